Source: an optimization exercise on an open RTL-to-GDS flow (aim: small area). Production flows keep margins and buffers that such runs may drop.
The RTL was checked by simulation tests, not by an equivalence proof against the original design.
Runs are listed by start time; runs that overlapped did not see each other's results, and the first one shown may already differ from the original design.
Not every run is shown, and edits may drop behaviour that the tests do not exercise.
No activity file was given, so power comes from the tool's default toggle rates.

===== design.v =====
module  clk_div_4Khz(clk_50Mhz,rst_n,clk_4Khz,tick);
	input clk_50Mhz,rst_n;
	output reg clk_4Khz;
	output tick;               
	parameter NUM = 10;
	reg[13:0] cnt;
	assign tick = (cnt == NUM - 1) && !clk_4Khz;
	always@(posedge clk_50Mhz or negedge rst_n) begin
		if(!rst_n)
			begin
				cnt <= 0;
				clk_4Khz <= 0;
			end
		else if(cnt == NUM - 1)
			begin
				cnt <= 0;
				clk_4Khz <= ~clk_4Khz;
			end
		else
			cnt <= cnt + 1'b1;
	end
endmodule
module key_scan  (
							clk,
							rst_n,
							key_in_y,          
							key_out_x,         
							led_out,           
							show_hou,          
							show_min,          
							show_sec,          
							stop_clk,
							h,m,s,             
							hou,               
							min,               
							sec,               
							led4
						);
input        clk;
input        rst_n;
input  [3:0] key_in_y;
input [5:0] show_hou,show_min,show_sec;
output reg [3:0] key_out_x;
output [15:0] led_out;
output reg[3:0] stop_clk,h,m,s,led4;
output reg[5:0] hou ,min ,sec;
reg [19:0] count;
always @(posedge clk or negedge rst_n)
begin
   if(!rst_n) begin
      count <= 20'd0;
      key_out_x <= 4'b1111;
   end
   else begin
	       if(count == 20'd0)
            begin
               key_out_x <= 4'b1110;
					count <= count + 20'b1;
            end
         else if(count == 20'd249)
            begin
               key_out_x <= 4'b1101;
					count <= count + 20'b1;
            end
			else if(count ==20'd499)
            begin
               key_out_x <= 4'b1011;
					count <= count + 20'b1;
            end
			else if(count ==20'd749)
            begin
               key_out_x <= 4'b0111;
					count <= count + 20'b1;
            end
         else if(count ==20'd999)
			   begin
               count <= 0;
            end
	      else
				count <= count + 20'b1;
     end
end
reg [3:0] key_h1_scan;
reg [3:0] key_h1_scan_r;
reg [3:0] key_h2_scan;
reg [3:0] key_h2_scan_r;
reg [3:0] key_h3_scan;
reg [3:0] key_h3_scan_r;
reg [3:0] key_h4_scan;
reg [3:0] key_h4_scan_r;
always @(posedge clk)
	begin
		if(!rst_n) begin
			key_h1_scan <= 4'b1111;
			key_h2_scan <= 4'b1111;
			key_h3_scan <= 4'b1111;
			key_h4_scan <= 4'b1111;
		end
		else begin
		  if(count == 20'd124)
			   key_h1_scan<=key_in_y;
		  else if(count == 20'd374)
			   key_h2_scan<=key_in_y;
		  else if(count == 20'd624)
			   key_h3_scan<=key_in_y;
		  else if(count == 20'd874)
			   key_h4_scan<=key_in_y;
		end
end
always @(posedge clk)
   begin
		 key_h1_scan_r <= key_h1_scan;
		 key_h2_scan_r <= key_h2_scan;
		 key_h3_scan_r <= key_h3_scan;
		 key_h4_scan_r <= key_h4_scan;
	end
wire [3:0] flag_h1_key = key_h1_scan_r[3:0] & (~key_h1_scan[3:0]);
wire [3:0] flag_h2_key = key_h2_scan_r[3:0] & (~key_h2_scan[3:0]);
wire [3:0] flag_h3_key = key_h3_scan_r[3:0] & (~key_h3_scan[3:0]);
wire [3:0] flag_h4_key = key_h4_scan_r[3:0] & (~key_h4_scan[3:0]);
reg [15:0] temp_led;
reg [5:0] hou_n, min_n, sec_n;
reg [3:0] led4_n;
always @ (posedge clk or negedge rst_n)
begin
    if (!rst_n)begin
         temp_led <= 16'd0;
			hou <= 12;
			min <= 46;
			sec <= 57;
			led4 <= 4'b0000;
			stop_clk <= 0;
			h <= 0;
			m <= 0;
			s <= 0;
		end
    else
         begin
             hou_n = hou;
             min_n = min;
             sec_n = sec;
             led4_n = led4;
             if ( flag_h1_key[0] ) begin
					temp_led[0] <= ~temp_led[0];
					led4_n = 4'b0001;
					stop_clk <= 1;
					h<=1;
					m<=0;
					s<=0;
					hou_n = show_hou;
					min_n = show_min;
					sec_n = show_sec;
				 end
             if ( flag_h1_key[1] ) begin
					temp_led[1] <= ~temp_led[1];
					led4_n = 4'b0010;
					stop_clk <= 1;
					h<=0;
					m<=1;
					s<=0;
					hou_n = show_hou;
					min_n = show_min;
					sec_n = show_sec;
				 end
             if ( flag_h1_key[2] ) begin
					temp_led[2] <= ~temp_led[2];
					led4_n = 4'b0100;
					stop_clk <= 1;
					h<=0;
					m<=0;
					s<=1;
					hou_n = show_hou;
					min_n = show_min;
					sec_n = show_sec;
				 end
             if ( flag_h1_key[3] ) begin
					temp_led[3] <= ~temp_led[3];
					led4_n = 4'b1100;
					stop_clk <= 1;
					if(h==1&&m==0&&s==0) begin hou_n = hou_n + 1;if (hou_n >= 24) hou_n = 0;end
					if(h==0&&m==1&&s==0) begin min_n = min_n + 1;if (min_n >= 60) min_n = 0;end
					if(h==0&&m==0&&s==1) begin sec_n = sec_n + 1;if (sec_n >= 60) sec_n = 0;end
				 end
				 if ( flag_h2_key[0] ) begin
					temp_led[4] <= ~temp_led[4];
					led4_n = 4'b0011;
					stop_clk <= 1;
					if(h==1&&m==0&&s==0) begin hou_n = hou_n - 1; if (hou_n <= 0) hou_n = 23;end
					if(h==0&&m==1&&s==0) begin min_n = min_n - 1; if (min_n <= 0) min_n = 59;end
					if(h==0&&m==0&&s==1) begin sec_n = sec_n - 1; if (sec_n <= 0) sec_n = 59;end
				 end
             if ( flag_h2_key[1] ) begin
					temp_led[5] <= ~temp_led[5];
					led4_n = 4'b1000;
					stop_clk <= 0;
					h<=0;
					m<=0;
					s<=0;
				 end
             if ( flag_h2_key[2] ) begin
					temp_led[6] <= ~temp_led[6];
					hou_n = 12;
					min_n = 46;
					sec_n = 57;
					h<=1;
					m<=1;
					s<=1;
					stop_clk <= 0;
					led4_n = 4'b0101;
				 end
             if ( flag_h2_key[3] ) temp_led[7] <= ~temp_led[7];
				 if ( flag_h3_key[0] ) temp_led[8] <= ~temp_led[8];
             if ( flag_h3_key[1] ) temp_led[9] <= ~temp_led[9];
             if ( flag_h3_key[2] ) temp_led[10] <= ~temp_led[10];
             if ( flag_h3_key[3] ) temp_led[11] <= ~temp_led[11];
				 if ( flag_h4_key[0] ) temp_led[12] <= ~temp_led[12];
             if ( flag_h4_key[1] ) temp_led[13] <= ~temp_led[13];
             if ( flag_h4_key[2] ) temp_led[14] <= ~temp_led[14];
				 if ( flag_h4_key[3] ) temp_led[15] <= ~temp_led[15];
             hou <= hou_n;
             min <= min_n;
             sec <= sec_n;
             led4 <= led4_n;
         end
end
 assign led_out = temp_led;
endmodule
module runing(clk_50Mhz,rst_n,h,m,s,stop_clk,hou_temp,min_temp,sec_temp,hou_show,min_show,sec_show,ring);
	input clk_50Mhz,h,m,s,stop_clk,rst_n;
	input [5:0]hou_temp,min_temp,sec_temp;
	output reg[5:0] hou_show,min_show,sec_show;
	output reg ring;
	reg[5:0] hou,min,sec;
	reg[5:0] hou_n,min_n,sec_n;
	reg [24:0] counter;
	reg clk_1hz;
	reg c;
	wire tick_1hz = (counter == 25000) && !clk_1hz;
	always @(posedge clk_50Mhz or negedge rst_n)begin
	if(!rst_n)begin
		counter <= 25'd0;
		clk_1hz <= 0;
	end
	else if(counter == 25000) begin
		counter <= 25'd0;
		clk_1hz <= ~clk_1hz;
	end
	else
		counter <= counter + 1;
	end
	always @(posedge clk_50Mhz or negedge rst_n)begin
		if(!rst_n)begin
			hou <= 0;
			min <= 0;
			sec <= 0;
			c <= 1;
			ring <= 0;
		end
		else if(tick_1hz)begin
			hou_n = hou;
			min_n = min;
			sec_n = sec;
			if(c)begin
				hou_n = hou_temp;
				min_n = min_temp;
				sec_n = sec_temp;
				c <= ~c;
			end
			if((h==1&&m==1&&s==1)||(h==1&&m==0&&s==0)||(h==0&&m==1&&s==0)||(h==0&&m==0&&s==1))begin
				hou_n = hou_temp;
				min_n = min_temp;
				sec_n = sec_temp;
			end
			if(!stop_clk)
				sec_n = sec_n + 1;
			if(sec_n >= 60)begin
				sec_n = 0;
				min_n = min_n + 1;
			end
			if(min_n >= 60)begin
				min_n = 0;
				hou_n = hou_n + 1;
			end
			if(hou_n >= 24)begin
				hou_n = 0;
			end
			if(min_n == 0 && sec_n <= 3)
				ring <= 1;
			else
				ring <= 0;
			hou <= hou_n;
			min <= min_n;
			sec <= sec_n;
		end
	end
	always @(posedge clk_50Mhz) begin
		hou_show <= hou;
		min_show <= min;
		sec_show <= sec;
	end
endmodule
module  seg7_scan(tick_4Khz,clk_50Mhz,rst_n,DIG_OUT,SEL,sec,min,hou,sec_back,min_back,hou_back);
	input tick_4Khz,rst_n,clk_50Mhz;
	input [5:0] sec,min,hou;
	output reg[5:0] sec_back,min_back,hou_back;
	output [7:0] DIG_OUT;
	output [5:0] SEL;
	reg[6:0] val;
	reg [5:0] current_state,next_state;
	reg [7:0] dig;
	reg [7:0] dig_hold;
	reg [5:0] sel_hold;
	parameter SEL0 = 6'b11_1111;
	parameter SEL_sec0 = 6'b01_1111;
	parameter SEL_sec1 = 6'b10_1111;
	parameter SEL_min0 = 6'b11_0111;
	parameter SEL_min1 = 6'b11_1011;
	parameter SEL_hou0 = 6'b11_1101;
	parameter SEL_hou1 = 6'b11_1110;
	always @(posedge clk_50Mhz )begin
		sec_back <= sec;
		min_back <= min;
		hou_back <= hou;
	end
	always @(posedge clk_50Mhz or negedge rst_n)begin
		if(!rst_n)
			current_state <= SEL0;
		else if(tick_4Khz)
			current_state <= next_state;
	end
	always @(*)begin
		case(current_state)
			SEL0:next_state = SEL_sec0;
			SEL_sec0:next_state = SEL_sec1;
			SEL_sec1:next_state = SEL_min0;
			SEL_min0:next_state = SEL_min1;
			SEL_min1:next_state = SEL_hou0;
			SEL_hou0:next_state = SEL_hou1;
			SEL_hou1:next_state = SEL0;
			default:next_state = SEL0;
		endcase
	end
	always @(*)begin
		val = 7'd0;
		dig = dig_hold;
		case(current_state)
			SEL_sec0:
				begin
					val = sec % 10;
					case(val)
						4'd0: dig = 8'b1100_0000;
						4'd1: dig = 8'b1111_1001;
						4'd2: dig = 8'b1010_0100;
						4'd3: dig = 8'b1011_0000;
						4'd4: dig = 8'b1001_1001;
						4'd5: dig = 8'b1001_0010;
						4'd6: dig = 8'b1000_0010;
						4'd7: dig = 8'b1111_1000;
						4'd8: dig = 8'b1000_0000;
						4'd9: dig = 8'b1001_0000;
						default: dig = dig_hold;
					endcase
				end
			SEL_sec1:
				begin
					val = sec / 10;
					case(val)
						4'd0: dig = 8'b1100_0000;
						4'd1: dig = 8'b1111_1001;
						4'd2: dig = 8'b1010_0100;
						4'd3: dig = 8'b1011_0000;
						4'd4: dig = 8'b1001_1001;
						4'd5: dig = 8'b1001_0010;
						4'd6: dig = 8'b1000_0010;
						4'd7: dig = 8'b1111_1000;
						4'd8: dig = 8'b1000_0000;
						4'd9: dig = 8'b1001_0000;
						default: dig = dig_hold;
					endcase
				end
			SEL_min0:
				begin
					val = min % 10;
					case(val)
						4'd0: dig = 8'b0100_0000;
						4'd1: dig = 8'b0111_1001;
						4'd2: dig = 8'b0010_0100;
						4'd3: dig = 8'b0011_0000;
						4'd4: dig = 8'b0001_1001;
						4'd5: dig = 8'b0001_0010;
						4'd6: dig = 8'b0000_0010;
						4'd7: dig = 8'b0111_1000;
						4'd8: dig = 8'b0000_0000;
						4'd9: dig = 8'b0001_0000;
						default: dig = dig_hold;
					endcase
				end
			SEL_min1:
				begin
					val = min / 10;
					case(val)
						4'd0: dig = 8'b1100_0000;
						4'd1: dig = 8'b1111_1001;
						4'd2: dig = 8'b1010_0100;
						4'd3: dig = 8'b1011_0000;
						4'd4: dig = 8'b1001_1001;
						4'd5: dig = 8'b1001_0010;
						4'd6: dig = 8'b1000_0010;
						4'd7: dig = 8'b1111_1000;
						4'd8: dig = 8'b1000_0000;
						4'd9: dig = 8'b1001_0000;
						default: dig = dig_hold;
					endcase
				end
			SEL_hou0:
				begin
					val = hou % 10;
					case(val)
						4'd0: dig = 8'b0100_0000;
						4'd1: dig = 8'b0111_1001;
						4'd2: dig = 8'b0010_0100;
						4'd3: dig = 8'b0011_0000;
						4'd4: dig = 8'b0001_1001;
						4'd5: dig = 8'b0001_0010;
						4'd6: dig = 8'b0000_0010;
						4'd7: dig = 8'b0111_1000;
						4'd8: dig = 8'b0000_0000;
						4'd9: dig = 8'b0001_0000;
						default: dig = dig_hold;
					endcase
				end
			SEL_hou1:
				begin
					val = hou / 10;
					case(val)
						4'd0: dig = 8'b1100_0000;
						4'd1: dig = 8'b1111_1001;
						4'd2: dig = 8'b1010_0100;
						4'd3: dig = 8'b1011_0000;
						4'd4: dig = 8'b1001_1001;
						4'd5: dig = 8'b1001_0010;
						4'd6: dig = 8'b1000_0010;
						4'd7: dig = 8'b1111_1000;
						4'd8: dig = 8'b1000_0000;
						4'd9: dig = 8'b1001_0000;
						default: dig = dig_hold;
					endcase
				end
			default: dig = dig_hold;
		endcase
	end
	wire shown = (current_state != SEL0);
	assign DIG_OUT = shown ? dig : dig_hold;
	assign SEL = shown ? current_state : sel_hold;
	always @(posedge clk_50Mhz or negedge rst_n)begin
		if(!rst_n)begin
			dig_hold <= 8'hff;
			sel_hold <= SEL0;
		end
		else begin
			dig_hold <= DIG_OUT;
			sel_hold <= SEL;
		end
	end
endmodule
module music_hz
(
 input  [7:0]  hz_sel,
 output reg [19:0] cycle
) ;
parameter CLK_HZ = 50000 ;
always @(*)
begin
  case(hz_sel)
     8'h01   : cycle = CLK_HZ/261 ;
     8'h02   : cycle = CLK_HZ/293 ;
     8'h03   : cycle = CLK_HZ/329 ;
     8'h04   : cycle = CLK_HZ/349 ;
     8'h05   : cycle = CLK_HZ/392 ;
     8'h06   : cycle = CLK_HZ/440 ;
     8'h07   : cycle = CLK_HZ/499 ;
     8'h11   : cycle = CLK_HZ/523 ;
     8'h12   : cycle = CLK_HZ/587 ;
     8'h13   : cycle = CLK_HZ/659 ;
     8'h14   : cycle = CLK_HZ/698 ;
     8'h15   : cycle = CLK_HZ/784 ;
     8'h16   : cycle = CLK_HZ/880 ;
     8'h17   : cycle = CLK_HZ/998 ;
     8'h21   : cycle = CLK_HZ/1046 ;
     8'h22   : cycle = CLK_HZ/1174 ;
     8'h23   : cycle = CLK_HZ/1318 ;
     8'h24   : cycle = CLK_HZ/1396 ;
     8'h25   : cycle = CLK_HZ/1568 ;
     8'h26   : cycle = CLK_HZ/1760 ;
     8'h27   : cycle = CLK_HZ/1976 ;
     8'h31   : cycle = CLK_HZ/2093 ;
     8'h32   : cycle = CLK_HZ/2349 ;
     8'h33   : cycle = CLK_HZ/2637 ;
     8'h34   : cycle = CLK_HZ/2794 ;
     8'h35   : cycle = CLK_HZ/3136 ;
     8'h36   : cycle = CLK_HZ/3520 ;
     8'h37   : cycle = CLK_HZ/3951 ;
     default : cycle = 20'd0 ;
  endcase
end
endmodule
module music_rom (
	address,
	clock,
	q);
	input	[8:0]  address;
	input	  clock;
	output reg [7:0]  q;
	reg [8:0] addr_r;
	reg [7:0] rom_q;
	always @(*) begin
		case (addr_r)
		9'd0: rom_q = 8'h13;
		9'd1: rom_q = 8'h15;
		9'd2: rom_q = 8'h16;
		9'd3: rom_q = 8'h21;
		9'd4: rom_q = 8'h22;
		9'd5: rom_q = 8'h16;
		9'd6: rom_q = 8'h21;
		9'd7: rom_q = 8'h15;
		9'd8: rom_q = 8'h25;
		9'd9: rom_q = 8'h31;
		9'd10: rom_q = 8'h26;
		9'd11: rom_q = 8'h25;
		9'd12: rom_q = 8'h23;
		9'd13: rom_q = 8'h25;
		9'd14: rom_q = 8'h22;
		9'd15: rom_q = 8'h22;
		9'd16: rom_q = 8'h22;
		9'd17: rom_q = 8'h23;
		9'd18: rom_q = 8'h17;
		9'd19: rom_q = 8'h16;
		9'd20: rom_q = 8'h15;
		9'd21: rom_q = 8'h16;
		9'd22: rom_q = 8'h21;
		9'd23: rom_q = 8'h22;
		9'd24: rom_q = 8'h13;
		9'd25: rom_q = 8'h21;
		9'd26: rom_q = 8'h16;
		9'd27: rom_q = 8'h15;
		9'd28: rom_q = 8'h16;
		9'd29: rom_q = 8'h21;
		9'd30: rom_q = 8'h15;
		9'd31: rom_q = 8'h23;
		9'd32: rom_q = 8'h25;
		9'd33: rom_q = 8'h17;
		9'd34: rom_q = 8'h22;
		9'd35: rom_q = 8'h16;
		9'd36: rom_q = 8'h21;
		9'd37: rom_q = 8'h15;
		9'd38: rom_q = 8'h15;
		9'd39: rom_q = 8'h13;
		9'd40: rom_q = 8'h15;
		9'd41: rom_q = 8'h13;
		9'd42: rom_q = 8'h15;
		9'd43: rom_q = 8'h16;
		9'd44: rom_q = 8'h17;
		9'd45: rom_q = 8'h22;
		9'd46: rom_q = 8'h16;
		9'd47: rom_q = 8'h15;
		9'd48: rom_q = 8'h16;
		9'd49: rom_q = 8'h21;
		9'd50: rom_q = 8'h22;
		9'd51: rom_q = 8'h25;
		9'd52: rom_q = 8'h23;
		9'd53: rom_q = 8'h22;
		9'd54: rom_q = 8'h23;
		9'd55: rom_q = 8'h22;
		9'd56: rom_q = 8'h21;
		9'd57: rom_q = 8'h16;
		9'd58: rom_q = 8'h15;
		9'd59: rom_q = 8'h13;
		9'd60: rom_q = 8'h21;
		9'd61: rom_q = 8'h16;
		9'd62: rom_q = 8'h21;
		9'd63: rom_q = 8'h16;
		9'd64: rom_q = 8'h15;
		9'd65: rom_q = 8'h13;
		9'd66: rom_q = 8'h15;
		9'd67: rom_q = 8'h16;
		9'd68: rom_q = 8'h21;
		9'd69: rom_q = 8'h15;
		9'd70: rom_q = 8'h13;
		9'd71: rom_q = 8'h15;
		9'd72: rom_q = 8'h12;
		9'd73: rom_q = 8'h13;
		9'd74: rom_q = 8'h12;
		9'd75: rom_q = 8'h11;
		9'd76: rom_q = 8'h07;
		9'd77: rom_q = 8'h06;
		default: rom_q = 8'h00;
		endcase
	end
	always @(posedge clock) begin
		addr_r <= address;
		q <= rom_q;
	end
endmodule
module music_time_rom (
	address,
	clock,
	q);
	input	[8:0]  address;
	input	  clock;
	output reg [7:0]  q;
	reg [8:0] addr_r;
	reg [7:0] rom_q;
	always @(*) begin
		case (addr_r)
		9'd0: rom_q = 8'h08;
		9'd1: rom_q = 8'h06;
		9'd2: rom_q = 8'h02;
		9'd3: rom_q = 8'h04;
		9'd4: rom_q = 8'h02;
		9'd5: rom_q = 8'h02;
		9'd6: rom_q = 8'h02;
		9'd7: rom_q = 8'h04;
		9'd8: rom_q = 8'h04;
		9'd9: rom_q = 8'h02;
		9'd10: rom_q = 8'h02;
		9'd11: rom_q = 8'h02;
		9'd12: rom_q = 8'h02;
		9'd13: rom_q = 8'h02;
		9'd14: rom_q = 8'h10;
		9'd15: rom_q = 8'h04;
		9'd16: rom_q = 8'h02;
		9'd17: rom_q = 8'h02;
		9'd18: rom_q = 8'h04;
		9'd19: rom_q = 8'h04;
		9'd20: rom_q = 8'h06;
		9'd21: rom_q = 8'h02;
		9'd22: rom_q = 8'h04;
		9'd23: rom_q = 8'h04;
		9'd24: rom_q = 8'h04;
		9'd25: rom_q = 8'h04;
		9'd26: rom_q = 8'h02;
		9'd27: rom_q = 8'h02;
		9'd28: rom_q = 8'h02;
		9'd29: rom_q = 8'h02;
		9'd30: rom_q = 8'h10;
		9'd31: rom_q = 8'h04;
		9'd32: rom_q = 8'h02;
		9'd33: rom_q = 8'h04;
		9'd34: rom_q = 8'h04;
		9'd35: rom_q = 8'h02;
		9'd36: rom_q = 8'h02;
		9'd37: rom_q = 8'h04;
		9'd38: rom_q = 8'h08;
		9'd39: rom_q = 8'h03;
		9'd40: rom_q = 8'h01;
		9'd41: rom_q = 8'h04;
		9'd42: rom_q = 8'h03;
		9'd43: rom_q = 8'h01;
		9'd44: rom_q = 8'h02;
		9'd45: rom_q = 8'h02;
		9'd46: rom_q = 8'h0c;
		9'd47: rom_q = 8'h02;
		9'd48: rom_q = 8'h02;
		9'd49: rom_q = 8'h04;
		9'd50: rom_q = 8'h04;
		9'd51: rom_q = 8'h04;
		9'd52: rom_q = 8'h04;
		9'd53: rom_q = 8'h04;
		9'd54: rom_q = 8'h02;
		9'd55: rom_q = 8'h02;
		9'd56: rom_q = 8'h04;
		9'd57: rom_q = 8'h02;
		9'd58: rom_q = 8'h02;
		9'd59: rom_q = 8'h08;
		9'd60: rom_q = 8'h08;
		9'd61: rom_q = 8'h03;
		9'd62: rom_q = 8'h01;
		9'd63: rom_q = 8'h02;
		9'd64: rom_q = 8'h02;
		9'd65: rom_q = 8'h02;
		9'd66: rom_q = 8'h02;
		9'd67: rom_q = 8'h02;
		9'd68: rom_q = 8'h02;
		9'd69: rom_q = 8'h0c;
		9'd70: rom_q = 8'h02;
		9'd71: rom_q = 8'h02;
		9'd72: rom_q = 8'h02;
		9'd73: rom_q = 8'h02;
		9'd74: rom_q = 8'h02;
		9'd75: rom_q = 8'h02;
		9'd76: rom_q = 8'h04;
		9'd77: rom_q = 8'h04;
		default: rom_q = 8'h00;
		endcase
	end
	always @(posedge clock) begin
		addr_r <= address;
		q <= rom_q;
	end
endmodule
module music_top
(
 input clk,
 input rst_n,
 input ring,
 output reg buzzer
) ;
parameter CLK_HZ    = 50000 ;
parameter music_len = 32'd78 ;
wire [19:0]    cycle ;
reg  [31:0]    play_cnt ;
reg  [31:0]    music_cnt ;
reg  [19:0]    hz_cnt ;
wire [7:0]     rom_hz_data ;
wire [7:0]     rom_time_data ;
reg  [31:0]    music_time ;
parameter IDLE      = 2'd0 ;
parameter PLAY      = 2'd1 ;
parameter PLAY_WAIT = 2'd2 ;
parameter PLAY_END  = 2'd3 ;
reg [1:0]  state ;
reg [1:0]  next_state ;
always @(posedge clk or negedge rst_n)
begin
  if (~rst_n)
    state <= IDLE ;
  else if (ring == 0)
    state <= IDLE ;
  else
    state <= next_state ;
end
always @(*)
begin
  case(state)
  IDLE      : begin
                if (ring == 1)
                 next_state = PLAY ;
                else
                 next_state = IDLE ;
              end
  PLAY      : begin
              if (play_cnt == music_time)
                next_state = PLAY_WAIT  ;
              else
                next_state = PLAY  ;
              end
  PLAY_WAIT : begin
               if (music_cnt == music_len - 1)
                 next_state = PLAY_END  ;
               else
                 next_state = PLAY  ;
              end
  PLAY_END  : next_state = IDLE ;
  default   : next_state = IDLE ;
  endcase
end
always @(posedge clk or negedge rst_n)
begin
  if (~rst_n)
    music_time <= 32'hffff_ffff ;
  else
    music_time <= rom_time_data*(CLK_HZ/8) ;
end
always @(posedge clk or negedge rst_n)
begin
  if (~rst_n)
    hz_cnt <= 20'd0 ;
  else if (state == PLAY || state == PLAY_WAIT)
  begin
    if (hz_cnt == cycle - 1)
      hz_cnt <= 20'd0 ;
    else
      hz_cnt <= hz_cnt + 1'b1 ;
  end
  else
    hz_cnt <= 20'd0 ;
end
always @(posedge clk or negedge rst_n)
begin
  if (~rst_n)
    buzzer <= 1'b1 ;
  else if (state == PLAY || state == PLAY_WAIT)
  begin
    if (hz_cnt < cycle/32)                      
      buzzer <= 1'b0 ;
    else
      buzzer <= 1'b1 ;
  end
  else if (state == IDLE || state == PLAY_END)
    buzzer <= 1'b1 ;
end
always @(posedge clk or negedge rst_n)
begin
  if (~rst_n)
    play_cnt <= 32'd0 ;
  else if (state == PLAY)
    play_cnt <= play_cnt + 1'b1 ;
  else
    play_cnt <= 32'd0 ;
end
always @(posedge clk or negedge rst_n)
begin
  if (~rst_n)
    music_cnt <= 32'd0 ;
  else if (state == PLAY_WAIT)
    music_cnt <= music_cnt + 1'b1 ;
  else if (state == IDLE || state == PLAY_END)
    music_cnt <= 32'd0 ;
end
music_hz hz0
(
 .hz_sel(rom_hz_data),
 .cycle(cycle)
) ;
music_rom hz_rom
(
	.address(music_cnt[8:0]),
	.clock(clk),
	.q(rom_hz_data)
	);
music_time_rom time_rom
(
	.address(music_cnt[8:0]),
	.clock(clk),
	.q(rom_time_data)
	);
endmodule
module  key_clock(clk_50Mhz,rst_n,key1,key2,DIG,SEL,key_row,key_col,led,led4,buzzer);
	input clk_50Mhz,rst_n,key1,key2;
	input [3:0] key_col;
	output buzzer;
	output [7:0] DIG;
	output [5:0] SEL;
	output [3:0] key_row;
	output [15:0] led;
	output [3:0] led4;
	wire [5:0] sec,min,hou,sec_show,min_show,hou_show,sec_back,min_back,hou_back;
	wire [3:0] stop_clk,h,m,s;
	wire ring;
	wire clk_4Khz;
	wire tick_4Khz;
	clk_div_4Khz U1(clk_50Mhz,rst_n,clk_4Khz,tick_4Khz);
	key_scan U3(clk_50Mhz,rst_n,key_col,key_row,led,hou_back,min_back,sec_back,stop_clk,h,m,s,hou,min,sec,led4);
	runing U6(clk_50Mhz,rst_n,h[0],m[0],s[0],stop_clk[0],hou,min,sec,hou_show,min_show,sec_show,ring);
	seg7_scan U2(tick_4Khz,clk_50Mhz,rst_n,DIG,SEL,sec_show,min_show,hou_show,sec_back,min_back,hou_back);
	music_top music(clk_50Mhz,rst_n,ring,buzzer);
endmodule

===== run.sh =====
#!/bin/bash
# synth_recipe.tcl (not shown) runs the flow's synth.tcl, then flattens the netlist and writes it again
# the make line also repeats each setting of config.mk as NAME=value (left out here)
make -C /OpenROAD-flow-scripts/flow DESIGN_CONFIG=/design/flow/config.mk WORK_HOME=/design/flow/orfs CLKGATE_MAP_FILE= SYNTH_SCRIPT=/design/flow/synth_recipe.tcl finish

===== config.mk =====
export PLATFORM = sky130hd
export DESIGN_NAME = key_clock
export DESIGN_NICKNAME = key_clock
export VERILOG_FILES = /design/flow/design.v
export SDC_FILE = /design/flow/constraint.sdc
export NUM_CORES = 4
export LEC_CHECK = 0
export CAP_MARGIN = 20
export CORE_MARGIN = 2
export CORE_UTILIZATION = 40
export SLEW_MARGIN = 20

===== constraint.sdc =====
create_clock -name core_clock -period 10.0 [get_ports {clk_50Mhz}]
set_input_delay 2.0000 -clock core_clock [delete_from_list [all_inputs] [get_ports {clk_50Mhz}]]
set_output_delay 2.0000 -clock core_clock [all_outputs]
set_load 0.01 [all_outputs]

==> results.rst, run 1 <==
.. list-table::
   :header-rows: 1

   * - Metric
     - Value
   * - Status
     - timing/DRC/antenna clean
   * - Relative area change from synthesis to final layout
     - 11.0%
   * - Via count
     - between 15k and 20k
   * - Overflow left after global routing
     - 0
   * - Commonest non-fill, non-tap cell in the layout
     - nor2_1
   * - Routed length on met1
     - roughly 23,000 µm
   * - Final Hold Fails
     - 0
   * - Overall track demand over capacity in global routing
     - 0.173
   * - Number of DRC violations after detailed-routing iteration 0
     - around 1.1k
   * - Via density
     - approximately 5.6
   * - Worst-Margin Slew
     - a little under 1 ns
   * - Worst hold path class
     - flop to flop
   * - Worst setup timing slack at the placement stage
     - 2.27 ns
   * - Worst setup margin
     - ~1.6 ns
   * - Placement row count
     - 84
   * - Die Y
     - 235 µm
   * - Achievable Freq
     - ~120 MHz
   * - Starting Density
     - 0.406
   * - Number of post-CTS setup repair buffers
     - 0
   * - Synthesized Nets
     - between 2k and 2.5k
   * - Buffer depth of the longest clock path
     - 3
   * - Standby leakage power
     - approximately 9.7 nW
   * - Max-slew violation count
     - 0
   * - Number of cells in the finished layout apart from fillers
     - approximately 3k
   * - Portion of the clock cycle consumed by the worst path in the final layout
     - 0.840
   * - Fraction of final layout cells with drive strength greater than 1
     - 0.0862
   * - Worst hold slack across all endpoints
     - between 0.3 and 0.4 ns
   * - Buffer cell driving the clock tree root
     - clkbuf_16
   * - Largest net degree at the start of global routing
     - 80
   * - Total of cells resized after clock tree synthesis
     - 0
   * - Sinks on Clock Net
     - 340
   * - DRC violations left
     - 0
   * - Final Wtd Congestion
     - 0.836
   * - Distinct cell type count after synthesis
     - roughly 110
   * - Post-place instance area
     - around 22,000 µm²
   * - Clock latency on the worst-skew pair
     - about 0.57 ns
   * - Floorplan die width
     - approximately 240 µm
   * - Max-cap viol count
     - 0
   * - Number of antenna violations at the first check in global routing
     - 0
   * - Remaining max-slew budget at the tightest pin
     - 0.346
   * - Floorplan Core Area
     - between 50,000 and 60,000 µm²
   * - Worst Skew
     - around 0.019 ns
   * - Power per unit of standard cell area
     - 136 nW/µm²
   * - CP Data Required Time
     - roughly 8.0 ns
   * - Number of primary I/O pins
     - 47
   * - Average detailed-routed wire length per instance
     - about 16 µm
   * - TritonCTS clock tree
     - built
   * - Clock edge transition at the registers on the reported setup and hold paths
     - around 0.060 ns
   * - Number of fill cells
     - around 5.0k
   * - Commonest cells after routing, fill and taps aside
     - nor2_1 (221), nand2_1 (210), dfrtp_1 (198)
   * - Inserted Clock Buffers
     - 40
   * - HPWL after DPL
     - roughly 34,000 µm
   * - Initial DRT Pass Iterations
     - 5
   * - First-pass GRT wire length
     - between 80,000 and 90,000 µm
   * - Critical path arrival
     - ~6.4 ns
   * - Peak ir drop on the vdd network
     - 0.144 mV
   * - Final critical-path required period
     - roughly 8.4 ns
   * - Worst Path Max Fanout
     - 15
   * - Number of cells after detailed placement
     - around 3.0k
   * - Via count of the first global-routing pass
     - between 15k and 20k
   * - Post-Syn Area
     - between 20,000 and 25,000 µm²
   * - CTS Hold Buffers Added
     - 0
   * - Count of H-tree levels built during CTS
     - 2
   * - Number of setup violations in the final report
     - 0
   * - Number of antenna repair diodes
     - 0
   * - Number of synthesized flops with an enable pin
     - 0
   * - Highest routing layer actually used
     - met4
   * - Number of register bits inferred by synthesis
     - 340
   * - Number of nets at the end of the flow
     - around 2.5k
   * - Sort of element at the start of the critical path
     - flop
   * - Area of all placed cells without fillers
     - between 20,000 and 25,000 µm²
   * - Category of the worst setup path capture point
     - output port
   * - Post-Route WL
     - slightly below 50,000 µm
   * - Share of flip-flops with an asynchronous set or reset after synthesis
     - 0.744
   * - Number of nets with antenna violations after routing
     - 0
   * - Unrepaired setup endpoints after global routing
     - no
   * - Mean instance size in the synthesized netlist
     - 9.00 µm²
   * - Met2 WL
     - approximately 22,000 µm
   * - Worst Setup Path Type
     - flop to output port
   * - Post-route setup TNS
     - 0 ns
   * - Share of the yosys chip area belonging to registers
     - 0.381
   * - Instance count of the mapped netlist
     - roughly 2.4k
   * - Synth warn
     - 8
   * - Port buffer count
     - 44
   * - Die Outline Area
     - between 50,000 and 60,000 µm²
   * - Primary flip-flop cell chosen by synthesis mapping
     - dfrtp_1
   * - Detail Route met3 WL
     - ~1900 µm
==> layer usage <==
metal	GRT usage	up-vias
met5	0	-
met4	0.0510	0
met3	0.0236	92
met2	0.275	331
met1	0.244	8273
li1	-	8516
==> cells by family (layout without fill, tap and decap cells) <==
| group | after synthesis | in the layout | share of synthesized area |
|---|---|---|---|
| buf+inv | 189 | 216 | 0.0368 |
| compound gates | 508 | 508 | 0.166 |
| flops | 340 | 340 | 0.381 |
| other cells | 1 | 1 | 0.000175 |
| xor+xnor | 233 | 233 | 0.0968 |
| fa+ha+maj | 99 | 99 | 0.0589 |
| mux | 79 | 79 | 0.0406 |
| simple gates | 925 | 925 | 0.219 |
==> synth_stat cells (28+ instances only) <==
cell      number  share of area
nor2_1       221          0.039
nand2_1      210          0.037
dfrtp_1      198           0.23
xnor2_1      135          0.055
a21oi_1      100          0.023
o21ai_0       98          0.023
nand3_1       97          0.023
xor2_1        96          0.039
ha_1          95          0.056
dfxtp_1       87          0.081
inv_1         81          0.014
clkbuf_1      71          0.012
nor3_1        62          0.015
mux2i_1       58          0.027
dfstp_2       55          0.068
and3_1        45          0.013
nand4_1       43          0.013
nand2b_1      42          0.012
a31oi_1       34          0.010
nor2b_1       30         0.0088
nor4_1        28         0.0082
==> cell type report <==
class	instances	area (µm²)	share of cell area
flip-flops and latches	340	8140	0.343
clock buffers	53	1130	0.0476
clock inverters	21	262	0.0110
multi-input cells	1845	12500	0.525
well taps	688	861	0.0363
inverters	82	308	0.0130
repair buffers	60	566	0.0238
==> flip-flops by register name (all words and copies together), names as in the netlist, 8 cells and up <==
signal and count:
U3.count 20, U1.cnt 14, music.music_cnt 32, music.time_rom.addr_r 9
music.music_time 19, U6.counter 25, U2.dig_hold 8, music.hz_cnt 20
music.play_cnt 32, U3.temp_led 16
==> stage by stage <==
step / utilization / power [mW]
floorplan: - / 1.64
global placement: 0.424 / 1.72
finish: 0.450 / 3.23
global route: 0.450 / 3.36
detailed placement: 0.424 / 1.73
CTS: 0.450 / 3.27
==> power breakdown <==
part,internal (mW),switching (mW),total [mW]
Sequential,1.40,0.0210,1.42
Combinational,0.124,0.164,0.288
Clock,0.911,0.611,1.52
Total,2.43,0.796,3.23
==> path summary, 6_finish.rpt <==
check	from	endpoint	slack [ns]	depth (start not counted)
max	U6.hou_show[4]	DIG[5]	1.60	20
min in group asynchronous	rst_n	U6.counter[8]	1.40	1
min reg2reg	U3.key_h3_scan[1]	U3.key_h3_scan_r[1]	0.36	0
max reg2reg	U6.hou_show[4]	U2.dig_hold[5]	4.65	19
min	U3.key_h3_scan[1]	U3.key_h3_scan_r[1]	0.36	0
max in group asynchronous	rst_n	U1.cnt[8]	6.60	3
==> worst max-delay path: stages, from the launching register on <==
cell and delay [ns]:
dfxtp_1 0.59, inv_1 0.16, ha_1 0.24, or2_1 0.24, ha_1 0.32, nand2b_1 0.22, o21a_1 0.24, nor2_1 0.24
xnor2_1 0.20, inv_1 0.18, ha_1 0.19, nand3_1 0.07, a211o_1 0.35, a311oi_2 0.34, nor3_1 0.08, or3_1 0.49
or4_1 0.56, nand4b_1 0.16, a221oi_1 0.10, a21oi_1 0.26, clkdlybuf4s50_1 0.60
==> run 2, diff against run 1 <==
==> design.v (replaced) <==
module key_clock(clk_50Mhz,rst_n,key1,key2,DIG,SEL,key_row,key_col,led,led4,buzzer);
	input clk_50Mhz,rst_n,key1,key2;
	input [3:0] key_col;
	output reg buzzer;
	output reg [7:0] DIG;
	output [5:0] SEL;
	output reg [3:0] key_row;
	output reg [15:0] led;
	output reg [3:0] led4;
	wire clk = clk_50Mhz;
	reg [4:0] lo;
	reg [5:0] hi;
	wire lo_end = (lo == 5'd19);
	wire hi_end = (hi == 6'd49);
	always @(posedge clk or negedge rst_n)
		if (!rst_n) begin
			lo <= 5'd0;
			hi <= 6'd0;
		end else begin
			lo <= lo_end ? 5'd0 : lo + 5'd1;
			if (lo_end)
				hi <= hi_end ? 6'd0 : hi + 6'd1;
		end
	wire at0   = (hi == 6'd0)  & (lo == 5'd0);
	wire at249 = (hi == 6'd12) & (lo == 5'd9);
	wire at499 = (hi == 6'd24) & lo_end;
	wire at749 = (hi == 6'd37) & (lo == 5'd9);
	wire samp  = (((hi == 6'd6) | (hi == 6'd31)) & (lo == 5'd4)) |
	             (((hi == 6'd18) | (hi == 6'd43)) & (lo == 5'd14));
	wire tick4k = (lo == 5'd9);
	always @(posedge clk or negedge rst_n)
		if (!rst_n)
			key_row <= 4'b1111;
		else if (at0 | at249 | at499 | at749)
			key_row <= {key_row[2:0], ~at0};
	reg [15:0] scanq;
	reg first;
	reg [3:0] fl;
	wire [3:0] old = scanq[15:12] | {4{first}};
	always @(posedge clk or negedge rst_n)
		if (!rst_n)
			first <= 1'b1;
		else if (lo_end & hi_end)
			first <= 1'b0;
	always @(posedge clk) begin
		if (samp)
			scanq <= {scanq[11:0], key_col};
		fl <= samp ? (old & ~key_col) : 4'b0000;
	end
	wire [3:0] rsel = ~key_row;
	always @(posedge clk or negedge rst_n)
		if (!rst_n)
			led <= 16'd0;
		else
			led <= led ^ {fl & {4{rsel[3]}}, fl & {4{rsel[2]}}, fl & {4{rsel[1]}}, fl & {4{rsel[0]}}};
	wire k0 = fl[0] & rsel[0];
	wire k1 = fl[1] & rsel[0];
	wire k2 = fl[2] & rsel[0];
	wire k3 = fl[3] & rsel[0];
	wire k4 = fl[0] & rsel[1];
	wire k5 = fl[1] & rsel[1];
	wire k6 = fl[2] & rsel[1];
	reg [5:0] kh, km, ks;        
	reg mh, mm, ms, stop;        
	reg [5:0] rh, rm, rs;        
	reg [5:0] bh, bm, bs;        
	wire ld = k0 | k1 | k2;
	wire [5:0] xh = ld ? bh : kh;
	wire [5:0] xm = ld ? bm : km;
	wire [5:0] xs = ld ? bs : ks;
	wire selH = mh & ~mm & ~ms;
	wire selM = ~mh & mm & ~ms;
	wire selS = ~mh & ~mm & ms;
	wire [5:0] xh1 = xh + 6'd1;
	wire [5:0] xm1 = xm + 6'd1;
	wire [5:0] xs1 = xs + 6'd1;
	wire [5:0] xhd = xh - 6'd1;
	wire [5:0] xmd = xm - 6'd1;
	wire [5:0] xsd = xs - 6'd1;
	always @(posedge clk or negedge rst_n)
		if (!rst_n) begin
			kh <= 6'd12; km <= 6'd46; ks <= 6'd57;
			mh <= 1'b0; mm <= 1'b0; ms <= 1'b0;
			stop <= 1'b0;
			led4 <= 4'b0000;
		end else begin
			if (k6) begin
				kh <= 6'd12; km <= 6'd46; ks <= 6'd57;
			end else begin
				kh <= (k3 & selH) ? ((xh1 >= 6'd24) ? 6'd0 : xh1) :
				      (k4 & selH) ? ((xhd == 6'd0) ? 6'd23 : xhd) : xh;
				km <= (k3 & selM) ? ((xm1 >= 6'd60) ? 6'd0 : xm1) :
				      (k4 & selM) ? ((xmd == 6'd0) ? 6'd59 : xmd) : xm;
				ks <= (k3 & selS) ? ((xs1 >= 6'd60) ? 6'd0 : xs1) :
				      (k4 & selS) ? ((xsd == 6'd0) ? 6'd59 : xsd) : xs;
			end
			if (k6)      begin mh <= 1'b1; mm <= 1'b1; ms <= 1'b1; end
			else if (k5) begin mh <= 1'b0; mm <= 1'b0; ms <= 1'b0; end
			else if (k2) begin mh <= 1'b0; mm <= 1'b0; ms <= 1'b1; end
			else if (k1) begin mh <= 1'b0; mm <= 1'b1; ms <= 1'b0; end
			else if (k0) begin mh <= 1'b1; mm <= 1'b0; ms <= 1'b0; end
			if (k5 | k6)
				stop <= 1'b0;
			else if (ld | k3 | k4)
				stop <= 1'b1;
			if (k6)      led4 <= 4'b0101;
			else if (k5) led4 <= 4'b1000;
			else if (k4) led4 <= 4'b0011;
			else if (k3) led4 <= 4'b1100;
			else if (k2) led4 <= 4'b0100;
			else if (k1) led4 <= 4'b0010;
			else if (k0) led4 <= 4'b0001;
		end
	reg [15:0] sc;
	reg c, ring;
	wire tick = (sc == 16'd25000);
	always @(posedge clk or negedge rst_n)
		if (!rst_n)
			sc <= 16'd0;
		else
			sc <= (sc == 16'd50001) ? 16'd0 : sc + 16'd1;
	wire tld = c | mh | mm | ms;
	wire [5:0] h0 = tld ? kh : rh;
	wire [5:0] m0 = tld ? km : rm;
	wire [5:0] s0 = tld ? ks : rs;
	wire [5:0] s1 = stop ? s0 : s0 + 6'd1;
	wire sw = (s1 >= 6'd60);
	wire [5:0] s2 = sw ? 6'd0 : s1;
	wire [5:0] m1 = sw ? m0 + 6'd1 : m0;
	wire mw = (m1 >= 6'd60);
	wire [5:0] m2 = mw ? 6'd0 : m1;
	wire [5:0] h1 = mw ? h0 + 6'd1 : h0;
	wire [5:0] h2 = (h1 >= 6'd24) ? 6'd0 : h1;
	always @(posedge clk or negedge rst_n)
		if (!rst_n) begin
			rh <= 6'd0; rm <= 6'd0; rs <= 6'd0;
			c <= 1'b1;
			ring <= 1'b0;
		end else if (tick) begin
			rh <= h2; rm <= m2; rs <= s2;
			c <= 1'b0;
			ring <= (m2 == 6'd0) & (s2 <= 6'd3);
		end
	always @(posedge clk)
		if (!rst_n | (sc == 16'd25002)) begin
			bh <= rh; bm <= rm; bs <= rs;
		end
	reg [2:0] st;
	wire [2:0] stn = !tick4k ? st :
	                 ((st == 3'd7) | (st == 3'd0)) ? 3'd1 :
	                 (st == 3'd6) ? 3'd0 : st + 3'd1;
	always @(posedge clk or negedge rst_n)
		if (!rst_n)
			st <= 3'd7;
		else
			st <= stn;
	assign SEL = (st == 3'd7) ? 6'b111111 :
	             (st == 3'd1) ? 6'b011111 :
	             (st == 3'd2) ? 6'b101111 :
	             (st == 3'd3) ? 6'b110111 :
	             (st == 3'd4) ? 6'b111011 :
	             (st == 3'd5) ? 6'b111101 : 6'b111110;
	function [6:0] seg(input [3:0] d);
		case (d)
			4'd0: seg = 7'b100_0000;
			4'd1: seg = 7'b111_1001;
			4'd2: seg = 7'b010_0100;
			4'd3: seg = 7'b011_0000;
			4'd4: seg = 7'b001_1001;
			4'd5: seg = 7'b001_0010;
			4'd6: seg = 7'b000_0010;
			4'd7: seg = 7'b111_1000;
			4'd8: seg = 7'b000_0000;
			4'd9: seg = 7'b001_0000;
			default: seg = 7'bxxx_xxxx;
		endcase
	endfunction
	wire [5:0] fv = (stn == 3'd1 || stn == 3'd2) ? rs :
	                (stn == 3'd3 || stn == 3'd4) ? rm : rh;
	wire [3:0] dv = stn[0] ? (fv % 6'd10) : (fv / 6'd10);
	always @(posedge clk or negedge rst_n)
		if (!rst_n)
			DIG <= 8'hff;
		else if (stn != 3'd0 && stn != 3'd7)
			DIG <= {~(stn == 3'd3 || stn == 3'd5), seg(dv)};
	localparam IDLE = 2'd0, PLAY = 2'd1, PLAY_WAIT = 2'd2, PLAY_END = 2'd3;
	reg [1:0] mst;
	reg [4:0] pe;                
	reg [12:0] psub;
	reg [19:0] hz;               
	reg [6:0] mc2;               
	reg [1:0] dinc, dclr;        
	wire [15:0] mr = mrom(mc2);
	wire play_end = (psub == 13'd0) & (pe == mr[4:0]);
	wire sound = (mst == PLAY) | (mst == PLAY_WAIT);
	always @(posedge clk or negedge rst_n)
		if (!rst_n)
			mst <= IDLE;
		else if (!ring)
			mst <= IDLE;
		else case (mst)
			IDLE:      mst <= PLAY;
			PLAY:      if (play_end) mst <= PLAY_WAIT;
			PLAY_WAIT: mst <= (mc2 == 7'd77) ? PLAY_END : PLAY;
			default:   mst <= IDLE;
		endcase
	wire psub_end = (psub == 13'd6249);
	always @(posedge clk) begin
		if (mst == PLAY) begin
			psub <= psub_end ? 13'd0 : psub + 13'd1;
			pe <= pe + {4'd0, psub_end};
		end else begin
			psub <= 13'd0;
			pe <= 5'd0;
		end
		dinc <= {dinc[0], mst == PLAY_WAIT};
		dclr <= {dclr[0], (mst == IDLE) | (mst == PLAY_END)};
		if (dinc[1])
			mc2 <= mc2 + 7'd1;
		else if (dclr[1])
			mc2 <= 7'd0;
		if (sound)
			hz <= (mr[15] & (hz[19:8] == 12'd0) & (hz[7:0] == mr[14:7])) ? 20'd0 : hz + 20'd1;
		else
			hz <= 20'd0;
	end
	always @(posedge clk or negedge rst_n)
		if (!rst_n)
			buzzer <= 1'b1;
		else
			buzzer <= ~(sound & (hz < {18'd0, mr[6:5]}));
	function [15:0] mrom(input [6:0] a);
		case (a)
		7'd0: mrom = 16'ha548;
		7'd1: mrom = 16'h9f26;
		7'd2: mrom = 16'h9ba2;
		7'd3: mrom = 16'h9724;
		7'd4: mrom = 16'h94a2;
		7'd5: mrom = 16'h9ba2;
		7'd6: mrom = 16'h9722;
		7'd7: mrom = 16'h9f24;
		7'd8: mrom = 16'h8f04;
		7'd9: mrom = 16'h8b02;
		7'd10: mrom = 16'h8d82;
		7'd11: mrom = 16'h8f02;
		7'd12: mrom = 16'h9222;
		7'd13: mrom = 16'h8f02;
		7'd14: mrom = 16'h94b0;
		7'd15: mrom = 16'h94a4;
		7'd16: mrom = 16'h94a2;
		7'd17: mrom = 16'h9222;
		7'd18: mrom = 16'h98a4;
		7'd19: mrom = 16'h9ba4;
		7'd20: mrom = 16'h9f26;
		7'd21: mrom = 16'h9ba2;
		7'd22: mrom = 16'h9724;
		7'd23: mrom = 16'h94a4;
		7'd24: mrom = 16'ha544;
		7'd25: mrom = 16'h9724;
		7'd26: mrom = 16'h9ba2;
		7'd27: mrom = 16'h9f22;
		7'd28: mrom = 16'h9ba2;
		7'd29: mrom = 16'h9722;
		7'd30: mrom = 16'h9f30;
		7'd31: mrom = 16'h9224;
		7'd32: mrom = 16'h8f02;
		7'd33: mrom = 16'h98a4;
		7'd34: mrom = 16'h94a4;
		7'd35: mrom = 16'h9ba2;
		7'd36: mrom = 16'h9722;
		7'd37: mrom = 16'h9f24;
		7'd38: mrom = 16'h9f28;
		7'd39: mrom = 16'ha543;
		7'd40: mrom = 16'h9f21;
		7'd41: mrom = 16'ha544;
		7'd42: mrom = 16'h9f23;
		7'd43: mrom = 16'h9ba1;
		7'd44: mrom = 16'h98a2;
		7'd45: mrom = 16'h94a2;
		7'd46: mrom = 16'h9bac;
		7'd47: mrom = 16'h9f22;
		7'd48: mrom = 16'h9ba2;
		7'd49: mrom = 16'h9724;
		7'd50: mrom = 16'h94a4;
		7'd51: mrom = 16'h8f04;
		7'd52: mrom = 16'h9224;
		7'd53: mrom = 16'h94a4;
		7'd54: mrom = 16'h9222;
		7'd55: mrom = 16'h94a2;
		7'd56: mrom = 16'h9724;
		7'd57: mrom = 16'h9ba2;
		7'd58: mrom = 16'h9f22;
		7'd59: mrom = 16'ha548;
		7'd60: mrom = 16'h9728;
		7'd61: mrom = 16'h9ba3;
		7'd62: mrom = 16'h9721;
		7'd63: mrom = 16'h9ba2;
		7'd64: mrom = 16'h9f22;
		7'd65: mrom = 16'ha542;
		7'd66: mrom = 16'h9f22;
		7'd67: mrom = 16'h9ba2;
		7'd68: mrom = 16'h9722;
		7'd69: mrom = 16'h9f2c;
		7'd70: mrom = 16'ha542;
		7'd71: mrom = 16'h9f22;
		7'd72: mrom = 16'haa42;
		7'd73: mrom = 16'ha542;
		7'd74: mrom = 16'haa42;
		7'd75: mrom = 16'haf42;
		7'd76: mrom = 16'hb1e4;
		7'd77: mrom = 16'hb864;
		7'd78: mrom = 16'h7f90;
		default: mrom = 16'hxxxx;
		endcase
	endfunction
endmodule
==> run 2 against run 1 <==
Net effect: register-to-register slack better by 0.38 ns; utilization is 0.69 points higher; critical endpoint is now DIG[0]; routed wire length is 34% lower.
==> results.rst, run 2 <==
.. list-table::
   :header-rows: 1

   * - Metric
     - Value
   * - Number of post-CTS setup repair buffers
     - 0
   * - Floorplan Core Area
     - approximately 32,000 µm²
   * - Routed length on met1
     - around 16,000 µm
   * - Placement row count
     - 66
   * - Starting Density
     - 0.406
   * - Unrepaired setup endpoints after global routing
     - no
   * - Launching instance or port of the critical path
     - st[2]
   * - Distinct cell type count after synthesis
     - 83
   * - Final critical-path required period
     - 4.97 ns
   * - Critical path arrival
     - 5.43 ns
   * - Sinks on Clock Net
     - between 200 and 250
   * - Number of antenna repair diodes
     - 0
   * - Synth warn
     - 1
   * - Clock edge transition at the registers on the reported setup and hold paths
     - approximately 0.060 ns
   * - Cell accounting for the most synthesized area
     - dfrtp_1
   * - Final Wtd Congestion
     - slightly above 0.9
   * - Via count
     - about 11k
   * - Die Y
     - ~190 µm
   * - Clock latency on the worst-skew pair
     - approximately 0.53 ns
   * - Average detailed-routed wire length per instance
     - around 16 µm
   * - Primary flip-flop cell chosen by synthesis mapping
     - dfrtp_1
   * - Power per unit of standard cell area
     - ~120 nW/µm²
   * - Largest net degree at the start of global routing
     - just under 60
   * - Post-route setup TNS
     - 0 ns
   * - Worst Path Max Fanout
     - 24
   * - Post-Syn Area
     - between 10,000 and 15,000 µm²
   * - Inserted Clock Buffers
     - 26
   * - Number of flip-flops in the largest register
     - 20
   * - Number of cells after detailed placement
     - 1,923
   * - Post-Route WL
     - roughly 32,000 µm
   * - Sort of element at the start of the critical path
     - flop
   * - DRC violations left
     - 0
   * - Share of the yosys chip area belonging to registers
     - 0.396
   * - Overall track demand over capacity in global routing
     - 0.188
   * - Worst-Margin Slew
     - between 1 and 1.5 ns
   * - Number of cells in the finished layout apart from fillers
     - ~2k
   * - Category of the worst setup path capture point
     - flop
   * - Fraction of final layout cells with drive strength greater than 1
     - 0.0765
   * - Number of nets at the end of the flow
     - 1,573
   * - Cell types with the largest area share after synthesis
     - dfrtp_1 (15%), dfxtp_1 (9.4%), edfxtp_1 (9.4%), dfstp_2 (5.6%), ha_1 (5.3%)
   * - Detail Route met3 WL
     - between 1500 and 2000 µm
   * - Worst hold start
     - dinc[0]
   * - Number of DRC violations after detailed-routing iteration 0
     - 940
   * - Buffer depth of the longest clock path
     - 3
   * - Number of nets with antenna violations after routing
     - 0
   * - Via density
     - 5.65
   * - Overall power consumption
     - approximately 1.8 mW
   * - Start of the worst register-to-register path
     - st[2]
   * - Status
     - timing/DRC/antenna clean
   * - Commonest non-fill, non-tap cell in the layout
     - nor2_1
   * - CP Data Required Time
     - around 10 ns
   * - Area of all placed cells without fillers
     - 14,800 µm²
   * - HPWL after DPL
     - ~22,000 µm
   * - Initial DRT Pass Iterations
     - 5
   * - Total of cells resized after clock tree synthesis
     - 0
   * - Count of H-tree levels built during CTS
     - 1
   * - Portion of the clock cycle consumed by the worst path in the final layout
     - 0.497
   * - Number of register bits inferred by synthesis
     - 211
   * - Worst Setup Path Type
     - flop to flop
   * - Most used standard cells in the synthesized netlist
     - nor2_1 (163), nand2_1 (151), dfrtp_1 (80), xnor2_1 (75), o21ai_0 (73)
   * - Number of antenna violations at the first check in global routing
     - 0
   * - Area share of the leading cell type in the synthesized netlist
     - 0.152
   * - Number of fill cells
     - 3,120
   * - Max-cap viol count
     - 0
   * - CTS Hold Buffers Added
     - 0
   * - Achievable Freq
     - 201 MHz
   * - Area used by sequential logic in the layout
     - 5210 µm²
   * - Worst hold slack across all endpoints
     - roughly 0.32 ns
   * - Number of synthesized flops with an enable pin
     - slightly above 40
   * - Standby leakage power
     - between 5 and 6 nW
   * - Die Outline Area
     - roughly 34,000 µm²
   * - Floorplan die width
     - ~190 µm
   * - Peak ir drop on the vdd network
     - 0.112 mV
   * - Area of combinational cells with multiple inputs
     - 7500 µm²
   * - Remaining max-slew budget at the tightest pin
     - 0.303
   * - First-pass GRT wire length
     - 53,300 µm
   * - Commonest cells after routing, fill and taps aside
     - nor2_1 (162), nand2_1 (151), dfrtp_1 (80)
   * - Share of flip-flops with an asynchronous set or reset after synthesis
     - 0.512
   * - Instance count of the mapped netlist
     - approximately 1.5k
   * - Number of primary I/O pins
     - 47
   * - Buffer cell driving the clock tree root
     - clkbuf_16
   * - Dominant cell by count in the synthesized netlist
     - nor2_1
   * - Final Hold Fails
     - 0
   * - Via count of the first global-routing pass
     - 10.4k
   * - Relative area change from synthesis to final layout
     - 12.7%
   * - Post-place instance area
     - 14,000 µm²
   * - Highest routing layer actually used
     - met4
   * - Max-slew violation count
     - 0
   * - Met2 WL
     - ~14,000 µm
   * - Worst hold path class
     - flop to flop
   * - Overflow left after global routing
     - 0
   * - TritonCTS clock tree
     - built
   * - Number of setup violations in the final report
     - 0
   * - Port buffer count
     - 44
   * - Synthesized Nets
     - ~1.6k
   * - Worst Skew
     - between 0.01 and 0.015 ns
   * - Mean instance size in the synthesized netlist
     - 8.84 µm²
[run 2: cell types whose count changed in the layout (fill, tap and decap cells not counted), sizes merged, moves of 37 or more]
cell	before	now
edfxtp	0	41
xor2	96	44
o21ai	111	73
nand2	210	151
nor2	224	163
xnor2	135	75
dfrtp	198	80
ha	95	56
nand3	99	62
[run 2: where the power goes]
group / switching [mW] / total (mW) / leakage (nW) / internal [mW]
Sequential: 0.00932 / 0.894 / 2.23 / 0.885
Clock: 0.367 / 0.891 / 0.404 / 0.525
Combinational: 0.0362 / 0.0619 / 3.27 / 0.0257
Total: 0.412 / 1.85 / 5.90 / 1.44
[run 2: logic make-up (layout without fill, tap and decap cells)]
family,Yosys count,count (layout),synth area share
adders and majority gates,57,57,0.0540
buffers and inverters,124,164,0.0364
xor gates and xnor gates,119,119,0.0792
AOI/OAI and AO/OA,340,340,0.179
and+or+nand+nor,588,588,0.216
muxes,50,50,0.0391
DFF,211,211,0.396
[run 2: critical path: stages, from the launching register on]
cell and delay, ns:
dfstp_2 0.79, inv_1 0.22, ha_1 0.61, nand2_1 0.20, o221a_2 0.33, o2111ai_1 0.78, nor3_1 0.27, and3_1 0.26
a221o_1 0.30, a211oi_2 0.53, mux2_2 0.40, a22o_1 0.20
[run 2: path summary, 6_finish.rpt]
kind	end	slack (ns)	cells after the start
min	dinc[1]	0.32	0
min reg2reg	dinc[1]	0.32	0
max in group asynchronous	led[14]	7.04	3
max reg2reg	DIG[0]	5.03	11
max	DIG[0]	5.03	11
min in group asynchronous	led[0]	1.69	2
[run 2: layout make-up]
class                      instances  area share
multi-input combinational       1154       0.505
sequential                       211       0.351
tap                              442      0.0373
clock inverter                    15     0.00674
timing repair buffer              60      0.0376
clock buffer                      33      0.0477
inverter                          56      0.0142
[run 2: stage by stage]
step,util,worst slack (ns)
2_1_floorplan,-,5.50
6_report,0.457,5.03
4_1_cts,0.457,5.15
5_1_grt,0.457,4.68
3_3_place_gp,0.432,5.19
3_5_place_dp,0.432,5.18
[run 2: routing by layer]
| layer | vias to the layer above | GRT usage |
|---|---|---|
| met5 | - | 0 |
| met4 | 0 | 0.0625 |
| met3 | 71 | 0.0244 |
| met2 | 311 | 0.287 |
| met1 | 5312 | 0.275 |
| li1 | 5440 | - |
==> run 3, diff against run 2 <==
==> design.v (replaced) <==
module key_clock(clk_50Mhz,rst_n,key1,key2,DIG,SEL,key_row,key_col,led,led4,buzzer);
	input clk_50Mhz,rst_n,key1,key2;
	input [3:0] key_col;
	output reg buzzer;
	output reg [7:0] DIG;        
	output [5:0] SEL;
	output reg [3:0] key_row;
	output reg [15:0] led;
	output reg [3:0] led4;
	wire clk = clk_50Mhz;
	reg [4:0] lo;
	reg [5:0] hi;
	wire lo_end = (lo == 5'h1d);
	wire hi_end = (hi == 6'd49);
	always @(posedge clk or negedge rst_n)
		if (!rst_n) begin
			lo <= 5'd0;
			hi <= 6'd0;
		end else begin
			lo <= lo_end ? 5'd0 : {lo[3:0], ~^(lo & 5'h14)};
			if (lo_end)
				hi <= hi_end ? 6'd0 : hi + 6'd1;
		end
	wire lo4 = (lo == 5'he);
	wire lo9 = (lo == 5'h8);
	wire lo14 = (lo == 5'h15);
	wire at0   = (hi == 6'd0) & (lo == 5'd0);
	wire at249 = (hi == 6'd12) & lo9;
	wire at499 = (hi == 6'd24) & lo_end;
	wire at749 = (hi == 6'd37) & lo9;
	wire samp  = (((hi == 6'd6) | (hi == 6'd31)) & lo4) |
	             (((hi == 6'd18) | (hi == 6'd43)) & lo14);
	wire tick4k = lo9;
	always @(posedge clk or negedge rst_n)
		if (!rst_n)
			key_row <= 4'b1111;
		else if (at0 | at249 | at499 | at749)
			key_row <= {key_row[2:0], ~at0};
	reg [15:0] scanq;
	reg first;
	reg [3:0] fl;
	wire [3:0] old = scanq[15:12] | {4{first}};
	always @(posedge clk or negedge rst_n)
		if (!rst_n)
			first <= 1'b1;
		else if (lo_end & hi_end)
			first <= 1'b0;
	always @(posedge clk) begin
		if (samp)
			scanq <= {scanq[11:0], key_col};
		fl <= samp ? (old & ~key_col) : 4'b0000;
	end
	wire [3:0] rsel = ~key_row;
	always @(posedge clk or negedge rst_n)
		if (!rst_n)
			led <= 16'd0;
		else
			led <= led ^ {fl & {4{rsel[3]}}, fl & {4{rsel[2]}}, fl & {4{rsel[1]}}, fl & {4{rsel[0]}}};
	wire k0 = fl[0] & rsel[0];
	wire k1 = fl[1] & rsel[0];
	wire k2 = fl[2] & rsel[0];
	wire k3 = fl[3] & rsel[0];
	wire k4 = fl[0] & rsel[1];
	wire k5 = fl[1] & rsel[1];
	wire k6 = fl[2] & rsel[1];
	reg [5:0] kh, km, ks;        
	reg mh, mm, ms, stop;        
	reg [5:0] rh, rm, rs;        
	wire ld = k0 | k1 | k2;
	wire [5:0] xh = ld ? rh : kh;
	wire [5:0] xm = ld ? rm : km;
	wire [5:0] xs = ld ? rs : ks;
	wire selH = mh & ~mm & ~ms;
	wire selM = ~mh & mm & ~ms;
	wire selS = ~mh & ~mm & ms;
	wire [5:0] v = selH ? xh : selM ? xm : xs;
	wire [5:0] vi = v + 6'd1;
	wire [5:0] vd = v - 6'd1;
	wire vbig = selH ? (vi >= 6'd24) : (vi >= 6'd60);
	wire [5:0] vn = k3 ? (vbig ? 6'd0 : vi) : ((vd == 6'd0) ? (selH ? 6'd23 : 6'd59) : vd);
	wire act = k3 | k4;
	always @(posedge clk or negedge rst_n)
		if (!rst_n) begin
			kh <= 6'd12; km <= 6'd46; ks <= 6'd57;
			mh <= 1'b0; mm <= 1'b0; ms <= 1'b0;
			stop <= 1'b0;
			led4 <= 4'b0000;
		end else begin
			kh <= k6 ? 6'd12 : (act & selH) ? vn : xh;
			km <= k6 ? 6'd46 : (act & selM) ? vn : xm;
			ks <= k6 ? 6'd57 : (act & selS) ? vn : xs;
			if (k6)      begin mh <= 1'b1; mm <= 1'b1; ms <= 1'b1; end
			else if (k5) begin mh <= 1'b0; mm <= 1'b0; ms <= 1'b0; end
			else if (k2) begin mh <= 1'b0; mm <= 1'b0; ms <= 1'b1; end
			else if (k1) begin mh <= 1'b0; mm <= 1'b1; ms <= 1'b0; end
			else if (k0) begin mh <= 1'b1; mm <= 1'b0; ms <= 1'b0; end
			if (k5 | k6)
				stop <= 1'b0;
			else if (ld | k3 | k4)
				stop <= 1'b1;
			if (k6)      led4 <= 4'b0101;
			else if (k5) led4 <= 4'b1000;
			else if (k4) led4 <= 4'b0011;
			else if (k3) led4 <= 4'b1100;
			else if (k2) led4 <= 4'b0100;
			else if (k1) led4 <= 4'b0010;
			else if (k0) led4 <= 4'b0001;
		end
	reg [15:0] sc;
	reg c, ring;
	wire tick = (sc == 16'hb003);
	wire tick_next = (sc == 16'h6007);
	always @(posedge clk or negedge rst_n)
		if (!rst_n)
			sc <= 16'd0;
		else
			sc <= (sc == 16'h521e) ? 16'd0 : {sc[14:0], ~^(sc & 16'hd008)};
	wire tld = c | mh | mm | ms;
	wire [5:0] h0 = tld ? kh : rh;
	wire [5:0] m0 = tld ? km : rm;
	wire [5:0] s0 = tld ? ks : rs;
	wire [5:0] s1 = stop ? s0 : s0 + 6'd1;
	wire sw = (s1 >= 6'd60);
	wire [5:0] s2 = sw ? 6'd0 : s1;
	wire [5:0] m1 = sw ? m0 + 6'd1 : m0;
	wire mw = (m1 >= 6'd60);
	wire [5:0] m2 = mw ? 6'd0 : m1;
	wire [5:0] h1 = mw ? h0 + 6'd1 : h0;
	wire [5:0] h2 = (h1 >= 6'd24) ? 6'd0 : h1;
	always @(posedge clk or negedge rst_n)
		if (!rst_n) begin
			rh <= 6'd0; rm <= 6'd0; rs <= 6'd0;
			c <= 1'b1;
			ring <= 1'b0;
		end else begin
			if (tick)
				ring <= (m2 == 6'd0) & (s2 <= 6'd3);
			if (tick_next) begin
				rh <= h2; rm <= m2; rs <= s2;
				c <= 1'b0;
			end
		end
	reg [2:0] st;
	reg [1:0] ht;
	always @(posedge clk or negedge rst_n)
		if (!rst_n)
			st <= 3'd7;
		else if (tick4k)
			st <= ((st == 3'd7) | (st == 3'd0)) ? 3'd1 :
			      (st == 3'd6) ? 3'd0 : st + 3'd1;
	assign SEL = (st == 3'd7) ? 6'b111111 :
	             (st == 3'd1) ? 6'b011111 :
	             (st == 3'd2) ? 6'b101111 :
	             (st == 3'd3) ? 6'b110111 :
	             (st == 3'd4) ? 6'b111011 :
	             (st == 3'd5) ? 6'b111101 : 6'b111110;
	function [6:0] seg(input [3:0] d);
		case (d)
			4'd0: seg = 7'b100_0000;
			4'd1: seg = 7'b111_1001;
			4'd2: seg = 7'b010_0100;
			4'd3: seg = 7'b011_0000;
			4'd4: seg = 7'b001_1001;
			4'd5: seg = 7'b001_0010;
			4'd6: seg = 7'b000_0010;
			4'd7: seg = 7'b111_1000;
			4'd8: seg = 7'b000_0000;
			4'd9: seg = 7'b001_0000;
			default: seg = 7'bxxx_xxxx;
		endcase
	endfunction
	wire [5:0] fv = (st == 3'd1 || st == 3'd2) ? rs :
	                (st == 3'd3 || st == 3'd4) ? rm : rh;
	wire [3:0] dv = (st == 3'd0) ? {2'b00, ht} : st[0] ? (fv % 6'd10) : (fv / 6'd10);
	always @(posedge clk)
		if (st == 3'd6)
			ht <= rh / 6'd10;
	always @(*)
		DIG = (st == 3'd7) ? 8'hff : {~(st == 3'd3 || st == 3'd5), seg(dv)};
	localparam IDLE = 2'd0, PLAY = 2'd1, PLAY_WAIT = 2'd2, PLAY_END = 2'd3;
	reg [1:0] mst;
	reg [4:0] pe;                
	reg [12:0] psub;
	reg [11:0] hzh;              
	reg [7:0] hzl;               
	reg [6:0] mc2;               
	reg [1:0] dinc, dclr;        
	wire [16:0] mr = mrom(mc2);
	wire play_end = (psub == 13'd0) & (pe == mr[4:0]);
	wire sound = (mst == PLAY) | (mst == PLAY_WAIT);
	always @(posedge clk or negedge rst_n)
		if (!rst_n)
			mst <= IDLE;
		else if (!ring)
			mst <= IDLE;
		else case (mst)
			IDLE:      mst <= PLAY;
			PLAY:      if (play_end) mst <= PLAY_WAIT;
			PLAY_WAIT: mst <= (mc2 == 7'd77) ? PLAY_END : PLAY;
			default:   mst <= IDLE;
		endcase
	wire psub_end = (psub == 13'h1b5a);
	wire hzl_end = (hzl == 8'h80);
	wire hz_wrap = mr[16] & (hzh == 12'd0) & (hzl == mr[15:8]);
	always @(posedge clk) begin
		if (mst == PLAY) begin
			psub <= psub_end ? 13'd0 : {psub[11:0], ~^(psub & 13'h100d)};
			pe <= pe + {4'd0, psub_end};
		end else begin
			psub <= 13'd0;
			pe <= 5'd0;
		end
		dinc <= {dinc[0], mst == PLAY_WAIT};
		dclr <= {dclr[0], (mst == IDLE) | (mst == PLAY_END)};
		if (dinc[1])
			mc2 <= mc2 + 7'd1;
		else if (dclr[1])
			mc2 <= 7'd0;
		if (sound & ~hz_wrap) begin
			hzl <= {hzl[6:0], ~^(hzl & 8'hb8) ^ (&hzl[6:0])};
			hzh <= hzh + {11'd0, hzl_end};
		end else begin
			hzl <= 8'd0;
			hzh <= 12'd0;
		end
	end
	wire hz_lt = (hzh == 12'd0) & (((hzl == 8'h0) & mr[5]) | ((hzl == 8'h1) & mr[6]) | ((hzl == 8'h3) & mr[7]));
	always @(posedge clk or negedge rst_n)
		if (!rst_n)
			buzzer <= 1'b1;
		else
			buzzer <= ~(sound & hz_lt);
	function [16:0] mrom(input [6:0] a);
		case (a)
		7'd0: mrom = 17'h1be68;
		7'd1: mrom = 17'h1d926;
		7'd2: mrom = 17'h1cd22;
		7'd3: mrom = 17'h14724;
		7'd4: mrom = 17'h1da22;
		7'd5: mrom = 17'h1cd22;
		7'd6: mrom = 17'h14722;
		7'd7: mrom = 17'h1d924;
		7'd8: mrom = 17'h1ee04;
		7'd9: mrom = 17'h15f02;
		7'd10: mrom = 17'h1fd02;
		7'd11: mrom = 17'h1ee02;
		7'd12: mrom = 17'h18e22;
		7'd13: mrom = 17'h1ee02;
		7'd14: mrom = 17'h1da30;
		7'd15: mrom = 17'h1da24;
		7'd16: mrom = 17'h1da22;
		7'd17: mrom = 17'h18e22;
		7'd18: mrom = 17'h13f24;
		7'd19: mrom = 17'h1cd24;
		7'd20: mrom = 17'h1d926;
		7'd21: mrom = 17'h1cd22;
		7'd22: mrom = 17'h14724;
		7'd23: mrom = 17'h1da24;
		7'd24: mrom = 17'h1be64;
		7'd25: mrom = 17'h14724;
		7'd26: mrom = 17'h1cd22;
		7'd27: mrom = 17'h1d922;
		7'd28: mrom = 17'h1cd22;
		7'd29: mrom = 17'h14722;
		7'd30: mrom = 17'h1d930;
		7'd31: mrom = 17'h18e24;
		7'd32: mrom = 17'h1ee02;
		7'd33: mrom = 17'h13f24;
		7'd34: mrom = 17'h1da24;
		7'd35: mrom = 17'h1cd22;
		7'd36: mrom = 17'h14722;
		7'd37: mrom = 17'h1d924;
		7'd38: mrom = 17'h1d928;
		7'd39: mrom = 17'h1be63;
		7'd40: mrom = 17'h1d921;
		7'd41: mrom = 17'h1be64;
		7'd42: mrom = 17'h1d923;
		7'd43: mrom = 17'h1cd21;
		7'd44: mrom = 17'h13f22;
		7'd45: mrom = 17'h1da22;
		7'd46: mrom = 17'h1cd2c;
		7'd47: mrom = 17'h1d922;
		7'd48: mrom = 17'h1cd22;
		7'd49: mrom = 17'h14724;
		7'd50: mrom = 17'h1da24;
		7'd51: mrom = 17'h1ee04;
		7'd52: mrom = 17'h18e24;
		7'd53: mrom = 17'h1da24;
		7'd54: mrom = 17'h18e22;
		7'd55: mrom = 17'h1da22;
		7'd56: mrom = 17'h14724;
		7'd57: mrom = 17'h1cd22;
		7'd58: mrom = 17'h1d922;
		7'd59: mrom = 17'h1be68;
		7'd60: mrom = 17'h14728;
		7'd61: mrom = 17'h1cd23;
		7'd62: mrom = 17'h14721;
		7'd63: mrom = 17'h1cd22;
		7'd64: mrom = 17'h1d922;
		7'd65: mrom = 17'h1be62;
		7'd66: mrom = 17'h1d922;
		7'd67: mrom = 17'h1cd22;
		7'd68: mrom = 17'h14722;
		7'd69: mrom = 17'h1d92c;
		7'd70: mrom = 17'h1be62;
		7'd71: mrom = 17'h1d922;
		7'd72: mrom = 17'h19262;
		7'd73: mrom = 17'h1be62;
		7'd74: mrom = 17'h19262;
		7'd75: mrom = 17'h16962;
		7'd76: mrom = 17'h13ce4;
		7'd77: mrom = 17'h142e4;
		7'd78: mrom = 17'h00010;
		default: mrom = 17'bx;
		endcase
	endfunction
endmodule
--- a/config.mk
+++ b/config.mk
@@ -6,4 +6,5 @@
 export NUM_CORES = 4
 export LEC_CHECK = 0
+export ABC_AREA = 1
 export CAP_MARGIN = 20
 export CORE_MARGIN = 2
==> run 3 against run 2 <==
Net effect: still clean on timing, DRC and antenna; global-route usage grew 0.68 points; first-iteration DRC count down 25%; worst hold slack improved by 0.00056 ns; sequential power is 12% lower; critical endpoint is now DIG[1].
==> results.rst, run 3 <==
.. list-table::
   :header-rows: 1

   * - Metric
     - Value
   * - Total of cells resized after clock tree synthesis
     - 0
   * - Power per unit of standard cell area
     - between 100 and 150 nW/µm²
   * - Worst Path Max Fanout
     - 11
   * - Number of antenna violations at the first check in global routing
     - 0
   * - Crit-path cells
     - inv_1 > nand3_1 > nand2_2 > inv_2 > nand3_1 > nand2_2 > nor2_1 > nand2_1 > nand2_1 > inv_1 > nand2_1 > nand2_1 > nand3_1 > nand2_2 > nand3_1 > nand3_1 > nand2_1 > nand2_1 > inv_1 > ha_1 > or2_1 > nand2_1 > clkdlybuf4s50_1
   * - Remaining max-slew budget at the tightest pin
     - 0.282
   * - Cell seen most often among critical-path stages
     - nand2_1
   * - Synth warn
     - 1
   * - DRC violations left
     - 0
   * - Clock network fraction of total power
     - 0.455
   * - Cell types with the largest area share after synthesis
     - dfrtp_1 (18%), dfxtp_1 (11%), nand2_1 (11%), inv_1 (7.2%), edfxtp_1 (6.7%)
   * - Worst hold path class
     - flop to flop
   * - Floorplan die width
     - around 170 µm
   * - Instance count of the mapped netlist
     - between 1.5k and 2k
   * - Count of H-tree levels built during CTS
     - 4
   * - Final Hold Fails
     - 0
   * - Final Wtd Congestion
     - 0.938
   * - Share of the yosys chip area belonging to registers
     - 0.406
   * - Max stage delay cell, worst path
     - dfstp_2
   * - Unrepaired setup endpoints after global routing
     - no
   * - CTS Hold Buffers Added
     - 0
   * - Buffers and inverters on the worst path
     - 5
   * - Number of flip-flops in the largest register
     - 17
   * - Average detailed-routed wire length per instance
     - between 10 and 15 µm
   * - Initial DRT Pass Iterations
     - 5
   * - Number of register bits inferred by synthesis
     - about 190
   * - Number of DRC violations after detailed-routing iteration 0
     - 701
   * - Peak ir drop on the vdd network
     - about 0.12 mV
   * - Number of post-CTS setup repair buffers
     - 0
   * - Commonest cells after routing, fill and taps aside
     - nand2_1 (333), inv_1 (214), nor2_1 (158)
   * - Status
     - timing/DRC/antenna clean
   * - HPWL after DPL
     - between 20,000 and 25,000 µm
   * - Power dissipated by switching net loads
     - 443 µW
   * - Number of primary I/O pins
     - 47
   * - Clock edge transition at the registers on the reported setup and hold paths
     - 0.08 ns
   * - Category of the worst setup path capture point
     - output port
   * - Routed length on met1
     - ~13,000 µm
   * - Synthesized Nets
     - approximately 1.6k
   * - Met2 WL
     - 12,800 µm
   * - Dominant cell by count in the synthesized netlist
     - nand2_1
   * - Portion of the clock cycle consumed by the worst path in the final layout
     - 0.615
   * - Sort of element at the start of the critical path
     - flop
   * - CP Data Required Time
     - approximately 8.0 ns
   * - Area share of the leading cell type in the synthesized netlist
     - 0.179
   * - Port buffer count
     - 44
   * - Floorplan Core Area
     - between 20,000 and 30,000 µm²
   * - Commonest non-fill, non-tap cell in the layout
     - nand2_1
   * - Clock latency on the worst-skew pair
     - approximately 0.46 ns
   * - Max-cap viol count
     - 0
   * - Number of nets at the end of the flow
     - 1,591
   * - Share of total power in sequential cells
     - 0.488
   * - Mean instance size in the synthesized netlist
     - between 7 and 8 µm²
   * - Final critical-path required period
     - slightly above 6 ns
   * - Standby leakage power
     - roughly 5.7 nW
   * - Sinks on Clock Net
     - roughly 190
   * - Via count of the first global-routing pass
     - just over 9k
   * - Worst Setup Path Type
     - flop to output port
   * - Number of setup violations in the final report
     - 0
   * - Internal
     - about 1.2 mW
   * - Overall track demand over capacity in global routing
     - 0.195
   * - Overflow left after global routing
     - 0
   * - Relative area change from synthesis to final layout
     - 12.4%
   * - Power share of the combinational group
     - 0.058
   * - Number of synthesized flops with an enable pin
     - 25
   * - Net switching fraction of the power
     - 0.275
   * - Via density
     - roughly 5.1
   * - Starting Density
     - 0.405
   * - Buffer cell driving the clock tree root
     - clkbuf_16
   * - Share of flip-flops with an asynchronous set or reset after synthesis
     - 0.532
   * - Primary flip-flop cell chosen by synthesis mapping
     - dfrtp_1
   * - Overall power consumption
     - 1.61 mW
   * - Number of nets with antenna violations after routing
     - 0
   * - Post-Route WL
     - 27,300 µm
   * - Post-route setup TNS
     - 0 ns
   * - Fraction of final layout cells with drive strength greater than 1
     - 0.0741
   * - Die Outline Area
     - 29,300 µm²
   * - Max-slew violation count
     - 0
   * - Placement row count
     - 61
   * - Worst-Margin Slew
     - 1.08 ns
   * - Largest net degree at the start of global routing
     - between 50 and 60
   * - Achievable Freq
     - between 150 and 200 MHz
   * - Number of antenna repair diodes
     - 0
   * - CP peak stage delay
     - 0.65 ns
   * - Detail Route met3 WL
     - roughly 1100 µm
   * - Most used standard cells in the synthesized netlist
     - nand2_1 (333), inv_1 (214), nor2_1 (158), nand3_1 (118), o21ai_0 (101)
   * - Critical path arrival
     - 4.15 ns
   * - Buffer depth of the longest clock path
     - 2
   * - Die Y
     - 171 µm
   * - Via count
     - ~9.9k
   * - Worst Skew
     - ~0.017 ns
   * - First-pass GRT wire length
     - ~46,000 µm
   * - Cell accounting for the most synthesized area
     - dfrtp_1
   * - Highest routing layer actually used
     - met4
   * - Post-Syn Area
     - approximately 11,000 µm²
   * - TritonCTS clock tree
     - built
   * - Distinct cell type count after synthesis
     - 57
   * - Cell type group with the largest total delay on the critical path
     - simple AND/OR/NAND/NOR gates
   * - Inserted Clock Buffers
     - 17
run 3: cell count changes after synthesis, sizes merged, moves of 42 or more:
| cell | change |
|---|---|
| nand2 | +197 |
| inv | +164 |
| nand3 | +58 |
| xnor2 | -56 |
| o21ai | +54 |
| mux2i | -42 |
run 3: power by group through the flow:
stage / registers (mW) / clock network (mW) / logic, mW
after floorplan: 0.802 / 0 / 0.0573
after global placement: 0.802 / 0 / 0.0932
after detailed placement: 0.802 / 0 / 0.0941
after CTS: 0.786 / 0.752 / 0.0946
after global routing: 0.787 / 0.785 / 0.106
final: 0.786 / 0.733 / 0.0929
run 3: cells by family (layout without fill, tap and decap cells):
kind of cell | after synthesis | after routing | share of synthesized area
simple gates | 723 | 723 | 0.284
buf+inv | 267 | 303 | 0.0954
compound gates | 250 | 250 | 0.131
flops | 188 | 188 | 0.406
xor+xnor | 46 | 46 | 0.0360
fa+ha+maj | 43 | 43 | 0.0481
run 3: metal layers:
layer,track usage,vias up
li1,-,4991
met1,0.264,4622
met2,0.317,247
met3,0.0299,41
met4,0.0704,0
met5,0,-
run 3: final cells by class:
type	instances	area, µm²
Clock buffer	17	425
Clock inverter	15	231
Fill cell	2815	15100
Inverter	220	826
Multi-Input combinational cell	1062	5590
Sequential cell	188	4540
Tap cell	378	473
Timing Repair Buffer	51	490
run 3: metrics by stage:
stage                     setup slack [ns]  hold slack, ns   util  instances  cell area (µm²)
after global routing                  3.48           0.343  0.455       1931            12600
after floorplan                       5.21           0.310      -       1517            11200
after CTS                             3.88           0.324  0.455       1931            12600
after global placement                4.46           0.312  0.431       1899            11900
after detailed placement              4.39           0.312  0.431       1899            11900
final                                 3.85           0.325  0.455       1931            12600
run 3: final timing paths:
kind                            depth (start not counted)      end  slack [ns]        from
worst min-delay path                                    0  dinc[1]        0.33     dinc[0]
worst max-delay path                                   23   DIG[1]        3.85       st[0]
worst min register to register                          0  dinc[1]        0.33     dinc[0]
worst max register to register                         17    kh[0]        6.61  key_row[0]
max in group asynchronous                               2       ms        7.34       rst_n
min in group asynchronous                               1    lo[4]        1.58       rst_n

==> static timing again, ports no longer ideal <==
No port has a modelled driver above. Below, the same layouts with a new extraction and two added sets of constraints. Step 1 (the two cells are an assumption about what drives the block):
set clk [get_ports {clk_50Mhz}]
set_driving_cell -lib_cell sky130_fd_sc_hd__clkbuf_16 $clk
set_driving_cell -lib_cell sky130_fd_sc_hd__buf_2 [delete_from_list [all_inputs] $clk]
Step 2 adds t to the input delays and takes it off the output delays; t is the mean of the earliest and latest rising clock arrival at the registers after step 1. Input paths then give back, and output paths get back, about the clock's delay inside the block. Slacks: no drivers / after step 1 / after step 2; pairs: no drivers / after step 1.
run | shift t [ns] | setup slack, ns | worst data-port slew with drivers (ns)
run 1 | 0.614 | 1.605 / 1.548 / 2.162 | 0.06
run 2 | 0.573 | 5.027 / 5.027 / 5.027 | 0.05
run 3 | 0.499 | 3.852 / 3.800 / 4.299 | 0.03
After both steps setup and hold are still met in every run listed.
